Background: an optimization exercise with open tools, aiming at small area. Do not read the settings as production practice. RTL that was checked went through simulation tests only; none was proved equivalent to the original. Runs are listed by start time; runs that overlapped did not see each other's results, and the first one shown may already differ from the original design. The series may have gaps, and a smaller design here may also do less where the tests do not look. The RTL of runs 4, 5, 7, 9, 14 and 15 was laid out without a check of its function. The flow treats the clock pin as an ideal source, which a real chip does not have. No activity file was given, so power comes from the tool's default toggle rates.

[design/flow/design.v]
module myCPU (
    input  wire        CLK,
    input  wire        RESET,
    input  wire [7:0]  DI,
    output wire [15:0] AB,
    output reg  [7:0]  DO,
    output wire        RW
);
localparam F1 = 2'd0, F2 = 2'd1, MR = 2'd2, MW = 2'd3;
reg [1:0]  ph;
reg        ptr;           
reg [15:0] pc;
reg [7:0]  ra, rb, rc, rd, pl, ph_, sl, sh, ir, r11, jl, jh, re, rf;
wire [2:0] op  = DI[2:0];
wire [3:0] sel = DI[7:4];
wire [2:0] iop = ir[2:0];
wire [3:0] ir_r = ir[7:4];
assign AB = ptr ? {ph_, pl} : pc;
assign RW = (ph == MW) | ((ph == F1) & (iop == 3'd2));
reg [7:0] rv;
always @* begin
    case (sel)
        4'd0:  rv = pc[7:0];
        4'd1:  rv = pc[15:8];
        4'd2:  rv = ra;
        4'd3:  rv = rb;
        4'd4:  rv = rc;
        4'd5:  rv = rd;
        4'd6:  rv = pl;
        4'd7:  rv = ph_;
        4'd8:  rv = sl;
        4'd9:  rv = sh;
        4'd10: rv = ir;
        4'd11: rv = r11;
        4'd12: rv = jl;
        4'd13: rv = jh;
        4'd14: rv = re;
        default: rv = rf;
    endcase
end
wire [8:0] sum = {1'b0, ra} + {1'b0, rv};
reg  [7:0] alu;
always @* begin
    case (op)
        3'd3:    alu = ra & rv;
        3'd4:    alu = sum[7:0];
        3'd5:    alu = ~rv;
        3'd7:    alu = ra;
        default: alu = rv;
    endcase
end
wire f1    = (ph == F1);
wire zop   = (iop == 3'd3) | (iop == 3'd4) | (iop == 3'd5);
wire genw  = f1 & ((iop == 3'd0) | (iop == 3'd1) | (iop == 3'd5) | (iop == 3'd7));
wire wa    = f1 & ((iop == 3'd3) | (iop == 3'd4)) | genw & (ir_r == 4'd2);
wire z     = (DO == 8'h00);
wire jmp   = (iop == 3'd6) & (sl[ir[6:4]] == ir[7]);
wire       f2   = (ph == F2);
wire [7:0] wd   = DO & {8{~RESET}};
wire [15:0] wen = {16{genw}} & (16'd1 << ir_r);
always @(posedge CLK) begin
    if (RESET | wen[3])  rb  <= wd;
    if (RESET | wen[4])  rc  <= wd;
    if (RESET | wen[5])  rd  <= wd;
    if (RESET | wen[6])  pl  <= wd;
    if (RESET | wen[7])  ph_ <= wd;
    if (RESET | wen[9])  sh  <= wd;
    if (RESET | wen[11]) r11 <= wd;
    if (RESET | wen[12]) jl  <= wd;
    if (RESET | wen[13]) jh  <= wd;
    if (RESET | wen[14]) re  <= wd;
    if (RESET | wen[15]) rf  <= wd;
    if (RESET | wa | (f2 & (op == 3'd7)))
        ra <= (f2 ? rv : DO) & {8{~RESET}};
    if (RESET | f2 | wen[10])
        ir <= (f2 ? DI : DO) & {8{~RESET}};
    if (RESET | wen[8])
        sl[7:2] <= wd[7:2];
    if (RESET | wen[8] | (f2 & (op == 3'd4)))
        sl[1] <= (f2 ? sum[8] : DO[1]) & ~RESET;
    if (RESET | wen[8] | (f1 & zop))
        sl[0] <= (zop ? z : DO[0]) & ~RESET;
    if (RESET | f1 | (f2 & (op == 3'd0)))
        pc <= ((f1 & jmp) ? {jh, jl} : pc + 16'd1) | {16{RESET}};
end
always @(posedge CLK) begin
    if (RESET) begin
        ph  <= F1;
        ptr <= 1'b1;
    end else begin
        case (ph)
        F1: begin ph <= F2; ptr <= 1'b0; end
        F2: begin
            case (op)
                3'd0: ph <= MR;
                3'd1: begin ph <= MR; ptr <= 1'b1; end
                3'd2: begin ph <= MW; ptr <= 1'b1; end
                default: ph <= F1;
            endcase
        end
        default: ph <= F1;
        endcase
    end
end
always @(posedge CLK) begin
    if (ph == F2)      DO <= alu;
    else if (ph == MR) DO <= DI;
end
endmodule
[design/flow/run.sh]
#!/bin/bash
# synth_recipe.tcl (not shown) runs the flow's synth.tcl, then flattens the netlist and writes it again
# the make line also repeats each setting of config.mk as NAME=value (left out here)
make -C /OpenROAD-flow-scripts/flow DESIGN_CONFIG=/design/flow/config.mk WORK_HOME=/design/flow/orfs CLKGATE_MAP_FILE= SYNTH_SCRIPT=/design/flow/synth_recipe.tcl finish
[design/flow/config.mk]
export PLATFORM = sky130hd
export DESIGN_NAME = myCPU
export DESIGN_NICKNAME = myCPU
export VERILOG_FILES = /design/flow/design.v
export SDC_FILE = /design/flow/constraint.sdc
export NUM_CORES = 4
export LEC_CHECK = 0
export ABC_AREA = 1
export CAP_MARGIN = 20
export CORE_MARGIN = 2
export CORE_UTILIZATION = 60
export SLEW_MARGIN = 20
[design/flow/constraint.sdc]
create_clock -name core_clock -period 5.5 [get_ports {CLK}]
set_input_delay 1.1000 -clock core_clock [delete_from_list [all_inputs] [get_ports {CLK}]]
set_output_delay 1.1000 -clock core_clock [all_outputs]
set_load 0.01 [all_outputs]
==> flow_metrics.env, run 1 <==
export IMPL_power_switching_mw=1.063
export IMPL_io_buffer_count=34
export IMPL_ys_ff_latch=139
export IMPL_syn2layout_area_growth_pct=14.28
export IMPL_netSwitchingFraction_pct=32.81
export IMPL_end_kind="register"
export IMPL_drt_wl_total_um=25500
export IMPL_grt_pass1_vias=6307
export IMPL_cts_root_buf="clkbuf_16"
export IMPL_period_minus_slack_ns=4.307
export IMPL_synth_adder_area_share_pct=2.212
export IMPL_setup_violations=0
export IMPL_slowest_delay_ns=0.72
export IMPL_nNetsFinal=933
export IMPL_p_clk_share_pct=35.1
export IMPL_nFillCells=961
export IMPL_hold_viol=0
export IMPL_yosys_warnings=1
export IMPL_crit_top_cell="nand2_1"
export IMPL_crit_family="simple AND/OR/NAND/NOR gates"
export IMPL_cts_tree="built"
export IMPL_ioPinCount=35
export IMPL_crit_buf_inv=6
export IMPL_synth_compound_area_share_pct=7.938
export IMPL_crit_fanout=13
export IMPL_holdBufCountCts=0
export IMPL_grt_pass1_wl_um=38060
export IMPL_grtUsageTotal_pct=39.06
export IMPL_core_um2=12570
export IMPL_synth_top_family_by_area="simple AND/OR/NAND/NOR gates"
export IMPL_chipHeight_um=117.2
export IMPL_cp_startpoint="DI[5]"
export IMPL_drv_slew=0
export IMPL_finClkSkew_ns=0.007705
export IMPL_avgSynthCellArea_um2=8.862
export IMPL_std_cell_rows=41
export IMPL_dieWidth_um=117.2
export IMPL_relSlewSlack_pct=20.28
export IMPL_synthMuxAreaShare_pct=0
export IMPL_grt_max_degree=30
export IMPL_synth_seq_area_share_pct=53.87
export IMPL_fin_crit_sh_pct=78.31
export IMPL_tightestPinTransition_ns=1.191
export IMPL_comb_power_share_pct=20.7
export IMPL_p_leak_nw=3.836
export IMPL_viasPerCell=6.400
export IMPL_hold_start="jl[1]$_DFFE_PP_"
export IMPL_cp_slowest_cell="nor2_1"
export IMPL_cts_resized=0
export IMPL_syn_num_nets=891
export IMPL_ir_drop_v=0.0002680
export IMPL_htreeDepth=4
export IMPL_cts_made_buffers=17
export IMPL_grt_overflow=0
export IMPL_cts_buffer_depth=2
export IMPL_dr_pass1_iters=7
export IMPL_cp_cell_sequence="clkdlybuf4s50_1 -> inv_2 -> nor2_1 -> nand3_1 -> nand2_1 -> nor2_1 -> nand2_1 -> o21ai_2 -> inv_1 -> ha_1 -> inv_1 -> fa_1 -> inv_1 -> nand3_1 -> nand2_1 -> a21oi_1 -> o21ai_0 -> nand2_1 -> inv_1 -> nand2_1 -> nand2_1 -> nand2_1"
export IMPL_power_density_nw_per_um2=368.6
export IMPL_r2r_start="ph[1]$_SDFF_PP0_"
export IMPL_via_count=7008
export IMPL_fin_util_pct=69.95
export IMPL_start_util_pct=61.20
export IMPL_synth_simple_area_share_pct=28.19
export IMPL_hp_class="reg2reg"
export IMPL_critPathKind="in2reg"
export IMPL_critPathRequiredTime_ns=5.69
export IMPL_globalplace_congestion=0.9912
export IMPL_cts_sinks=139
export IMPL_status="finished clean"
export IMPL_drt_iter0_drc=1269
export IMPL_yosysUniqueCellTypes=42
export IMPL_cap_violations=0
export IMPL_hpwl_um=18210
export IMPL_antenna_left=0
export IMPL_fin_setup_tns_ns=0
export IMPL_syn_area_um2=7692
export IMPL_synth_edf_count=136
export IMPL_internal_power_mw=2.177
export IMPL_synth_xor_area_share_pct=1.594
export IMPL_syn_inst=868
export IMPL_ys_async_sr_fraction_pct=0
export IMPL_clk_pin_slew_ns=0.07
export IMPL_cts_setup_buffers=0
export IMPL_drive_above_1_share_pct=9.101
export IMPL_dieArea_um2=13740
export IMPL_antenna_cells=0
export IMPL_drc_errors=0
export IMPL_r2r_slack_ns=2.39
export IMPL_synth_main_ff_cell="edfxtp_1"
export IMPL_wl_per_cell_um=23.29
export IMPL_crit_arrival_ns=4.50
export IMPL_crit_path_start_kind="input pin"
export IMPL_clk_latency_ns=0.44
export IMPL_seq_power_share_pct=44.2
export IMPL_antenna_found_initial=0
export IMPL_clock_fmax_mhz=232.2
export IMPL_rsz0062_at_grt="no"
[flip-flops by register name (all words and copies together), names as in the netlist]
signal,flops
pc,16
DO,8
ir,8
jh,8
jl,8
ph_,8
pl,8
r11,8
ra,8
rb,8
rc,8
rd,8
re,8
rf,8
sh,8
sl,8
ph,2
ptr,1
[final timing paths]
check | endpoint | cells past startpoint
min reg2reg | pc[1]$_DFFE_PP_ | 2
max reg2reg | ra[0]$_DFFE_PP_ | 6
max | DO[4]$_DFFE_PP_ | 22
min | pc[1]$_DFFE_PP_ | 2
[layer usage]
metal | share of wire [%] | vias up | track usage [%]
li1 | - | 3066 | -
met1 | 38 | 3239 | 55.96
met2 | 44 | 601 | 56.63
met3 | 14 | 102 | 10.30
met4 | 4.9 | 0 | 16.55
met5 | 0 | - | 0
[cell type report]
class | count | area [um^2] | share of cell area (%)
tap | 172 | 215.2 | 2.448
timing repair buffer | 51 | 467.9 | 5.323
inverter | 83 | 311.5 | 3.544
sequential | 139 | 4144 | 47.14
clock inverter | 15 | 152.6 | 1.736
multi-input combinational | 618 | 3074 | 34.97
clock buffer | 17 | 425.4 | 4.839
[metrics by stage]
stage / power (mW) / instance area, um^2 / hold WS [ns] / worst slack, ns / instances
after global placement: 2.072 / 8210 / 0.6054 / 0.8631 / 1063
after detailed placement: 2.092 / 8210 / 0.6243 / 0.8420 / 1063
final: 3.241 / 8791 / 0.6627 / 1.193 / 1095
after CTS: 3.208 / 8788 / 0.6536 / 1.269 / 1095
after global routing: 3.353 / 8791 / 0.7038 / 0.9867 / 1095
after floorplan: 1.828 / 7692 / 0.5851 / 2.125 / 868
[power groups by stage]
| stage | logic, mW | registers [mW] | clock network, mW |
|---|---|---|---|
| after global placement | 0.631 | 1.44 | 0 |
| final | 0.671 | 1.43 | 1.14 |
| after floorplan | 0.442 | 1.39 | 0 |
| after detailed placement | 0.650 | 1.44 | 0 |
| after global routing | 0.731 | 1.44 | 1.18 |
| after CTS | 0.655 | 1.42 | 1.13 |
[Yosys cell counts, types with 8 or more instances]
cell type  number  area share, %
nor2_2          8           0.65
ha_1           12            2.0
nand4_1        20            1.6
nand3_1        99            6.4
clkbuf_1       14           0.68
o41ai_1         8           0.91
nand2_1       261             13
xor2_1         14            1.6
nor3_1          9           0.59
a21oi_1        25            1.6
edfxtp_1      136             53
inv_1          74            3.6
nor2_1         75            3.7
o21ai_0        35            2.3
[cell families (layout without fill, tap and decap cells)]
logic type	Yosys count	in the layout
simple gates	495	495
buf+inv	111	166
fa+ha+maj	13	13
flops	139	139
compound gates	96	96
xor+xnor	14	14
[tightest hold or removal path, stage by stage (launching register included)]
cell	delay, ns
edfxtp_1	0.36
nand4_1	0.10
nand3_1	0.09
[cell usage in the layout (no fill, tap or decap), types with 3 or more instances in the layout]
cell type / instances
nand2_1: 261
edfxtp_1: 136
nand3_1: 99
inv_1: 74
nor2_1: 74
o21ai_0: 34
clkdlybuf4s50_1: 34
a21oi_1: 25
nand4_1: 20
clkbuf_16: 17
buf_4: 17
xor2_1: 14
ha_1: 12
nor2_2: 9
nor3_1: 9
o41ai_1: 8
o21ai_2: 7
inv_2: 6
inv_6: 6
nand2_2: 5
or2_1: 5
a211oi_1: 5
o211ai_1: 4
clkinv_1: 4
nor4_1: 4
inv_8: 4
a221oi_1: 3
dfxtp_1: 3
==> run 2: changes to the inputs <==
--- a/design/flow/config.mk
+++ b/design/flow/config.mk
@@ -10,3 +10,4 @@
 export CORE_MARGIN = 2
 export CORE_UTILIZATION = 60
+export CTS_BUF_LIST = sky130_fd_sc_hd__clkbuf_4 sky130_fd_sc_hd__clkbuf_8
 export SLEW_MARGIN = 20
==> run 2 against run 1 <==
Effect of this change: sequential cell count stayed put; sequential share of layout area is 1.0 points higher; synthesized area unchanged; clock power decreased by 27%; combinational power is essentially flat; die area unchanged; utilization fell by 1.5 points; clock-buffer cell count unchanged; clock skew increased by 0.0066 ns; maximum frequency up 2.4%; first-iteration DRC count fell by 3.5%.
==> flow_metrics.env, run 2 <==
export IMPL_ir_drop_v=0.0002005
export IMPL_cts_buffer_depth=2
export IMPL_rsz0062_at_grt="no"
export IMPL_cts_resized=0
export IMPL_dieWidth_um=117.2
export IMPL_crit_buf_inv=6
export IMPL_syn_num_nets=891
export IMPL_final_cell_mix="nand2_1, edfxtp_1, nand3_1, inv_1, nor2_1"
export IMPL_crit_arrival_ns=4.42
export IMPL_synth_common_cells="nand2_1, edfxtp_1, nand3_1"
export IMPL_clk_latency_ns=0.45
export IMPL_ys_ff_latch=139
export IMPL_ioPinCount=35
export IMPL_synth_seq_area_share_pct=53.87
export IMPL_power_density_nw_per_um2=340.2
export IMPL_wl_per_cell_um=22.87
export IMPL_synth_main_ff_cell="edfxtp_1"
export IMPL_antenna_cells=0
export IMPL_grtUsageTotal_pct=38.27
export IMPL_cts_made_buffers=17
export IMPL_finClkSkew_ns=0.01429
export IMPL_antenna_left=0
export IMPL_antenna_found_initial=0
export IMPL_synth_edf_count=136
export IMPL_clk_pin_slew_ns=0.09
export IMPL_fin_util_pct=68.42
export IMPL_cp_slowest_cell="nor2_1"
export IMPL_fin_crit_sh_pct=76.50
export IMPL_period_minus_slack_ns=4.208
export IMPL_ys_async_sr_fraction_pct=0
export IMPL_nFillCells=988
export IMPL_holdPathStages=2
export IMPL_syn_area_um2=7692
export IMPL_nNetsFinal=933
export IMPL_holdBufCountCts=0
export IMPL_critPathKind="in2reg"
export IMPL_ff_latch_area_um2=4144
export IMPL_io_buffer_count=34
export IMPL_cts_root_buf="clkbuf_8"
export IMPL_slowest_delay_ns=0.69
export IMPL_cts_setup_buffers=0
export IMPL_grt_pass1_wl_um=37340
export IMPL_tightestPinTransition_ns=1.190
export IMPL_htreeDepth=4
export IMPL_grt_util_met2_pct=55.90
export IMPL_dr_pass1_iters=6
export IMPL_drc_errors=0
export IMPL_hpwl_um=18210
export IMPL_yosysUniqueCellTypes=42
export IMPL_synth_most_common_cell="nand2_1"
export IMPL_crit_path_start_kind="input pin"
export IMPL_via_count=6925
export IMPL_relSlewSlack_pct=20.38
export IMPL_top_usage_layer="met1"
export IMPL_drt_wl_total_um=25050
export IMPL_grt_use_met1_pct=56.23
export IMPL_grt_max_degree=30
export IMPL_std_cell_rows=41
export IMPL_drt_iter0_drc=1224
export IMPL_dieArea_um2=13740
export IMPL_chipHeight_um=117.2
export IMPL_core_um2=12570
export IMPL_drv_slew=0
export IMPL_syn_inst=868
export IMPL_crit_top_cell="nand2_1"
export IMPL_grt_pass1_vias=6209
export IMPL_end_kind="register"
export IMPL_crit_family="simple AND/OR/NAND/NOR gates"
export IMPL_synth_area_leaders="edfxtp_1, nand2_1, nand3_1"
export IMPL_avgSynthCellArea_um2=8.862
export IMPL_cts_tree="built"
export IMPL_start_util_pct=61.20
export IMPL_cts_sinks=139
export IMPL_yosys_warnings=1
export IMPL_hold_viol=0
export IMPL_critPathRequiredTime_ns=5.72
export IMPL_clock_fmax_mhz=237.7
export IMPL_globalplace_congestion=0.9912
export IMPL_ff2ff_path_depth=6
export IMPL_final_common_cell="nand2_1"
export IMPL_yosysTopAreaCell="edfxtp_1"
export IMPL_setup_violations=0
export IMPL_grt_overflow=0
export IMPL_crit_fanout=13
export IMPL_status="finished clean"
export IMPL_cap_violations=0
export IMPL_fin_setup_tns_ns=0
export IMPL_synth_top_area_share_pct=53.09
export IMPL_largest_reg_flops=16
export IMPL_hp_class="reg2reg"
export IMPL_use_met3_pct=8.548
export IMPL_viasPerCell=6.324
export IMPL_drive_above_1_share_pct=9.101
export IMPL_cp_cell_sequence="clkdlybuf4s50_1 -> inv_2 -> nor2_1 -> nand3_1 -> nand2_1 -> nor2_1 -> nand2_1 -> o21ai_2 -> inv_1 -> ha_1 -> inv_1 -> fa_1 -> inv_1 -> nand3_1 -> nand2_1 -> a21oi_1 -> o21ai_0 -> nand2_1 -> inv_1 -> nand2_1 -> nand2_1 -> nand2_1"
export IMPL_path_depth=22
export IMPL_p_leak_nw=3.749
export IMPL_largest_register="pc"
export IMPL_syn2layout_area_growth_pct=11.79
export IMPL_multi_input_area_um2=3074
==> run 2: cell counts after synthesis <==
No cell type changed its count.
==> run 2: worst paths after layout <==
check | startpoint | endpoint | slack [ns]
setup / recovery | DI[5] | DO[4]$_DFFE_PP_ | 1.29
hold reg to reg | jl[2]$_DFFE_PP_ | pc[2]$_DFFE_PP_ | 0.65
setup reg to reg | ph[1]$_SDFF_PP0_ | ra[6]$_DFFE_PP_ | 2.41
hold / removal | jl[2]$_DFFE_PP_ | pc[2]$_DFFE_PP_ | 0.65
==> run 2: cell type report <==
cell class                      count  share of cell area (%)
Sequential cell                   139                   48.19
Multi-Input combinational cell    618                   35.75
Timing Repair Buffer               51                   5.442
Inverter                           83                   3.623
Clock buffer                       17                   2.721
Tap cell                          172                   2.503
Clock inverter                     15                   1.775
==> run 2: worst reg2reg max path, cell delays in order (launching register included) <==
cell,delay (ns)
dfxtp_1,0.33
inv_1,0.08
ha_1,0.22
inv_1,0.16
nor3_1,0.74
nand3_1,0.33
o221ai_1,0.86
==> run 2: per-stage QoR <==
| stage | setup WS, ns | power [mW] | hold slack (ns) | instance area [um^2] | std cells |
|---|---|---|---|---|---|
| 5_1_grt | 1.036 | 3.035 | 0.6932 | 8600 | 1095 |
| 4_1_cts | 1.315 | 2.896 | 0.6501 | 8597 | 1095 |
| 3_3_place_gp | 0.8631 | 2.072 | 0.6054 | 8210 | 1063 |
| 3_5_place_dp | 0.8420 | 2.092 | 0.6243 | 8210 | 1063 |
| 6_report | 1.292 | 2.926 | 0.6550 | 8600 | 1095 |
| 2_1_floorplan | 2.125 | 1.828 | 0.5851 | 7692 | 868 |
==> run 2: cells by family (layout without fill, tap and decap cells) <==
logic type,Yosys count,after routing,synth area share (%)
flip-flops,139,139,53.87
AO/OA/AOI/OAI,96,96,7.938
AND/OR/NAND/NOR,495,495,28.19
buffers and inverters,111,166,6.197
XOR/XNOR,14,14,1.594
adder cells (fa/ha/maj),13,13,2.212
==> run 2: per-layer routing <==
metal / part of all wire (%) / wire, um
met1: 39 / 9790
met2: 44 / 11010
met3: 13 / 3235
met4: 4.0 / 1004
met5: 0 / 0
==> run 2: power by group <==
| part | internal [mW] | switching, mW | total, mW |
|---|---|---|---|
| logic | 0.226 | 0.443 | 0.669 |
| registers | 1.31 | 0.120 | 1.43 |
| clock network | 0.376 | 0.451 | 0.827 |
==> run 3: changes to the inputs <==
==> design/flow/flow/run.sh (new file) <==
#!/bin/bash
# Own layout flow: the standard synthesis, then the combinational logic
# re-mapped for area (registers untouched), then the standard layout
# with small port buffers and a clock tree without dummy loads.
set -euo pipefail
W=$(pwd)
F=$W/flow
R=$W/orfs/results/$FLOW_PLATFORM/myCPU/base
LIB=$FLOW_HOME/platforms/$FLOW_PLATFORM/lib/sky130_fd_sc_hd__tt_025C_1v80.lib
YOSYS=$(command -v yosys || echo /OpenROAD-flow-scripts/tools/install/yosys/bin/yosys)

bash standard.sh synth > $W/synth_std.log 2>&1
cp $R/1_2_yosys.v $W/1_2_yosys.std.v

python3 $F/gen_cells.py $LIB $W/comb_cells.v > $W/gen_cells.log 2>&1
LIB=$LIB CELLS=$W/comb_cells.v IN=$W/1_2_yosys.std.v TOP=$FLOW_TOP \
  ABC_SCRIPT="+strash;&get,-n;&dch,-f;&nf,-R,1000;&put;topo" \
  STAT=$W/resynth_stat.txt OUT=$W/1_2_yosys.resynth.v \
  $YOSYS -c $F/resynth.tcl > $W/resynth.log 2>&1
LIB=$LIB OUT=$W/1_2_yosys.resynth.v TOP=$FLOW_TOP $YOSYS -c $F/check.tcl > $W/resynth_check.log 2>&1
cp $W/1_2_yosys.resynth.v $R/1_2_yosys.v
rm -f $R/1_synth.odb $R/1_synth.sdc

export BUFFER_PORTS_ARGS="-buffer_cell sky130_fd_sc_hd__buf_1"
export CTS_ARGS="-sink_clustering_enable -repair_clock_nets -dont_use_dummy_load -buf_list {sky130_fd_sc_hd__clkbuf_2 sky130_fd_sc_hd__clkbuf_4 sky130_fd_sc_hd__clkbuf_8}"
bash standard.sh > $W/layout.log 2>&1
==> design/flow/flow/check.tcl (new file) <==
# Re-read the re-mapped netlist on its own and check it is fully mapped.
yosys read_liberty -lib $::env(LIB)
yosys read_verilog $::env(OUT)
yosys hierarchy -top $::env(TOP)
yosys check -assert -mapped
==> design/flow/flow/gen_cells.py (new file) <==
#!/usr/bin/env python3
"""Write Verilog models (assign statements) of the liberty's combinational
cells, so Yosys can flatten a mapped netlist back into plain logic."""
import re, sys
lib, out = sys.argv[1], sys.argv[2]
t = open(lib).read()

def block(s, i):
    d = 1
    while d:
        c = s[i]
        if c == '{': d += 1
        elif c == '}': d -= 1
        i += 1
    return i

def conv(f):
    f = f.replace('!', '~').replace('+', '|').replace('*', '&')
    f = re.sub(r'\)\s*\(', ')&(', f)
    f = re.sub(r'(\w|\))\s+(?=[\w(~])', r'\1&', f)
    return f

res = []
for m in re.finditer(r'\n\s*cell\s*\(\s*"?(\w+)"?\s*\)\s*\{', t):
    name = m.group(1)
    body = t[m.end():block(t, m.end())]
    if re.search(r'\b(ff|latch|statetable)\s*\(', body):
        continue
    pins = []
    for pm in re.finditer(r'\n\s*pin\s*\(\s*"?(\w+)"?\s*\)\s*\{', body):
        pb = body[pm.end():block(body, pm.end())]
        dm = re.search(r'direction\s*:\s*"?(\w+)"?', pb)
        fm = re.search(r'function\s*:\s*"([^"]*)"', pb)
        pins.append((pm.group(1), dm.group(1) if dm else None, fm.group(1) if fm else None))
    outs = [p for p in pins if p[1] == 'output']
    if not outs or any(p[2] is None for p in outs):
        continue
    ins = [p for p in pins if p[1] == 'input']
    s = 'module %s(%s);\n' % (name, ', '.join(p[0] for p in ins + outs))
    for p in ins:
        s += '  input %s;\n' % p[0]
    for p in outs:
        s += '  output %s;\n  assign %s = %s;\n' % (p[0], p[0], conv(p[2]))
    res.append(s + 'endmodule\n')
open(out, 'w').write(''.join(res))
==> design/flow/flow/resynth.tcl (new file) <==
# Re-map the combinational logic of the standard synthesis with a stronger
# area-oriented ABC script. Registers (and their names and cell types) are
# kept: flip-flop cells stay black boxes; every combinational cell is
# flattened back into plain logic and mapped again.
set lib $::env(LIB)
yosys read_liberty -lib $lib
yosys read_verilog -overwrite $::env(CELLS)
yosys read_verilog $::env(IN)
yosys hierarchy -top $::env(TOP)
yosys flatten
yosys delete t:\$scopeinfo
yosys techmap
yosys opt -fast
yosys abc -liberty $lib -dont_use sky130_fd_sc_hd__probe_p_8 -dont_use sky130_fd_sc_hd__probec_p_8 -dont_use sky130_fd_sc_hd__lpflow_* -script $::env(ABC_SCRIPT)
yosys opt_clean -purge
yosys hilomap -singleton -hicell sky130_fd_sc_hd__conb_1 HI -locell sky130_fd_sc_hd__conb_1 LO
yosys insbuf -buf sky130_fd_sc_hd__buf_4 A X
yosys tee -o $::env(STAT) stat -liberty $lib
yosys write_verilog -noattr -nohex -nodec $::env(OUT)
==> design/flow/standard.sh (new file) <==
#!/bin/bash
# synth_recipe.tcl (not shown) runs the flow's synth.tcl, then flattens the netlist and writes it again
# the make line also repeats each setting of config.mk as NAME=value (left out here)
make -C /OpenROAD-flow-scripts/flow DESIGN_CONFIG=/design/flow/config.mk WORK_HOME=/design/flow/orfs CLKGATE_MAP_FILE= SYNTH_SCRIPT=/design/flow/synth_recipe.tcl "${@:-finish}"
--- a/design/flow/config.mk
+++ b/design/flow/config.mk
@@ -10,4 +10,3 @@
 export CORE_MARGIN = 2
 export CORE_UTILIZATION = 60
-export CTS_BUF_LIST = sky130_fd_sc_hd__clkbuf_4 sky130_fd_sc_hd__clkbuf_8
 export SLEW_MARGIN = 20
removed: design/flow/run.sh
==> run 3 against run 2 <==
Effect of this change: still clean; sequential power is essentially flat; via count shrank 23%; cell area shrank 15%; wire length shrank 18%; synthesized cell count shrank 37%; global-route usage shrank 1.9 points; setup slack lost 0.68 ns; clock power shrank 26%; critical endpoint is now DO[7]$_DFFE_PP_; largest cell class unchanged; largest power group unchanged; highest routed layer is now met5.
==> flow_metrics.env, run 3 <==
export IMPL_fin_util_pct=67.14
export IMPL_antenna_found_initial=3
export IMPL_hold_start="jl[3]$_DFFE_PP_"
export IMPL_dieArea_um2=11940
export IMPL_wl_per_cell_um=27.40
export IMPL_min_to="pc[3]$_DFFE_PP_"
export IMPL_clk_pin_slew_ns=0.06
export IMPL_dr_pass1_iters=6
export IMPL_ir_drop_v=0.0001813
export IMPL_p_leak_nw=2.501
export IMPL_cts_sinks=139
export IMPL_final_cell_mix="edfxtp_1, nand2_1, a21oi_1, o21ai_0, buf_1"
export IMPL_drive_above_1_share_pct=6.525
export IMPL_cap_violations=0
export IMPL_critPathRequiredTime_ns=5.77
export IMPL_cts_resized=0
export IMPL_cts_buffer_depth=2
export IMPL_grt_pass1_vias=4902
export IMPL_period_minus_slack_ns=4.889
export IMPL_cts_tree="built"
export IMPL_end_kind="register"
export IMPL_relSlewSlack_pct=34.85
export IMPL_hpwl_um=14750
export IMPL_worstReg2RegEnd="DO[7]$_DFFE_PP_"
export IMPL_nFillCells=824
export IMPL_final_common_cell="edfxtp_1"
export IMPL_chipHeight_um=109.3
export IMPL_syn_area_um2=6646
export IMPL_cts_made_buffers=17
export IMPL_grt_overflow=0
export IMPL_hp_class="reg2reg"
export IMPL_clk_latency_ns=0.46
export IMPL_antenna_left=0
export IMPL_core_um2=10840
export IMPL_avgSynthCellArea_um2=12.08
export IMPL_grt_pass1_wl_um=29970
export IMPL_status="finished clean"
export IMPL_hold_viol=0
export IMPL_holdBufCountCts=0
export IMPL_drt_wl_total_um=20640
export IMPL_fin_setup_tns_ns=0
export IMPL_crit_arrival_ns=5.16
export IMPL_drc_errors=0
export IMPL_pre_cts_slack_ns=0.2852
export IMPL_dieWidth_um=109.3
export IMPL_yosys_warnings=1
export IMPL_cts_setup_buffers=0
export IMPL_antenna_cells=0
export IMPL_layout_setup_ws_ns=0.6105
export IMPL_viasPerCell=7.105
export IMPL_crit_fanout=8
export IMPL_rsz0062_at_grt="no"
export IMPL_syn_num_nets=560
export IMPL_power_density_nw_per_um2=342.1
export IMPL_grtUsageTotal_pct=36.36
export IMPL_largest_register="pc"
export IMPL_htreeDepth=4
export IMPL_largest_reg_flops=16
export IMPL_p_total_mw=2.490
export IMPL_drv_slew=0
export IMPL_syn2layout_area_growth_pct=9.507
export IMPL_r2r_slack_ns=1.69
export IMPL_nNetsFinal=625
export IMPL_setup_violations=0
export IMPL_ff2ff_path_depth=14
export IMPL_ioPinCount=35
export IMPL_clock_fmax_mhz=204.5
export IMPL_drt_iter0_drc=691
export IMPL_holdPathStages=2
export IMPL_tightestPinTransition_ns=0.9759
export IMPL_finClkSkew_ns=0.04037
export IMPL_stdcell_count=753
export IMPL_r2r_start="pc[11]$_DFFE_PP_"
export IMPL_via_count=5350
export IMPL_dp_cells=735
export IMPL_crit_path_start_kind="input pin"
export IMPL_fin_crit_sh_pct=88.90
export IMPL_std_cell_rows=38
export IMPL_syn_inst=550
export IMPL_globalplace_congestion=0.9468
export IMPL_cts_root_buf="clkbuf_8"
export IMPL_io_buffer_count=34
export IMPL_critPathKind="in2reg"
export IMPL_grt_max_degree=33
export IMPL_start_util_pct=61.31
==> run 3: worst max-delay path, cell delays in order <==
cell and delay, ns:
buf_1 0.26, clkinv_1 0.23, nand2_1 0.20, nor2_1 0.22
a22o_1 0.24, a221oi_1 0.21, nand4_1 0.16, o22ai_1 0.60
xnor2_1 0.25, nor2_1 0.06, a21boi_0 0.29, nor2_1 0.12
o21ai_0 0.32, o22a_1 0.19, or2_0 0.15, a32oi_1 0.11
a221o_1 0.35, o21ai_0 0.08
==> run 3: through the flow <==
step	area [um^2]	hold slack, ns
floorplan	6646	0.5241
global placement	7039	0.5506
detailed placement	7039	0.5748
CTS	7273	0.5925
global route	7278	0.6363
finish	7278	0.5927
==> run 3: area by class of cell <==
class                      instances  area [um^2]  share of cell area (%)
multi-input combinational        387         2389                   32.82
inverter                          16        60.06                  0.8252
sequential                       139         4144                   56.94
timing repair buffer              54        276.5                   3.799
tap                              140        175.2                   2.407
clock buffer                      17        234.0                   3.215
==> run 3: power by group <==
group | switching (mW) | leakage [nW] | internal, mW
Clock | 0.336 | 0.122 | 0.272
Combinational | 0.302 | 0.989 | 0.155
Sequential | 0.117 | 1.39 | 1.31
==> run 3: per-layer routing <==
| layer | vias up | global-route usage (%) | routed length, um |
|---|---|---|---|
| met5 | - | 0 | 24 |
| met2 | 391 | 51.46 | 8962 |
| met4 | 4 | 14.83 | 695 |
| met3 | 70 | 14.41 | 3130 |
| met1 | 2578 | 50.36 | 7822 |
| li1 | 2307 | - | - |
==> run 3: worst max path at each step <==
| stage | start | to | cells past startpoint |
|---|---|---|---|
| 2_1_floorplan | DI[4] | DO[7]$_DFFE_PP_ | 16 |
| 3_3_place_gp | DI[4] | DO[7]$_DFFE_PP_ | 17 |
| 3_5_place_dp | DI[4] | DO[7]$_DFFE_PP_ | 17 |
| 4_1_cts | DI[4] | DO[7]$_DFFE_PP_ | 17 |
| 5_1_grt | DI[7] | DO[7]$_DFFE_PP_ | 18 |
| 6_report | DI[7] | DO[7]$_DFFE_PP_ | 18 |
==> run 4: changes to the inputs <==
--- a/design/flow/design.v
+++ b/design/flow/design.v
@@ -47,5 +47,6 @@
         3'd5:    alu = ~rv;
         3'd7:    alu = ra;
-        default: alu = rv;
+        3'd2:    alu = rv;
+        default: alu = 8'bx;
     endcase
 end
@@ -55,6 +56,7 @@
 wire wa    = f1 & ((iop == 3'd3) | (iop == 3'd4)) | genw & (ir_r == 4'd2);
 wire z     = (DO == 8'h00);
-wire jmp   = (iop == 3'd6) & (sl[ir[6:4]] == ir[7]);
+wire jmp   = (iop == 3'd6) & (sl[ir[6:4]] == ir[7]) | ptr & (iop == 3'd0);
 wire       f2   = (ph == F2);
+wire       f2n  = f2 & ~RESET;
 wire [7:0] wd   = DO & {8{~RESET}};
 wire [15:0] wen = {16{genw}} & (16'd1 << ir_r);
@@ -72,15 +74,15 @@
     if (RESET | wen[15]) rf  <= wd;
     if (RESET | wa | (f2 & (op == 3'd7)))
-        ra <= (f2 ? rv : DO) & {8{~RESET}};
+        ra <= f2n ? rv : wd;
     if (RESET | f2 | wen[10])
-        ir <= (f2 ? DI : DO) & {8{~RESET}};
+        ir <= f2n ? DI : wd;
     if (RESET | wen[8])
         sl[7:2] <= wd[7:2];
     if (RESET | wen[8] | (f2 & (op == 3'd4)))
-        sl[1] <= (f2 ? sum[8] : DO[1]) & ~RESET;
+        sl[1] <= f2n ? sum[8] : wd[1];
     if (RESET | wen[8] | (f1 & zop))
         sl[0] <= (zop ? z : DO[0]) & ~RESET;
-    if (RESET | f1 | (f2 & (op == 3'd0)))
-        pc <= ((f1 & jmp) ? {jh, jl} : pc + 16'd1) | {16{RESET}};
+    if (f1 | (f2 & (op == 3'd0)))
+        pc <= (f1 & jmp) ? {jh, jl} : pc + 16'd1;
 end
 always @(posedge CLK) begin
--- a/design/flow/flow/run.sh
+++ b/design/flow/flow/run.sh
@@ -14,9 +14,28 @@
 
 python3 $F/gen_cells.py $LIB $W/comb_cells.v > $W/gen_cells.log 2>&1
-LIB=$LIB CELLS=$W/comb_cells.v IN=$W/1_2_yosys.std.v TOP=$FLOW_TOP \
-  ABC_SCRIPT="+strash;&get,-n;&dch,-f;&nf,-R,1000;&put;topo" \
-  STAT=$W/resynth_stat.txt OUT=$W/1_2_yosys.resynth.v \
-  $YOSYS -c $F/resynth.tcl > $W/resynth.log 2>&1
-LIB=$LIB OUT=$W/1_2_yosys.resynth.v TOP=$FLOW_TOP $YOSYS -c $F/check.tcl > $W/resynth_check.log 2>&1
+# Try a few ABC scripts and keep the smallest result.
+best=""; best_area=""
+i=0
+for S in "+strash;&get,-n;&dch,-f;&nf,-R,1000;&put;topo" \
+         "+strash;&get,-n;&dc2;&dch,-f;&nf,-R,1000,-E,100;&put;strash;&get,-n;&dc2;&dch,-f;&nf,-R,1000,-E,100;&put;topo" \
+         "+strash;&get,-n;&deepsyn,-T,30;&dch,-f;&nf,-R,1000;&put;topo"; do
+  i=$((i+1))
+  if LIB=$LIB CELLS=$W/comb_cells.v IN=$W/1_2_yosys.std.v TOP=$FLOW_TOP ABC_SCRIPT="$S" \
+       STAT=$W/resynth_$i.stat OUT=$W/resynth_$i.v \
+       $YOSYS -c $F/resynth.tcl > $W/resynth_$i.log 2>&1 &&
+     LIB=$LIB OUT=$W/resynth_$i.v TOP=$FLOW_TOP $YOSYS -c $F/check.tcl > $W/resynth_check_$i.log 2>&1; then
+    a=$(sed -n 's/.*Chip area for module .* \([0-9.]*\)$/\1/p' $W/resynth_$i.stat)
+    echo "script $i: area $a" >> $W/resynth_choice.log
+    if [[ -z "$best_area" ]] || python3 -c "import sys; sys.exit(0 if $a < $best_area else 1)"; then
+      best=$i; best_area=$a
+    fi
+  fi
+done
+echo "chosen: $best ($best_area)" >> $W/resynth_choice.log
+if [[ -n "$best" ]]; then
+  cp $W/resynth_$best.v $W/1_2_yosys.resynth.v
+else
+  cp $W/1_2_yosys.std.v $W/1_2_yosys.resynth.v
+fi
 cp $W/1_2_yosys.resynth.v $R/1_2_yosys.v
 rm -f $R/1_synth.odb $R/1_synth.sdc
--- a/design/flow/flow/resynth.tcl
+++ b/design/flow/flow/resynth.tcl
@@ -12,8 +12,9 @@
 yosys techmap
 yosys opt -fast
+yosys rename -hide w:*.*
 yosys abc -liberty $lib -dont_use sky130_fd_sc_hd__probe_p_8 -dont_use sky130_fd_sc_hd__probec_p_8 -dont_use sky130_fd_sc_hd__lpflow_* -script $::env(ABC_SCRIPT)
 yosys opt_clean -purge
 yosys hilomap -singleton -hicell sky130_fd_sc_hd__conb_1 HI -locell sky130_fd_sc_hd__conb_1 LO
-yosys insbuf -buf sky130_fd_sc_hd__buf_4 A X
+yosys insbuf -buf sky130_fd_sc_hd__buf_1 A X
 yosys tee -o $::env(STAT) stat -liberty $lib
 yosys write_verilog -noattr -nohex -nodec $::env(OUT)
--- a/design/flow/config.mk
+++ b/design/flow/config.mk
@@ -10,3 +10,4 @@
 export CORE_MARGIN = 2
 export CORE_UTILIZATION = 60
+export GPL_TIMING_DRIVEN = 0
 export SLEW_MARGIN = 20
==> run 4 against run 3 <==
Effect of this change: setup slack lost 0.41 ns; wire length down 9.2%; synthesized area decreased by 3.0%; global-route usage is 2.7 points lower; still clean on timing, DRC and antenna; highest routed layer is now met4; first-iteration DRC count shrank 5.2%; maximum frequency is 7.7% lower; register-to-register slack got worse by 0.25 ns; combinational power up 4.6%; utilization grew 1.3 points; cell area is 2.5% lower.
==> flow_metrics.env, run 4 <==
export IMPL_status="finished clean"
export IMPL_cap_violations=0
export IMPL_clk_latency_ns=0.46
export IMPL_dr_pass1_iters=6
export IMPL_core_um2=10370
export IMPL_layout_setup_ws_ns=0.1999
export IMPL_period_minus_slack_ns=5.300
export IMPL_largest_register="pc"
export IMPL_syn2layout_area_growth_pct=10.03
export IMPL_io_buffer_count=34
export IMPL_dr_max_layer_used="met4"
export IMPL_syn_area_um2=6447
export IMPL_grt_overflow=0
export IMPL_grt_pass1_vias=4638
export IMPL_hold_viol=0
export IMPL_syn_num_nets=545
export IMPL_ioPinCount=35
export IMPL_drive_above_1_share_pct=7.797
export IMPL_stdcell_count=726
export IMPL_start_util_pct=62.17
export IMPL_cts_tree="built"
export IMPL_setup_violations=0
export IMPL_drc_errors=0
export IMPL_dieArea_um2=11590
export IMPL_dp_cells=708
export IMPL_drv_slew=0
export IMPL_wl_met3_um=2346
export IMPL_crit_fanout=12
export IMPL_pre_cts_slack_ns=-0.6139
export IMPL_htreeDepth=4
export IMPL_largest_reg_flops=16
export IMPL_end_kind="register"
export IMPL_drt_wl_total_um=18730
export IMPL_globalplace_congestion=0.9769
export IMPL_cts_setup_buffers=0
export IMPL_antenna_cells=0
export IMPL_dieWidth_um=107.7
export IMPL_final_common_cell="edfxtp_1"
export IMPL_clk_pin_slew_ns=0.07
export IMPL_relSlewSlack_pct=23.60
export IMPL_via_count=5046
export IMPL_grtUsageTotal_pct=33.64
export IMPL_final_cell_mix="edfxtp_1, nand2_1, o21ai_0, a21oi_1, nor2_1"
export IMPL_cts_made_buffers=17
export IMPL_hpwl_um=13000
export IMPL_clock_fmax_mhz=188.7
export IMPL_nNetsFinal=602
export IMPL_ir_drop_v=0.0002197
export IMPL_p_leak_nw=2.399
export IMPL_viasPerCell=6.950
export IMPL_hp_class="reg2reg"
export IMPL_std_cell_rows=37
export IMPL_cts_root_buf="clkbuf_8"
export IMPL_finClkSkew_ns=0.02583
export IMPL_holdBufCountCts=0
export IMPL_nFillCells=797
export IMPL_wl_met2_um=8806
export IMPL_crit_path_start_kind="input pin"
export IMPL_antenna_found_initial=0
export IMPL_avgSynthCellArea_um2=12.05
export IMPL_fin_crit_sh_pct=96.37
export IMPL_cts_buffer_depth=2
export IMPL_tightestPinTransition_ns=1.144
export IMPL_antenna_left=0
export IMPL_wl_met1_um=7125
export IMPL_chipHeight_um=107.7
export IMPL_cts_sinks=139
export IMPL_crit_arrival_ns=5.50
export IMPL_drt_iter0_drc=655
export IMPL_rsz0062_at_grt="no"
export IMPL_power_density_nw_per_um2=360.1
export IMPL_critPathKind="in2reg"
export IMPL_syn_inst=535
export IMPL_cts_resized=1
export IMPL_grt_max_degree=32
export IMPL_critPathRequiredTime_ns=5.70
export IMPL_wl_per_cell_um=25.80
export IMPL_grt_pass1_wl_um=27390
export IMPL_yosys_warnings=1
[run 4: worst paths after layout]
kind / from / depth (start not counted) / end / slack [ns]
max reg2reg: ra[2]$_DFFE_PP_ / 17 / sl[1]$_DFFE_PP_ / 1.44
min reg2reg: jl[4]$_DFFE_PP_ / 1 / pc[4]$_DFFE_PP_ / 0.58
min: jl[4]$_DFFE_PP_ / 1 / pc[4]$_DFFE_PP_ / 0.58
max: DI[6] / 20 / DO[7]$_DFFE_PP_ / 0.20
[run 4: per-layer routing]
metal  track usage (%)  vias to the layer above
met4             13.55                        0
met3             7.446                       45
met2             50.90                      362
li1                  -                     2222
met5                 0                        -
met1             47.77                     2417
[run 4: worst max-delay path, cell delays in order]
cell and delay [ns]:
buf_2 0.22, clkinvlp_4 0.16, nand2_1 0.13, nor3_2 0.74, a22oi_1 0.24, nand4_1 0.17
nor2_1 0.05, a31oi_1 0.36, a21oi_1 0.14, o21ai_0 0.34, maj3_1 0.31, maj3_1 0.21
nand2_1 0.07, a21oi_1 0.22, nand2_1 0.11, a21oi_1 0.25, nand2_1 0.12, a21oi_1 0.28
xnor2_1 0.15, o21ai_0 0.10
[run 4: power by group]
part	internal (mW)	total, mW	switching (mW)	leakage [nW]
logic	0.173	0.478	0.304	0.866
clock network	0.271	0.596	0.325	0.122
registers	1.35	1.48	0.132	1.41
total	1.79	2.55	0.762	2.40
[run 4: stage by stage]
stage / hold slack, ns / utilization [%] / power (mW) / cell area [um^2] / setup TNS [ns]
CTS: 0.5775 / 67.86 / 2.538 / 7037 / -0.03344
floorplan: 0.5059 / - / 1.766 / 6447 / 0
finish: 0.5822 / 68.41 / 2.555 / 7094 / 0
detailed placement: 0.5640 / 65.59 / 1.961 / 6802 / -2.208
global placement: 0.5434 / 65.05 / 1.938 / 6745 / -1.953
global route: 0.6103 / 68.41 / 2.648 / 7094 / 0
[run 4: layout make-up]
type / count / area [um^2] / area share [%]
sequential: 139 / 4144 / 58.41
multi-input combinational: 375 / 2298 / 32.40
clock buffer: 17 / 234.0 / 3.298
tap: 136 / 170.2 / 2.399
timing repair buffer: 38 / 165.2 / 2.328
inverter: 21 / 82.58 / 1.164
==> run 5: changes to the inputs <==
--- a/design/flow/config.mk
+++ b/design/flow/config.mk
@@ -9,5 +9,5 @@
 export CAP_MARGIN = 20
 export CORE_MARGIN = 2
-export CORE_UTILIZATION = 60
+export CORE_UTILIZATION = 75
 export GPL_TIMING_DRIVEN = 0
 export SLEW_MARGIN = 20
==> run 5 against run 4 <==
Effect of this change: still clean; sequential power about the same; cell count decreased by 4.4%; clock skew up 0.0090 ns; critical path depth rose by 1; sequential cell count unchanged; synthesized cell count unchanged; combinational power rose by 4.8%; global-route usage is 7.7 points higher; wire length grew 4.4%; sequential share of layout area shrank 0.33 points; clock-buffer cell count stayed put; power increased by 1.5%; highest routed layer unchanged.
==> flow_metrics.env, run 5 <==
export IMPL_syn_area_um2=6447
export IMPL_drt_wl_total_um=19560
export IMPL_min_to="ph[0]$_SDFF_PP0_"
export IMPL_drv_slew=0
export IMPL_htreeDepth=4
export IMPL_grt_max_degree=32
export IMPL_relSlewSlack_pct=18.68
export IMPL_crit_top_cell="nand2_1"
export IMPL_largest_register="pc"
export IMPL_holdPathStages=1
export IMPL_ff2ff_path_depth=17
export IMPL_ioPinCount=35
export IMPL_final_common_cell="edfxtp_1"
export IMPL_fin_util_pct=86.39
export IMPL_final_cell_mix="edfxtp_1, nand2_1, a21oi_1, o21ai_0, nor2_1"
export IMPL_setup_violations=0
export IMPL_end_kind="register"
export IMPL_seq_power_share_pct=57.5
export IMPL_cts_buffer_depth=2
export IMPL_clk_latency_ns=0.44
export IMPL_antenna_found_initial=0
export IMPL_cap_violations=0
export IMPL_status="finished clean"
export IMPL_yosys_warnings=1
export IMPL_drt_iter0_drc=1228
export IMPL_whs_ns=0.5799
export IMPL_tightestPinTransition_ns=1.217
export IMPL_worstReg2RegEnd="sl[1]$_DFFE_PP_"
export IMPL_hold_start="ph[0]$_SDFF_PP0_"
export IMPL_crit_family="simple AND/OR/NAND/NOR gates"
export IMPL_via_count=5523
export IMPL_crit_buf_inv=3
export IMPL_antenna_cells=0
export IMPL_netSwitchingFraction_pct=30.79
export IMPL_p_total_mw=2.594
export IMPL_power_density_nw_per_um2=363.6
export IMPL_io_buffer_count=34
export IMPL_cts_tree="built"
export IMPL_avgSynthCellArea_um2=12.05
export IMPL_holdBufCountCts=0
export IMPL_chipHeight_um=96.72
export IMPL_dp_cells=676
export IMPL_internal_power_mw=1.795
export IMPL_critPathKind="in2reg"
export IMPL_grt_pass1_vias=5135
export IMPL_comb_power_share_pct=19.3
export IMPL_start_util_pct=78.08
export IMPL_dieArea_um2=9354
export IMPL_p_leak_nw=2.411
export IMPL_hold_viol=0
export IMPL_crit_fanout=8
export IMPL_cp_slowest_cell="maj3_1"
export IMPL_crit_arrival_ns=5.39
export IMPL_dieWidth_um=96.72
export IMPL_syn_inst=535
export IMPL_stdcell_count=694
export IMPL_grtUsageTotal_pct=41.33
export IMPL_dr_pass1_iters=9
export IMPL_core_um2=8258
export IMPL_largest_reg_flops=16
export IMPL_grt_pass1_wl_um=28840
export IMPL_crit_path_start_kind="input pin"
export IMPL_nNetsFinal=601
export IMPL_wl_per_cell_um=28.19
export IMPL_clock_fmax_mhz=191.4
export IMPL_r2r_slack_ns=1.32
export IMPL_fin_crit_sh_pct=94.98
export IMPL_r2r_start="ra[2]$_DFFE_PP_"
export IMPL_cts_made_buffers=17
export IMPL_finClkSkew_ns=0.03486
export IMPL_drc_errors=0
export IMPL_cp_cell_sequence="clkbuf_2 -> clkinv_1 -> nand2_2 -> nor3_4 -> a222oi_1 -> nand2_1 -> nor3_2 -> nor2_1 -> a31oi_2 -> clkinv_1 -> maj3_1 -> maj3_1 -> nor2_1 -> a21oi_1 -> nand2_1 -> a21oi_1 -> nor2_1 -> a21oi_1 -> maj3_1 -> nand2_1 -> nand2_1"
export IMPL_power_switching_mw=0.7988
export IMPL_hp_class="reg2reg"
export IMPL_std_cell_rows=33
export IMPL_slowest_delay_ns=0.47
export IMPL_period_minus_slack_ns=5.224
export IMPL_antenna_left=0
export IMPL_grt_overflow=0
export IMPL_ir_drop_v=0.0002570
export IMPL_critPathRequiredTime_ns=5.67
export IMPL_p_clk_share_pct=23.2
export IMPL_syn2layout_area_growth_pct=10.65
export IMPL_cts_sinks=139
export IMPL_hpwl_um=13120
export IMPL_globalplace_congestion=0.9347
export IMPL_viasPerCell=7.958
export IMPL_cts_root_buf="clkbuf_8"
export IMPL_clk_pin_slew_ns=0.06
export IMPL_syn_num_nets=545
export IMPL_drive_above_1_share_pct=8.829
-- run 5: what timing repair did --
item | in CTS | in global routing
pin swaps | 0 | 1
setup buffers | 0 | 1
endpoints found under the setup margin | 4 | 4
gates cloned | 0 | 0
resized for setup | 7 | 28
endpoints found under the hold margin | 0 | 0
-- run 5: metrics by stage --
stage          TNS (ns)  setup WS (ns)  instance area [um^2]
6_report              0         0.2759                  7134
5_1_grt        -0.01354       -0.01229                  7134
4_1_cts               0         0.1067                  7005
3_5_place_dp     -2.067        -0.5845                  6755
3_3_place_gp     -1.507        -0.4431                  6706
2_1_floorplan         0          1.052                  6447
-- run 5: metal layers --
| metal | GRT usage, % | wire [um] | vias up | part of all wire, % |
|---|---|---|---|---|
| met5 | 0 | 0 | - | 0 |
| met4 | 18.42 | 1130 | 0 | 5.8 |
| met3 | 13.22 | 3240 | 129 | 17 |
| met2 | 62.18 | 8849 | 644 | 45 |
| met1 | 56.08 | 6341 | 2538 | 32 |
| li1 | - | - | 2212 | - |
-- run 5: worst max-delay path by stage --
stage | from | endpoint | slack [ns] | depth (start not counted)
2_1_floorplan | DI[7] | sl[1]$_DFFE_PP_ | 1.05 | 19
3_3_place_gp | DI[6] | sl[1]$_DFFE_PP_ | -0.44 | 19
3_5_place_dp | DI[6] | DO[7]$_DFFE_PP_ | -0.58 | 19
4_1_cts | DI[7] | sl[1]$_DFFE_PP_ | 0.11 | 20
5_1_grt | DI[4] | sl[1]$_DFFE_PP_ | -0.01 | 21
6_report | DI[7] | sl[1]$_DFFE_PP_ | 0.28 | 21
-- run 5: layout make-up --
| class | instances | area, um^2 |
|---|---|---|
| timing repair buffer | 37 | 165.2 |
| tap | 105 | 131.4 |
| sequential | 139 | 4144 |
| inverter | 21 | 90.09 |
| clock buffer | 17 | 234.0 |
| multi-input combinational | 375 | 2370 |
| fill | 392 | 1124 |
-- run 5: power by group through the flow --
stage	clock (mW)	combinational (mW)	sequential [mW]
floorplan	0	0.319	1.45
global placement	0	0.435	1.49
detailed placement	0	0.466	1.50
CTS	0.584	0.470	1.48
global route	0.623	0.539	1.50
finish	0.602	0.501	1.49
==> run 6: changes to the inputs <==
--- a/design/flow/design.v
+++ b/design/flow/design.v
@@ -12,10 +12,12 @@
 reg [15:0] pc;
 reg [7:0]  ra, rb, rc, rd, pl, ph_, sl, sh, ir, r11, jl, jh, re, rf;
-wire [2:0] op  = DI[2:0];
-wire [3:0] sel = DI[7:4];
-wire [2:0] iop = ir[2:0];
+wire [2:0] op   = DI[2:0];
+wire [3:0] sel  = DI[7:4];
+wire [2:0] iop  = ir[2:0];
 wire [3:0] ir_r = ir[7:4];
+wire       f1   = (ph == F1);
+wire       f2   = (ph == F2);
 assign AB = ptr ? {ph_, pl} : pc;
-assign RW = (ph == MW) | ((ph == F1) & (iop == 3'd2));
+assign RW = (ph == MW) | (f1 & (iop == 3'd2));
 reg [7:0] rv;
 always @* begin
@@ -39,25 +41,26 @@
     endcase
 end
-wire [8:0] sum = {1'b0, ra} + {1'b0, rv};
-reg  [7:0] alu;
+always @(posedge CLK) begin
+    if (f2)             DO <= rv;
+    else if (ph == MR)  DO <= DI;
+end
+wire [8:0] sum = {1'b0, ra} + {1'b0, DO};
+reg  [7:0] res;
 always @* begin
-    case (op)
-        3'd3:    alu = ra & rv;
-        3'd4:    alu = sum[7:0];
-        3'd5:    alu = ~rv;
-        3'd7:    alu = ra;
-        3'd2:    alu = rv;
-        default: alu = 8'bx;
+    case (iop)
+        3'd3:    res = ra & DO;
+        3'd4:    res = sum[7:0];
+        3'd5:    res = ~DO;
+        3'd7:    res = ra;
+        default: res = DO;       
     endcase
 end
-wire f1    = (ph == F1);
-wire zop   = (iop == 3'd3) | (iop == 3'd4) | (iop == 3'd5);
-wire genw  = f1 & ((iop == 3'd0) | (iop == 3'd1) | (iop == 3'd5) | (iop == 3'd7));
-wire wa    = f1 & ((iop == 3'd3) | (iop == 3'd4)) | genw & (ir_r == 4'd2);
-wire z     = (DO == 8'h00);
-wire jmp   = (iop == 3'd6) & (sl[ir[6:4]] == ir[7]) | ptr & (iop == 3'd0);
-wire       f2   = (ph == F2);
-wire       f2n  = f2 & ~RESET;
-wire [7:0] wd   = DO & {8{~RESET}};
+wire zop  = (iop == 3'd3) | (iop == 3'd4) | (iop == 3'd5);
+wire genw = f1 & ((iop == 3'd0) | (iop == 3'd1) | (iop == 3'd5) | (iop == 3'd7));
+wire wa   = f1 & ((iop == 3'd3) | (iop == 3'd4) | (iop == 3'd7)) | genw & (ir_r == 4'd2);
+wire z    = (res == 8'h00);
+wire jmp  = (iop == 3'd6) & (sl[ir[6:4]] == ir[7]) | ptr & (iop == 3'd0);
+wire        f2n = f2 & ~RESET;
+wire [7:0]  wd  = res & {8{~RESET}};
 wire [15:0] wen = {16{genw}} & (16'd1 << ir_r);
 always @(posedge CLK) begin
@@ -73,14 +76,14 @@
     if (RESET | wen[14]) re  <= wd;
     if (RESET | wen[15]) rf  <= wd;
-    if (RESET | wa | (f2 & (op == 3'd7)))
-        ra <= f2n ? rv : wd;
+    if (RESET | wa)
+        ra <= ((iop == 3'd7) ? DO : res) & {8{~RESET}};
     if (RESET | f2 | wen[10])
         ir <= f2n ? DI : wd;
     if (RESET | wen[8])
         sl[7:2] <= wd[7:2];
-    if (RESET | wen[8] | (f2 & (op == 3'd4)))
-        sl[1] <= f2n ? sum[8] : wd[1];
+    if (RESET | wen[8] | (f1 & (iop == 3'd4)))
+        sl[1] <= ((iop == 3'd4) ? sum[8] : res[1]) & ~RESET;
     if (RESET | wen[8] | (f1 & zop))
-        sl[0] <= (zop ? z : DO[0]) & ~RESET;
+        sl[0] <= (zop ? z : res[0]) & ~RESET;
     if (f1 | (f2 & (op == 3'd0)))
         pc <= (f1 & jmp) ? {jh, jl} : pc + 16'd1;
@@ -105,7 +108,3 @@
     end
 end
-always @(posedge CLK) begin
-    if (ph == F2)      DO <= alu;
-    else if (ph == MR) DO <= DI;
-end
 endmodule
--- a/design/flow/flow/run.sh
+++ b/design/flow/flow/run.sh
@@ -43,3 +43,4 @@
 export BUFFER_PORTS_ARGS="-buffer_cell sky130_fd_sc_hd__buf_1"
 export CTS_ARGS="-sink_clustering_enable -repair_clock_nets -dont_use_dummy_load -buf_list {sky130_fd_sc_hd__clkbuf_2 sky130_fd_sc_hd__clkbuf_4 sky130_fd_sc_hd__clkbuf_8}"
+export POST_CTS_TCL=$F/downsize_clk.tcl
 bash standard.sh > $W/layout.log 2>&1
==> design/flow/flow/downsize_clk.tcl (new file) <==
set clk_limit 0.110
set sizes {sky130_fd_sc_hd__clkbuf_4 sky130_fd_sc_hd__clkbuf_8 sky130_fd_sc_hd__clkbuf_16}
proc clk_slew_ok {limit} {
  foreach p [get_pins -hierarchical */CLK] {
    if {[get_property $p slew_max] > $limit} { return 0 }
  }
  return 1
}
estimate_parasitics -placement
puts "clock slew limit $clk_limit, ok at start: [clk_slew_ok $clk_limit]"
foreach inst [get_cells -hierarchical clkbuf_*] {
  set name [get_full_name $inst]
  if {[string match "clkbuf_0_*" $name]} { continue }
  set cur [get_property [get_lib_cells -of_objects $inst] name]
  set idx [lsearch $sizes $cur]
  while {$idx > 0} {
    set smaller [lindex $sizes [expr {$idx - 1}]]
    replace_cell $inst $smaller
    estimate_parasitics -placement
    if {[clk_slew_ok $clk_limit]} {
      puts "downsized $name $cur -> $smaller"
      set cur $smaller
      incr idx -1
    } else {
      replace_cell $inst $cur
      estimate_parasitics -placement
      break
    }
  }
}
detailed_placement
check_placement
estimate_parasitics -placement
--- a/design/flow/config.mk
+++ b/design/flow/config.mk
@@ -9,5 +9,5 @@
 export CAP_MARGIN = 20
 export CORE_MARGIN = 2
-export CORE_UTILIZATION = 75
+export CORE_UTILIZATION = 60
 export GPL_TIMING_DRIVEN = 0
 export SLEW_MARGIN = 20
==> run 6 against run 5 <==
Effect of this change: still clean; utilization is 19 points lower; register-to-register slack worse by 0.18 ns; cell count is 0.72% higher.
==> flow_metrics.env, run 6 <==
export IMPL_viasPerCell=7.067
export IMPL_multi_input_area_um2=2271
export IMPL_cp_cell_sequence="a21o_1 -> nand2_1 -> nand2_1 -> or2_0 -> nand2_1 -> nand2_1 -> or2_0 -> nand2_1 -> nand2_1 -> or2_0 -> nand2_1 -> nand2_1 -> or2_0 -> nand2_1 -> nand2_1 -> or2_0 -> nand2_1 -> nand2_1 -> or2_0 -> a21o_1 -> nand3_1 -> o21ai_0 -> nor3_2 -> a22o_1"
export IMPL_hold_start="jl[1]$_DFFE_PP_"
export IMPL_syn_inst=502
export IMPL_crit_buf_inv=0
export IMPL_core_um2=10320
export IMPL_fin_area_um2=6972
export IMPL_r2r_slack_ns=1.14
export IMPL_syn2layout_area_growth_pct=9.169
export IMPL_crit_top_cell="nand2_1"
export IMPL_nNetsFinal=575
export IMPL_dieWidth_um=107.2
export IMPL_ioPinCount=35
export IMPL_holdPathStages=1
export IMPL_post_dp_cell_area_um2=6825
export IMPL_wl_per_cell_um=26.60
export IMPL_via_count=4940
export IMPL_drt_wl_total_um=18590
export IMPL_end_kind="register"
export IMPL_netSwitchingFraction_pct=32.22
export IMPL_grtUsageTotal_pct=34.35
export IMPL_antenna_found_initial=0
export IMPL_power_density_nw_per_um2=381.5
export IMPL_grt_overflow=0
export IMPL_critPathRequiredTime_ns=5.81
export IMPL_globalplace_congestion=0.9188
export IMPL_min_to="pc[1]$_DFFE_PP_"
export IMPL_dr_pass1_iters=5
export IMPL_crit_arrival_ns=4.67
export IMPL_cts_tree="built"
export IMPL_final_cell_mix="edfxtp_1, nand2_1, nor2_1, buf_1, a21oi_1"
export IMPL_period_minus_slack_ns=4.360
export IMPL_p_leak_nw=2.409
export IMPL_grt_pass1_wl_um=27920
export IMPL_io_buffer_count=34
export IMPL_comb_power_share_pct=21.2
export IMPL_grt_pass1_vias=4727
export IMPL_antenna_cells=0
export IMPL_relSlewSlack_pct=29.57
export IMPL_drv_slew=0
export IMPL_crit_fanout=13
export IMPL_std_cell_rows=37
export IMPL_fin_crit_sh_pct=79.28
export IMPL_nFillCells=770
export IMPL_worstReg2RegEnd="ra[7]$_DFFE_PP_"
export IMPL_syn_num_nets=512
export IMPL_cts_sinks=139
export IMPL_drive_above_1_share_pct=6.927
export IMPL_fin_setup_tns_ns=0
export IMPL_clock_fmax_mhz=229.3
export IMPL_ir_drop_v=0.0002481
export IMPL_internal_power_mw=1.803
export IMPL_setup_violations=0
export IMPL_p_clk_share_pct=18.1
export IMPL_drc_errors=0
export IMPL_antenna_left=0
export IMPL_cp_slowest_cell="nor3_2"
export IMPL_r2r_start="ra[0]$_DFFE_PP_"
export IMPL_power_switching_mw=0.8570
export IMPL_largest_reg_flops=16
export IMPL_dieArea_um2=11480
export IMPL_status="finished clean"
export IMPL_hp_class="reg2reg"
export IMPL_finClkSkew_ns=0.02943
export IMPL_hold_viol=0
export IMPL_slowest_delay_ns=0.69
export IMPL_yosys_warnings=1
export IMPL_syn_area_um2=6386
export IMPL_start_util_pct=61.86
export IMPL_clk_latency_ns=0.43
export IMPL_rsz0062_at_grt="no"
export IMPL_tightestPinTransition_ns=1.053
export IMPL_crit_family="simple AND/OR/NAND/NOR gates"
export IMPL_seq_power_share_pct=60.7
export IMPL_ff2ff_path_depth=24
export IMPL_largest_register="pc"
export IMPL_final_common_cell="edfxtp_1"
export IMPL_clk_pin_slew_ns=0.11
export IMPL_ff_latch_area_um2=4144
export IMPL_hpwl_um=13080
export IMPL_chipHeight_um=107.2
export IMPL_critPathKind="reg2reg"
export IMPL_p_total_mw=2.660
export IMPL_cap_violations=0
export IMPL_grt_max_degree=25
export IMPL_crit_path_start_kind="register"
export IMPL_avgSynthCellArea_um2=12.72
export IMPL_drt_iter0_drc=801
-- run 6: worst max path at each step --
stage                          startpoint               to  slack (ns)  cells past startpoint
after global placement    DO[0]$_DFFE_PP_  ra[7]$_DFFE_PP_        0.85                     24
after global routing      DO[0]$_DFFE_PP_  ra[7]$_DFFE_PP_        0.70                     24
after detailed placement  ra[0]$_DFFE_PP_  ra[7]$_DFFE_PP_        1.20                     24
final                     ra[0]$_DFFE_PP_  ra[7]$_DFFE_PP_        1.14                     24
after floorplan           DO[0]$_DFFE_PP_  ra[7]$_DFFE_PP_        1.55                     24
-- run 6: power groups by stage --
| stage | combinational [mW] | sequential, mW | clock [mW] |
|---|---|---|---|
| floorplan | 0.377 | 1.55 | 0 |
| global placement | 0.519 | 1.62 | 0 |
| detailed placement | 0.552 | 1.63 | 0 |
| global route | 0.622 | 1.63 | 0.521 |
| finish | 0.563 | 1.61 | 0.482 |
-- run 6: stage by stage --
stage | std cells | hold WS [ns] | setup slack [ns] | utilization, %
2_1_floorplan | 502 | 0.5248 | 1.555 | -
3_3_place_gp | 672 | 0.5493 | 0.8540 | 64.74
3_5_place_dp | 682 | 0.5670 | 1.204 | 66.11
5_1_grt | 699 | 0.5884 | 0.7046 | 67.53
6_report | 699 | 0.5729 | 1.140 | 67.53
-- run 6: layer usage --
metal  GRT usage (%)  wire, um
met1           48.71      7459
met2           52.22      8618
met3           8.146      1971
met4           12.43       545
met5               0         0
-- run 6: layout make-up --
type	count	area share, %
clock buffer	17	2.100
sequential	139	59.44
inverter	9	0.4846
timing repair buffer	44	2.961
multi-input combinational	354	32.57
tap	136	2.441
==> run 7: changes to the inputs <==
--- a/design/flow/design.v
+++ b/design/flow/design.v
@@ -42,6 +42,5 @@
 end
 always @(posedge CLK) begin
-    if (f2)             DO <= rv;
-    else if (ph == MR)  DO <= DI;
+    if (f2) DO <= rv;
 end
 wire [8:0] sum = {1'b0, ra} + {1'b0, DO};
@@ -53,5 +52,5 @@
         3'd5:    res = ~DO;
         3'd7:    res = ra;
-        default: res = DO;       
+        default: res = DI;       
     endcase
 end
--- a/design/flow/config.mk
+++ b/design/flow/config.mk
@@ -7,7 +7,7 @@
 export LEC_CHECK = 0
 export ABC_AREA = 1
-export CAP_MARGIN = 20
+export CAP_MARGIN = 5
 export CORE_MARGIN = 2
 export CORE_UTILIZATION = 60
 export GPL_TIMING_DRIVEN = 0
-export SLEW_MARGIN = 20
+export SLEW_MARGIN = 5
==> run 7 against run 6 <==
Effect of this change: now fails the layout checks on capacitance limit, slew limit; via count fell by 0.24%; wire length fell by 1.8%; setup slack improved by 0.018 ns; cell count fell by 0.29%; critical path depth fell by 9; utilization fell by 0.55 points; critical endpoint is now rd[7]$_DFFE_PP_; largest power group unchanged.
==> flow_metrics.env, run 7 <==
export IMPL_status="failed layout checks"
export IMPL_so_violations="capacitance limit, slew limit"
export IMPL_layout_setup_ws_ns=1.158
export IMPL_antenna_found_initial=0
export IMPL_viasPerCell=7.070
export IMPL_critPathKind="reg2reg"
export IMPL_finClkSkew_ns=0.03262
export IMPL_dieWidth_um=107.2
export IMPL_tightestPinTransition_ns=1.524
export IMPL_syn_inst=505
export IMPL_avgSynthCellArea_um2=12.64
export IMPL_ioPinCount=35
export IMPL_grt_pass1_wl_um=27120
export IMPL_drive_above_1_share_pct=4.635
export IMPL_final_common_cell="edfxtp_1"
export IMPL_setup_violations=0
export IMPL_holdPathStages=2
export IMPL_largest_reg_flops=16
export IMPL_cp_cell_sequence="and2_0 -> nor3_1 -> or3_1 -> nand2_1 -> nand2_1 -> maj3_1 -> nor3_1 -> nor2_1 -> maj3_1 -> maj3_1 -> xor2_1 -> o211ai_1 -> o221ai_1 -> or3_1 -> clkinv_1"
export IMPL_core_um2=10320
export IMPL_slowest_delay_ns=0.48
export IMPL_min_to="pc[12]$_DFFE_PP_"
export IMPL_dieArea_um2=11480
export IMPL_drt_iter0_drc=868
export IMPL_cp_slowest_cell="edfxtp_1"
export IMPL_pre_cts_slack_ns=1.294
export IMPL_nNetsFinal=573
export IMPL_via_count=4928
export IMPL_fin_crit_sh_pct=78.95
export IMPL_rsz0062_at_grt="no"
export IMPL_globalplace_congestion=0.9567
export IMPL_wl_per_cell_um=26.20
export IMPL_clock_fmax_mhz=230.3
export IMPL_clk_pin_slew_ns=0.10
export IMPL_stdcell_count=697
export IMPL_hp_class="reg2reg"
export IMPL_hold_viol=0
export IMPL_critPathRequiredTime_ns=5.70
export IMPL_grt_pass1_vias=4681
export IMPL_hpwl_um=12950
export IMPL_p_leak_nw=2.286
export IMPL_final_cell_mix="edfxtp_1, nand2_1, nor2_1, buf_1, o21ai_0"
export IMPL_r2r_start="DO[1]$_DFFE_PP_"
export IMPL_fin_area_um2=6915
export IMPL_worstReg2RegEnd="rd[7]$_DFFE_PP_"
export IMPL_post_dp_cell_area_um2=6746
export IMPL_clk_latency_ns=0.43
export IMPL_crit_fanout=12
export IMPL_grtUsageTotal_pct=33.30
export IMPL_cap_violations=1
export IMPL_drt_wl_total_um=18260
export IMPL_antenna_left=0
export IMPL_io_buffer_count=34
export IMPL_power_density_nw_per_um2=390.1
export IMPL_start_util_pct=61.85
export IMPL_period_minus_slack_ns=4.342
export IMPL_crit_top_cell="maj3_1"
export IMPL_fin_setup_tns_ns=0
export IMPL_ff2ff_path_depth=15
export IMPL_crit_buf_inv=1
export IMPL_r2r_slack_ns=1.16
export IMPL_dp_cells=679
export IMPL_end_kind="register"
export IMPL_cts_tree="built"
export IMPL_crit_path_start_kind="register"
export IMPL_drv_slew=9
export IMPL_syn_area_um2=6385
export IMPL_nFillCells=804
export IMPL_relSlewSlack_pct=-2.406
export IMPL_cts_sinks=139
export IMPL_crit_family="simple AND/OR/NAND/NOR gates"
export IMPL_syn2layout_area_growth_pct=8.309
export IMPL_antenna_cells=0
export IMPL_syn_num_nets=515
export IMPL_grt_overflow=0
export IMPL_crit_arrival_ns=4.55
export IMPL_yosys_warnings=1
export IMPL_dr_pass1_iters=7
export IMPL_grt_max_degree=31
export IMPL_chipHeight_um=107.2
export IMPL_drc_errors=0
export IMPL_hold_start="jh[4]$_DFFE_PP_"
export IMPL_whs_ns=0.5436
export IMPL_std_cell_rows=37
export IMPL_ir_drop_v=0.0002471
export IMPL_largest_register="pc"
[run 7: worst register-to-register path, cell delays in order, from the launching register on]
cell,delay (ns)
edfxtp_1,0.48
and2_0,0.23
nor3_1,0.09
or3_1,0.33
nand2_1,0.08
nand2_1,0.14
maj3_1,0.42
nor3_1,0.15
nor2_1,0.10
maj3_1,0.40
maj3_1,0.43
xor2_1,0.18
o211ai_1,0.23
o221ai_1,0.17
or3_1,0.43
clkinv_1,0.25
[run 7: metrics by stage]
stage | power (mW) | util [%]
floorplan | 1.954 | -
global placement | 2.179 | 64.73
detailed placement | 2.214 | 65.35
global route | 2.812 | 66.99
finish | 2.698 | 66.99
[run 7: layer usage]
layer  vias up  track usage (%)  part of all wire (%)
met1      2368            45.36                    39
li1       2140                -                     -
met2       350            51.58                    47
met4         0            15.12                   3.9
met3        70            7.356                    11
met5         -                0                     0
[run 7: worst max path at each step]
stage | endpoint | cells after the start | from | slack [ns]
5_1_grt | rd[7]$_DFFE_PP_ | 15 | DO[1]$_DFFE_PP_ | 0.88
3_3_place_gp | ptr$_SDFFE_PP1P_ | 4 | DI[2] | 0.52
2_1_floorplan | sl[0]$_DFFE_PP_ | 14 | DO[1]$_DFFE_PP_ | 1.77
3_5_place_dp | r11[7]$_DFFE_PP_ | 15 | DO[1]$_DFFE_PP_ | 1.29
6_report | rd[7]$_DFFE_PP_ | 15 | DO[1]$_DFFE_PP_ | 1.16
[run 7: final cells by class]
cell class | instances | area [um^2] | area share (%)
clock buffers | 17 | 158.9 | 2.298
inverters | 12 | 45.04 | 0.6513
multi-input cells | 354 | 2227 | 32.21
flip-flops and latches | 139 | 4144 | 59.92
well taps | 136 | 170.2 | 2.461
repair buffers | 39 | 170.2 | 2.461
[run 7: power breakdown]
part | leakage, nW | internal (mW) | switching, mW | total, mW
Clock | 0.0912 | 0.182 | 0.310 | 0.493
Combinational | 0.781 | 0.208 | 0.361 | 0.569
Sequential | 1.41 | 1.44 | 0.193 | 1.64
==> run 8: changes to the inputs <==
--- a/design/flow/design.v
+++ b/design/flow/design.v
@@ -42,5 +42,6 @@
 end
 always @(posedge CLK) begin
-    if (f2) DO <= rv;
+    if (f2)             DO <= rv;
+    else if (ph == MR)  DO <= DI;
 end
 wire [8:0] sum = {1'b0, ra} + {1'b0, DO};
@@ -52,5 +53,5 @@
         3'd5:    res = ~DO;
         3'd7:    res = ra;
-        default: res = DI;       
+        default: res = DO;       
     endcase
 end
--- a/design/flow/flow/run.sh
+++ b/design/flow/flow/run.sh
@@ -14,20 +14,34 @@
 
 python3 $F/gen_cells.py $LIB $W/comb_cells.v > $W/gen_cells.log 2>&1
-# Try a few ABC scripts and keep the smallest result.
+# Try several ABC scripts (four of them deepsyn with different seeds, run in
+# parallel) and keep the smallest result.
+SCRIPTS=(
+  "+strash;&get,-n;&dch,-f;&nf,-R,1000;&put;topo"
+  "+strash;&get,-n;&dc2;&dch,-f;&nf,-R,1000,-E,100;&put;strash;&get,-n;&dc2;&dch,-f;&nf,-R,1000,-E,100;&put;topo"
+  "+strash;&get,-n;&deepsyn,-T,60,-S,1;&dch,-f;&nf,-R,1000;&put;topo"
+  "+strash;&get,-n;&deepsyn,-T,60,-S,2;&dch,-f;&nf,-R,1000;&put;topo"
+  "+strash;&get,-n;&deepsyn,-T,60,-S,3;&dch,-f;&nf,-R,1000;&put;topo"
+  "+strash;&get,-n;&deepsyn,-T,60,-S,4;&dch,-f;&nf,-R,1000;&put;topo"
+)
+resynth_one() {
+  local i=$1 S=$2
+  LIB=$LIB CELLS=$W/comb_cells.v IN=$W/1_2_yosys.std.v TOP=$FLOW_TOP ABC_SCRIPT="$S" \
+    STAT=$W/resynth_$i.stat OUT=$W/resynth_$i.v \
+    $YOSYS -c $F/resynth.tcl > $W/resynth_$i.log 2>&1 &&
+  LIB=$LIB OUT=$W/resynth_$i.v TOP=$FLOW_TOP $YOSYS -c $F/check.tcl > $W/resynth_check_$i.log 2>&1 &&
+  touch $W/resynth_$i.ok
+}
+for i in "${!SCRIPTS[@]}"; do
+  resynth_one $i "${SCRIPTS[$i]}" &
+  if (( i % 4 == 3 )); then wait; fi
+done
+wait
 best=""; best_area=""
-i=0
-for S in "+strash;&get,-n;&dch,-f;&nf,-R,1000;&put;topo" \
-         "+strash;&get,-n;&dc2;&dch,-f;&nf,-R,1000,-E,100;&put;strash;&get,-n;&dc2;&dch,-f;&nf,-R,1000,-E,100;&put;topo" \
-         "+strash;&get,-n;&deepsyn,-T,30;&dch,-f;&nf,-R,1000;&put;topo"; do
-  i=$((i+1))
-  if LIB=$LIB CELLS=$W/comb_cells.v IN=$W/1_2_yosys.std.v TOP=$FLOW_TOP ABC_SCRIPT="$S" \
-       STAT=$W/resynth_$i.stat OUT=$W/resynth_$i.v \
-       $YOSYS -c $F/resynth.tcl > $W/resynth_$i.log 2>&1 &&
-     LIB=$LIB OUT=$W/resynth_$i.v TOP=$FLOW_TOP $YOSYS -c $F/check.tcl > $W/resynth_check_$i.log 2>&1; then
-    a=$(sed -n 's/.*Chip area for module .* \([0-9.]*\)$/\1/p' $W/resynth_$i.stat)
-    echo "script $i: area $a" >> $W/resynth_choice.log
-    if [[ -z "$best_area" ]] || python3 -c "import sys; sys.exit(0 if $a < $best_area else 1)"; then
-      best=$i; best_area=$a
-    fi
+for i in "${!SCRIPTS[@]}"; do
+  [[ -f $W/resynth_$i.ok ]] || { echo "script $i: failed" >> $W/resynth_choice.log; continue; }
+  a=$(sed -n 's/.*Chip area for module .* \([0-9.]*\)$/\1/p' $W/resynth_$i.stat)
+  echo "script $i: area $a" >> $W/resynth_choice.log
+  if [[ -z "$best_area" ]] || python3 -c "import sys; sys.exit(0 if $a < $best_area else 1)"; then
+    best=$i; best_area=$a
   fi
 done
--- a/design/flow/config.mk
+++ b/design/flow/config.mk
@@ -7,7 +7,7 @@
 export LEC_CHECK = 0
 export ABC_AREA = 1
-export CAP_MARGIN = 5
+export CAP_MARGIN = 20
 export CORE_MARGIN = 2
 export CORE_UTILIZATION = 60
 export GPL_TIMING_DRIVEN = 0
-export SLEW_MARGIN = 5
+export SLEW_MARGIN = 20
==> run 8 against run 7 <==
Effect of this change: the run now finishes clean; global-route usage rose by 2.4 points; setup slack got worse by 0.10 ns; power fell by 0.56%; clock-buffer cell count did not move; maximum frequency fell by 2.3%; combinational power fell by 1%; via count rose by 0.81%.
==> flow_metrics.env, run 8 <==
export IMPL_clk_pin_slew_ns=0.09
export IMPL_std_cell_rows=37
export IMPL_dieWidth_um=106.8
export IMPL_antenna_cells=0
export IMPL_largest_register="pc"
export IMPL_clk_latency_ns=0.42
export IMPL_ff2ff_path_depth=16
export IMPL_drv_slew=0
export IMPL_avgSynthCellArea_um2=12.69
export IMPL_crit_fanout=14
export IMPL_p_leak_nw=2.341
export IMPL_holdPathStages=2
export IMPL_critPathRequiredTime_ns=5.77
export IMPL_slowest_delay_ns=0.61
export IMPL_grt_pass1_wl_um=28720
export IMPL_syn_inst=500
export IMPL_grtUsageTotal_pct=35.69
export IMPL_drt_wl_total_um=19410
export IMPL_viasPerCell=7.159
export IMPL_cts_tree="built"
export IMPL_hp_class="reg2reg"
export IMPL_grt_max_degree=31
export IMPL_grt_overflow=0
export IMPL_io_buffer_count=34
export IMPL_drt_iter0_drc=889
export IMPL_post_dp_cell_area_um2=6726
export IMPL_antenna_left=0
export IMPL_tightestPinTransition_ns=1.156
export IMPL_cts_sinks=139
export IMPL_syn_area_um2=6346
export IMPL_yosys_warnings=1
export IMPL_setup_violations=0
export IMPL_wl_per_cell_um=27.96
export IMPL_grt_pass1_vias=4552
export IMPL_whs_ns=0.5652
export IMPL_clock_fmax_mhz=225.0
export IMPL_drive_above_1_share_pct=6.810
export IMPL_period_minus_slack_ns=4.445
export IMPL_fin_crit_sh_pct=80.81
export IMPL_hold_viol=0
export IMPL_relSlewSlack_pct=22.67
export IMPL_syn2layout_area_growth_pct=8.793
export IMPL_dp_cells=677
export IMPL_fin_util_pct=67.18
export IMPL_crit_arrival_ns=4.72
export IMPL_critPathKind="reg2reg"
export IMPL_final_common_cell="edfxtp_1"
export IMPL_dr_pass1_iters=6
export IMPL_drc_errors=0
export IMPL_fin_setup_tns_ns=0
export IMPL_nFillCells=779
export IMPL_syn_num_nets=510
export IMPL_ir_drop_v=0.0002256
export IMPL_power_density_nw_per_um2=388.6
export IMPL_ioPinCount=35
export IMPL_finClkSkew_ns=0.03217
export IMPL_start_util_pct=61.75
export IMPL_crit_top_cell="maj3_1"
export IMPL_cp_slowest_cell="nor2_2"
export IMPL_rsz0062_at_grt="no"
export IMPL_globalplace_congestion=1.038
export IMPL_via_count=4968
export IMPL_fin_area_um2=6904
export IMPL_crit_path_start_kind="register"
export IMPL_antenna_found_initial=0
export IMPL_cp_cell_sequence="a21oi_1 -> nor2_1 -> a21o_1 -> maj3_1 -> maj3_1 -> and2_0 -> nor2_1 -> nor2_1 -> maj3_1 -> maj3_1 -> a21oi_1 -> o21a_1 -> o32a_1 -> nand2_1 -> nor2_2 -> a22o_1"
export IMPL_status="finished clean"
export IMPL_largest_reg_flops=16
export IMPL_hpwl_um=13660
export IMPL_cap_violations=0
export IMPL_final_cell_mix="edfxtp_1, nand2_1, nor2_1, buf_1, a222oi_1"
export IMPL_end_kind="register"
export IMPL_nNetsFinal=570
export IMPL_stdcell_count=694
export IMPL_core_um2=10280
export IMPL_dieArea_um2=11420
export IMPL_chipHeight_um=106.8
run 8: stage by stage:
stage / worst slack (ns) / power [mW]
floorplan: 1.580 / 1.919
global placement: 0.4210 / 2.158
detailed placement: 1.165 / 2.188
global route: 0.8245 / 2.786
finish: 1.055 / 2.683
run 8: layout make-up:
type / count / area, um^2 / area share (%)
tap: 136 / 170.2 / 2.465
clock buffer: 17 / 152.6 / 2.211
timing repair buffer: 41 / 173.9 / 2.519
inverter: 6 / 22.52 / 0.3262
sequential: 139 / 4144 / 60.02
multi-input combinational: 355 / 2241 / 32.46
run 8: path summary, 6_finish.rpt:
| check | to | slack [ns] | start |
|---|---|---|---|
| setup / recovery | ir[7]$_DFFE_PP_ | 1.06 | DO[0]$_DFFE_PP_ |
| hold / removal | pc[3]$_DFFE_PP_ | 0.57 | jl[3]$_DFFE_PP_ |
| setup reg to reg | ir[7]$_DFFE_PP_ | 1.06 | DO[0]$_DFFE_PP_ |
| hold reg to reg | pc[3]$_DFFE_PP_ | 0.57 | jl[3]$_DFFE_PP_ |
run 8: power by group:
part           internal, mW  switching [mW]
Combinational         0.197           0.365
Sequential             1.43           0.198
Clock                 0.175           0.317
Total                  1.80           0.880
run 8: critical path: cells and delay by family (launching register included):
kind	cells	cell delay (ns)
AOI/OAI and AO/OA	6	1.14
adders and majority gates	4	1.57
DFF	1	0.48
and+or+nand+nor	6	1.12
run 8: metal layers:
metal | part of all wire, % | wire, um | GRT usage, % | vias to the layer above
li1 | - | - | - | 2145
met1 | 38 | 7346 | 49.83 | 2387
met2 | 45 | 8688 | 52.68 | 379
met3 | 14 | 2680 | 11.61 | 57
met4 | 3.6 | 691 | 13.45 | 0
met5 | 0 | 0 | 0 | -
==> run 9: changes to the inputs <==
--- a/design/flow/design.v
+++ b/design/flow/design.v
@@ -42,6 +42,5 @@
 end
 always @(posedge CLK) begin
-    if (f2)             DO <= rv;
-    else if (ph == MR)  DO <= DI;
+    if (f2) DO <= rv;
 end
 wire [8:0] sum = {1'b0, ra} + {1'b0, DO};
@@ -53,5 +52,5 @@
         3'd5:    res = ~DO;
         3'd7:    res = ra;
-        default: res = DO;       
+        default: res = DI;       
     endcase
 end
==> run 9 against run 8 <==
Effect of this change: critical path type unchanged; clock skew shrank 0.0028 ns; synthesized area shrank 0.49%; non-clock buffer count grew 9; combinational power increased by 4.8%; first-iteration DRC count grew 6.3%; power grew 1.1%; sequential power barely moved; largest cell class unchanged; hold slack improved by 0.0062 ns.
==> flow_metrics.env, run 9 <==
export IMPL_status="finished clean"
export IMPL_tightestPinTransition_ns=1.082
export IMPL_cap_violations=0
export IMPL_p_leak_nw=2.363
export IMPL_dp_cells=677
export IMPL_yosys_warnings=1
export IMPL_std_cell_rows=37
export IMPL_cts_sinks=139
export IMPL_fin_crit_sh_pct=71.85
export IMPL_hp_class="reg2reg"
export IMPL_ir_drop_v=0.0002024
export IMPL_crit_arrival_ns=4.10
export IMPL_core_um2=10280
export IMPL_syn_inst=492
export IMPL_setup_violations=0
export IMPL_finClkSkew_ns=0.02942
export IMPL_drive_above_1_share_pct=8.408
export IMPL_slowest_delay_ns=0.51
export IMPL_final_common_cell="edfxtp_1"
export IMPL_crit_path_start_kind="register"
export IMPL_grt_pass1_vias=4586
export IMPL_viasPerCell=7.250
export IMPL_ff2ff_path_depth=18
export IMPL_wl_met2_um=8757
export IMPL_cts_tree="built"
export IMPL_critPathKind="reg2reg"
export IMPL_wl_per_cell_um=28.54
export IMPL_r2r_start="ra[1]$_DFFE_PP_"
export IMPL_path_depth=18
export IMPL_clk_latency_ns=0.42
export IMPL_crit_buf_inv=1
export IMPL_end_kind="register"
export IMPL_cp_cell_sequence="a21o_1 -> nand2_1 -> nand2_1 -> or2_0 -> nand2_1 -> nand3b_1 -> a21oi_1 -> nand2_1 -> nand2_1 -> nand3b_1 -> a21oi_1 -> nand2_1 -> a21oi_1 -> nor2_1 -> o31ai_1 -> nand2b_1 -> clkinv_1 -> a22o_1"
export IMPL_cp_startpoint="ra[1]$_DFFE_PP_"
export IMPL_drv_slew=0
export IMPL_largest_register="pc"
export IMPL_relSlewSlack_pct=27.32
export IMPL_drc_errors=0
export IMPL_whs_ns=0.5714
export IMPL_drt_iter0_drc=945
export IMPL_globalplace_congestion=0.9981
export IMPL_grtUsageTotal_pct=36.18
export IMPL_clock_fmax_mhz=253.0
export IMPL_dieWidth_um=106.6
export IMPL_post_dp_cell_area_um2=6789
export IMPL_crit_family="compound AO/OA/AOI/OAI gates"
export IMPL_fin_area_um2=6954
export IMPL_via_count=5039
export IMPL_wl_met1_um=7360
export IMPL_cp_slowest_cell="edfxtp_1"
export IMPL_stdcell_count=695
export IMPL_power_density_nw_per_um2=390.2
export IMPL_crit_top_cell="nand2_1"
export IMPL_ioPinCount=35
export IMPL_dr_max_layer_used="met5"
export IMPL_wl_met3_um=2979
export IMPL_critPathRequiredTime_ns=5.65
export IMPL_syn_num_nets=502
export IMPL_dieArea_um2=11360
export IMPL_syn_area_um2=6315
export IMPL_final_cell_mix="edfxtp_1, nand2_1, buf_1, nor2_1, a222oi_1"
export IMPL_clk_pin_slew_ns=0.09
export IMPL_drt_wl_total_um=19840
export IMPL_r2r_slack_ns=1.55
export IMPL_io_buffer_count=34
export IMPL_avgSynthCellArea_um2=12.83
export IMPL_grt_max_degree=21
export IMPL_hold_viol=0
export IMPL_hpwl_um=14150
export IMPL_grt_overflow=0
export IMPL_antenna_left=0
export IMPL_start_util_pct=61.44
export IMPL_nNetsFinal=571
export IMPL_antenna_cells=0
export IMPL_fin_setup_tns_ns=0
export IMPL_worstReg2RegEnd="ra[6]$_DFFE_PP_"
export IMPL_dr_pass1_iters=10
export IMPL_antenna_found_initial=0
export IMPL_period_minus_slack_ns=3.952
export IMPL_crit_fanout=13
export IMPL_chipHeight_um=106.6
export IMPL_nFillCells=805
export IMPL_largest_reg_flops=16
export IMPL_rsz0062_at_grt="no"
export IMPL_crit_end="ra[6]$_DFFE_PP_"
export IMPL_fin_util_pct=67.66
export IMPL_grt_pass1_wl_um=28960
export IMPL_syn2layout_area_growth_pct=10.12
## run 9: per-stage QoR
stage | worst slack, ns | power, mW
floorplan | 2.058 | 1.926
global placement | 0.4430 | 2.172
detailed placement | 1.420 | 2.223
global route | 1.136 | 2.812
finish | 1.548 | 2.714
## run 9: area by class of cell
| type | instances | area (um^2) | area share [%] |
|---|---|---|---|
| Inverter | 12 | 45.04 | 0.6477 |
| Multi-Input combinational cell | 341 | 2197 | 31.59 |
| Timing Repair Buffer | 50 | 245.2 | 3.526 |
| Clock buffer | 17 | 152.6 | 2.195 |
| Sequential cell | 139 | 4144 | 59.59 |
| Tap cell | 136 | 170.2 | 2.447 |
## run 9: how the worst min path moves through the flow
stage	start	end	slack, ns	depth (start not counted)
after global routing	ph[1]$_SDFF_PP0_	ptr$_SDFFE_PP1P_	0.59	1
after floorplan	ph[1]$_SDFF_PP0_	ptr$_SDFFE_PP1P_	0.49	1
after detailed placement	ph[1]$_SDFF_PP0_	ptr$_SDFFE_PP1P_	0.55	1
after global placement	ph[1]$_SDFF_PP0_	ptr$_SDFFE_PP1P_	0.52	1
final	ph[1]$_SDFF_PP0_	ptr$_SDFFE_PP1P_	0.57	1
## run 9: layer usage
layer / global-route usage (%) / vias to the layer above
li1: - / 2146
met1: 53.44 / 2395
met2: 51.91 / 446
met3: 8.936 / 50
met4: 13.91 / 2
met5: 4.286 / -
## run 9: report_power, final
| part | total, mW | switching [mW] | internal, mW |
|---|---|---|---|
| Combinational | 0.589 | 0.378 | 0.211 |
| Clock | 0.476 | 0.302 | 0.175 |
| Sequential | 1.65 | 0.217 | 1.43 |
| Total | 2.71 | 0.896 | 1.82 |
==> run 10: changes to the inputs <==
--- a/design/flow/design.v
+++ b/design/flow/design.v
@@ -42,5 +42,6 @@
 end
 always @(posedge CLK) begin
-    if (f2) DO <= rv;
+    if (f2)             DO <= rv;
+    else if (ph == MR)  DO <= DI;
 end
 wire [8:0] sum = {1'b0, ra} + {1'b0, DO};
@@ -52,5 +53,5 @@
         3'd5:    res = ~DO;
         3'd7:    res = ra;
-        default: res = DI;       
+        default: res = DO;       
     endcase
 end
--- a/design/flow/flow/run.sh
+++ b/design/flow/flow/run.sh
@@ -17,10 +17,10 @@
 # parallel) and keep the smallest result.
 SCRIPTS=(
-  "+strash;&get,-n;&dch,-f;&nf,-R,1000;&put;topo"
-  "+strash;&get,-n;&dc2;&dch,-f;&nf,-R,1000,-E,100;&put;strash;&get,-n;&dc2;&dch,-f;&nf,-R,1000,-E,100;&put;topo"
-  "+strash;&get,-n;&deepsyn,-T,60,-S,1;&dch,-f;&nf,-R,1000;&put;topo"
-  "+strash;&get,-n;&deepsyn,-T,60,-S,2;&dch,-f;&nf,-R,1000;&put;topo"
-  "+strash;&get,-n;&deepsyn,-T,60,-S,3;&dch,-f;&nf,-R,1000;&put;topo"
-  "+strash;&get,-n;&deepsyn,-T,60,-S,4;&dch,-f;&nf,-R,1000;&put;topo"
+  "+strash;&get,-n;&dch,-f;&nf,-R,1000;&put;mfs3,-a;topo"
+  "+strash;&get,-n;&dc2;&dch,-f;&nf,-R,1000,-E,100;&put;strash;&get,-n;&dc2;&dch,-f;&nf,-R,1000,-E,100;&put;mfs3,-a;topo"
+  "+strash;&get,-n;&deepsyn,-T,60,-S,1;&dch,-f;&nf,-R,1000;&put;mfs3,-a;topo"
+  "+strash;&get,-n;&deepsyn,-T,60,-S,2;&dch,-f;&nf,-R,1000;&put;mfs3,-a;topo"
+  "+strash;&get,-n;&deepsyn,-T,60,-S,3;&dch,-f;&nf,-R,1000;&put;mfs3,-a;topo"
+  "+strash;&get,-n;&deepsyn,-T,60,-S,4;&dch,-f;&nf,-R,1000;&put;mfs3,-a;topo"
 )
 resynth_one() {
==> run 10 against run 9 <==
Effect of this change: wire length shrank 0.97%; clock skew is essentially flat; utilization shrank 0.30 points; still clean on timing, DRC and antenna; via count shrank 0.46%; power shrank 0.69%.
==> flow_metrics.env, run 10 <==
export IMPL_grt_pass1_wl_um=28790
export IMPL_setup_violations=0
export IMPL_globalplace_congestion=1.014
export IMPL_chipHeight_um=106.8
export IMPL_rsz0062_at_grt="no"
export IMPL_cts_tree="built"
export IMPL_hpwl_um=13590
export IMPL_drt_iter0_drc=882
export IMPL_avgSynthCellArea_um2=12.77
export IMPL_slowest_delay_ns=0.64
export IMPL_critPathRequiredTime_ns=5.77
export IMPL_core_um2=10280
export IMPL_drive_above_1_share_pct=7.387
export IMPL_period_minus_slack_ns=4.382
export IMPL_largest_reg_flops=16
export IMPL_yosys_warnings=1
export IMPL_dieArea_um2=11400
export IMPL_hp_class="reg2reg"
export IMPL_drt_wl_total_um=19650
export IMPL_clock_fmax_mhz=228.2
export IMPL_ioPinCount=35
export IMPL_syn_inst=496
export IMPL_cts_sinks=139
export IMPL_power_density_nw_per_um2=389.3
export IMPL_cp_cell_sequence="and3_1 -> nor2_1 -> nor2_1 -> maj3_1 -> maj3_1 -> and2_0 -> nor2_1 -> nor2_1 -> maj3_1 -> maj3_1 -> a21oi_1 -> o21a_1 -> o32a_1 -> nand2_1 -> nor2_2 -> a22o_1"
export IMPL_relSlewSlack_pct=23.37
export IMPL_dr_pass1_iters=7
export IMPL_status="finished clean"
export IMPL_syn_num_nets=506
export IMPL_io_buffer_count=34
export IMPL_crit_arrival_ns=4.65
export IMPL_cap_violations=0
export IMPL_via_count=5016
export IMPL_cp_slowest_cell="nor2_2"
export IMPL_fin_setup_tns_ns=0
export IMPL_ir_drop_v=0.0002114
export IMPL_tightestPinTransition_ns=1.147
export IMPL_clk_pin_slew_ns=0.10
export IMPL_start_util_pct=61.65
export IMPL_final_common_cell="edfxtp_1"
export IMPL_grt_overflow=0
export IMPL_wl_per_cell_um=28.43
export IMPL_grt_pass1_vias=4676
export IMPL_finClkSkew_ns=0.02981
export IMPL_dieWidth_um=106.8
export IMPL_grtUsageTotal_pct=35.92
export IMPL_syn_area_um2=6336
export IMPL_grt_max_degree=31
export IMPL_syn2layout_area_growth_pct=9.261
export IMPL_drv_slew=0
export IMPL_nNetsFinal=567
export IMPL_antenna_found_initial=0
export IMPL_final_cell_mix="edfxtp_1, nand2_1, nor2_1, buf_1, a222oi_1"
export IMPL_clk_latency_ns=0.42
export IMPL_viasPerCell=7.259
export IMPL_hold_viol=0
export IMPL_p_total_mw=2.695
export IMPL_std_cell_rows=37
export IMPL_largest_register="pc"
export IMPL_crit_fanout=14
export IMPL_antenna_left=0
export IMPL_antenna_cells=0
export IMPL_critPathKind="reg2reg"
export IMPL_crit_path_start_kind="register"
export IMPL_end_kind="register"
export IMPL_fin_crit_sh_pct=79.68
export IMPL_drc_errors=0
export IMPL_p_leak_nw=2.326
run 10: routing by layer:
layer	vias to the layer above	global-route usage, %	wire [um]
met3	75	10.58	2769
met2	406	54.60	8957
met1	2406	49.43	7108
met4	0	13.73	809
met5	-	0	0
li1	2129	-	-
run 10: critical path: cells and delay by family (launching register included):
kind | cells | cell delay, ns
flops | 1 | 0.50
compound gates | 4 | 0.73
fa+ha+maj | 4 | 1.55
simple gates | 8 | 1.45
run 10: final timing paths:
check,end,slack [ns],depth (start not counted),from
min reg2reg,pc[1]$_DFFE_PP_,0.57,2,jl[1]$_DFFE_PP_
max,ir[7]$_DFFE_PP_,1.12,16,ra[0]$_DFFE_PP_
max reg2reg,ir[7]$_DFFE_PP_,1.12,16,ra[0]$_DFFE_PP_
min,pc[1]$_DFFE_PP_,0.57,2,jl[1]$_DFFE_PP_
run 10: stage by stage:
step | instance area, um^2 | setup slack (ns) | hold slack [ns] | util [%] | instances
6_report | 6923 | 1.118 | 0.5670 | 67.36 | 691
3_5_place_dp | 6735 | 0.9009 | 0.5483 | 65.53 | 673
2_1_floorplan | 6336 | 1.631 | 0.5174 | - | 496
5_1_grt | 6923 | 0.8593 | 0.5936 | 67.36 | 691
3_3_place_gp | 6634 | 0.5320 | 0.5465 | 64.55 | 666
run 10: layout make-up:
class / count / area (um^2)
inverters: 8 / 30.03
repair buffers: 42 / 185.2
flip-flops and latches: 139 / 4144
fillers: 774 / 3354
clock buffers: 17 / 165.2
multi-input cells: 349 / 2228
well taps: 136 / 170.2
run 10: where the power goes:
part	total (mW)	internal (mW)	switching (mW)
Combinational	0.562	0.197	0.364
Clock	0.503	0.190	0.314
Sequential	1.63	1.43	0.200
Total	2.70	1.82	0.878
==> run 11: changes to the inputs <==
--- a/design/flow/design.v
+++ b/design/flow/design.v
@@ -7,7 +7,6 @@
     output wire        RW
 );
-localparam F1 = 2'd0, F2 = 2'd1, MR = 2'd2, MW = 2'd3;
+localparam F1 = 2'd0, F2 = 2'd1, M = 2'd2, F1R = 2'd3;
 reg [1:0]  ph;
-reg        ptr;           
 reg [15:0] pc;
 reg [7:0]  ra, rb, rc, rd, pl, ph_, sl, sh, ir, r11, jl, jh, re, rf;
@@ -18,6 +17,9 @@
 wire       f1   = (ph == F1);
 wire       f2   = (ph == F2);
+wire       mem  = (ph == M);
+wire       ldst = (iop == 3'd1) | (iop == 3'd2);
+wire       ptr  = (mem | f1) & ldst | (ph == F1R);
 assign AB = ptr ? {ph_, pl} : pc;
-assign RW = (ph == MW) | (f1 & (iop == 3'd2));
+assign RW = (mem | f1) & (iop == 3'd2);
 reg [7:0] rv;
 always @* begin
@@ -42,6 +44,6 @@
 end
 always @(posedge CLK) begin
-    if (f2)             DO <= rv;
-    else if (ph == MR)  DO <= DI;
+    if (f2)                        DO <= rv;
+    else if (mem & (iop != 3'd2))  DO <= DI;
 end
 wire [8:0] sum = {1'b0, ra} + {1'b0, DO};
@@ -60,5 +62,5 @@
 wire wa   = f1 & ((iop == 3'd3) | (iop == 3'd4) | (iop == 3'd7)) | genw & (ir_r == 4'd2);
 wire z    = (res == 8'h00);
-wire jmp  = (iop == 3'd6) & (sl[ir[6:4]] == ir[7]) | ptr & (iop == 3'd0);
+wire jmp  = f1 & (iop == 3'd6) & (sl[ir[6:4]] == ir[7]) | (ph == F1R);
 wire        f2n = f2 & ~RESET;
 wire [7:0]  wd  = res & {8{~RESET}};
@@ -86,25 +88,15 @@
     if (RESET | wen[8] | (f1 & zop))
         sl[0] <= (zop ? z : res[0]) & ~RESET;
-    if (f1 | (f2 & (op == 3'd0)))
-        pc <= (f1 & jmp) ? {jh, jl} : pc + 16'd1;
+    if (f1 | (ph == F1R) | (f2 & (op == 3'd0)))
+        pc <= jmp ? {jh, jl} : pc + 16'd1;
 end
 always @(posedge CLK) begin
-    if (RESET) begin
-        ph  <= F1;
-        ptr <= 1'b1;
-    end else begin
-        case (ph)
-        F1: begin ph <= F2; ptr <= 1'b0; end
-        F2: begin
-            case (op)
-                3'd0: ph <= MR;
-                3'd1: begin ph <= MR; ptr <= 1'b1; end
-                3'd2: begin ph <= MW; ptr <= 1'b1; end
-                default: ph <= F1;
-            endcase
-        end
-        default: ph <= F1;
-        endcase
-    end
+    if (RESET)
+        ph <= F1R;
+    else case (ph)
+        F2:      ph <= ((op == 3'd0) | (op == 3'd1) | (op == 3'd2)) ? M : F1;
+        M:       ph <= F1;
+        default: ph <= F2;
+    endcase
 end
 endmodule
--- a/design/flow/config.mk
+++ b/design/flow/config.mk
@@ -11,3 +11,4 @@
 export CORE_UTILIZATION = 60
 export GPL_TIMING_DRIVEN = 0
+export PLACE_DENSITY = 0.85
 export SLEW_MARGIN = 20
==> run 11 against run 10 <==
Effect of this change: critical path type unchanged; via count down 1.0%; still clean on timing, DRC and antenna; hold slack better by 0.038 ns; power down 9.8%; non-clock buffer count unchanged.
==> flow_metrics.env, run 11 <==
export IMPL_dieWidth_um=106.4
export IMPL_worstReg2RegEnd="ra[7]$_DFFE_PP_"
export IMPL_critPathRequiredTime_ns=5.79
export IMPL_via_count=4966
export IMPL_drt_iter0_drc=911
export IMPL_wl_per_cell_um=27.37
export IMPL_grt_max_degree=24
export IMPL_crit_arrival_ns=5.03
export IMPL_hpwl_um=13120
export IMPL_final_cell_mix="edfxtp_1, nor2_1, nand2_1, buf_1, a21oi_1"
export IMPL_tightestPinTransition_ns=1.169
export IMPL_largest_reg_flops=16
export IMPL_antenna_left=0
export IMPL_setup_violations=0
export IMPL_nNetsFinal=552
export IMPL_drive_above_1_share_pct=6.667
export IMPL_hp_class="reg2reg"
export IMPL_start_util_pct=61.25
export IMPL_finClkSkew_ns=0.03458
export IMPL_critPathKind="reg2reg"
export IMPL_std_cell_rows=37
export IMPL_syn2layout_area_growth_pct=8.766
export IMPL_grt_pass1_vias=4609
export IMPL_clk_latency_ns=0.44
export IMPL_ioPinCount=35
export IMPL_rsz0062_at_grt="no"
export IMPL_use_met3_pct=11.04
export IMPL_yosys_warnings=1
export IMPL_cp_startpoint="DO[1]$_DFFE_PP_"
export IMPL_crit_fanout=14
export IMPL_power_density_nw_per_um2=355.2
export IMPL_viasPerCell=7.346
export IMPL_layout_setup_ws_ns=0.7673
export IMPL_syn_inst=481
export IMPL_core_um2=10280
export IMPL_grt_util_met2_pct=50.50
export IMPL_fin_setup_tns_ns=0
export IMPL_grt_use_met1_pct=47.86
export IMPL_globalplace_congestion=0.9616
export IMPL_antenna_cells=0
export IMPL_relSlewSlack_pct=21.77
export IMPL_cap_violations=0
export IMPL_p_total_mw=2.432
export IMPL_fin_util_pct=66.62
export IMPL_pre_cts_slack_ns=0.7873
export IMPL_clk_pin_slew_ns=0.10
export IMPL_end_kind="register"
export IMPL_fin_crit_sh_pct=86.05
export IMPL_dieArea_um2=11330
export IMPL_drt_wl_total_um=18500
export IMPL_crit_path_start_kind="register"
export IMPL_syn_area_um2=6295
export IMPL_grt_overflow=0
export IMPL_p_leak_nw=2.302
export IMPL_ir_drop_v=0.0002311
export IMPL_dr_pass1_iters=7
export IMPL_avgSynthCellArea_um2=13.09
export IMPL_final_common_cell="edfxtp_1"
export IMPL_period_minus_slack_ns=4.733
export IMPL_largest_register="pc"
export IMPL_cts_tree="built"
export IMPL_r2r_start="DO[1]$_DFFE_PP_"
export IMPL_syn_num_nets=491
export IMPL_status="finished clean"
export IMPL_io_buffer_count=34
export IMPL_top_usage_layer="met2"
export IMPL_grtUsageTotal_pct=34.47
export IMPL_cts_sinks=138
export IMPL_crit_end="ra[7]$_DFFE_PP_"
export IMPL_hold_viol=0
export IMPL_drv_slew=0
export IMPL_chipHeight_um=106.4
export IMPL_clock_fmax_mhz=211.3
export IMPL_r2r_slack_ns=0.77
export IMPL_ff2ff_path_depth=17
export IMPL_drc_errors=0
export IMPL_antenna_found_initial=1
export IMPL_grt_pass1_wl_um=27690
## run 11: cell types whose count changed in the layout (fill, tap and decap cells not counted), sizes merged, moves of 4 or more
cell / change
o21ai: -12
o32a: -6
o21bai: -8
xnor2: +4
a222oi: -5
nand2: -21
a21oi: +9
a22o: +8
## run 11: area by class of cell
type,count,area (um^2)
repair buffers,42,181.4
fillers,773,3431
multi-input cells,333,2193
well taps,136,170.2
flip-flops and latches,138,4124
clock buffers,17,140.1
inverters,10,37.54
## run 11: worst min-delay path by stage
stage                     slack (ns)  cells past startpoint            start          endpoint
after global routing            0.62                      1  rf[0]$_DFFE_PP_   DO[0]$_DFFE_PP_
after floorplan                 0.53                      2  rf[3]$_DFFE_PP_   DO[3]$_DFFE_PP_
after global placement          0.55                      2  jl[2]$_DFFE_PP_   pc[2]$_DFFE_PP_
after detailed placement        0.58                      1  jh[4]$_DFFE_PP_  pc[12]$_DFFE_PP_
final                           0.60                      1  rf[0]$_DFFE_PP_   DO[0]$_DFFE_PP_
## run 11: report_power, final
part           switching (mW)  leakage (nW)  internal (mW)
Clock                   0.301        0.0834          0.159
Sequential              0.130          1.39           1.36
Combinational           0.315         0.823          0.165
## run 11: critical path: stages (launching register included)
cell	delay, ns
edfxtp_1	0.47
or2_0	0.20
nand2_1	0.09
a21o_1	0.19
and3_1	0.20
nor2_1	0.09
nor2_1	0.07
maj3_1	0.44
maj3_1	0.42
maj3_1	0.39
or2_0	0.23
nand2_1	0.07
nand2_1	0.07
or2_0	0.22
a21o_1	0.17
a311o_1	0.36
nor2_1	0.66
a22o_1	0.26
## run 11: per-layer routing
metal | up-vias | share of wire (%) | wire (um)
li1 | 2094 | - | -
met1 | 2383 | 38 | 6987
met2 | 408 | 45 | 8351
met3 | 79 | 13 | 2327
met4 | 2 | 4.4 | 823
met5 | - | 0.070 | 13
## run 11: stage by stage
step                      hold WS, ns  cell area, um^2  cells
after floorplan                0.5328             6295    481
after global placement         0.5541             6593    651
after detailed placement       0.5816             6695    659
after global routing           0.6205             6847    676
final                          0.6049             6847    676
==> run 12: changes to the inputs <==
--- a/design/flow/config.mk
+++ b/design/flow/config.mk
@@ -11,4 +11,3 @@
 export CORE_UTILIZATION = 60
 export GPL_TIMING_DRIVEN = 0
-export PLACE_DENSITY = 0.85
 export SLEW_MARGIN = 20
==> run 12 against run 11 <==
Effect of this change: power up 1.1%; clock skew down 0.0052 ns; synthesized cell count unchanged; utilization up 0.097 points; sequential power about the same; sequential share of layout area down 0.088 points; cell count up 0.15%; highest routed layer is now met4; hold slack worse by 0.019 ns; global-route usage up 1.6 points.
==> flow_metrics.env, run 12 <==
export IMPL_status="finished clean"
export IMPL_crit_arrival_ns=5.00
export IMPL_relSlewSlack_pct=21.11
export IMPL_clock_fmax_mhz=213.3
export IMPL_seq_power_share_pct=61.2
export IMPL_finClkSkew_ns=0.02934
export IMPL_grt_pass1_wl_um=28680
export IMPL_cts_tree="built"
export IMPL_crit_fanout=14
export IMPL_r2r_start="ra[1]$_DFFE_PP_"
export IMPL_nNetsFinal=552
export IMPL_cp_startpoint="ra[1]$_DFFE_PP_"
export IMPL_drt_wl_total_um=19600
export IMPL_grt_overflow=0
export IMPL_hold_viol=0
export IMPL_dieWidth_um=106.4
export IMPL_grt_use_met1_pct=51.61
export IMPL_dieArea_um2=11330
export IMPL_power_density_nw_per_um2=358.6
export IMPL_via_count=4997
export IMPL_whs_ns=0.5856
export IMPL_tightestPinTransition_ns=1.174
export IMPL_io_buffer_count=34
export IMPL_setup_violations=0
export IMPL_drive_above_1_share_pct=7.407
export IMPL_fin_setup_tns_ns=0
export IMPL_dr_pass1_iters=11
export IMPL_hpwl_um=13590
export IMPL_syn_inst=481
export IMPL_ir_drop_v=0.0002097
export IMPL_grt_pass1_vias=4548
export IMPL_final_cell_mix="edfxtp_1, nor2_1, nand2_1, buf_1, a21oi_1"
export IMPL_clk_pin_slew_ns=0.11
export IMPL_top_usage_layer="met2"
export IMPL_syn_area_um2=6295
export IMPL_ff2ff_path_depth=17
export IMPL_p_leak_nw=2.301
export IMPL_grtUsageTotal_pct=36.04
export IMPL_drv_slew=0
export IMPL_fin_util_pct=66.72
export IMPL_netSwitchingFraction_pct=31.61
export IMPL_power_switching_mw=0.7772
export IMPL_ioPinCount=35
export IMPL_critPathKind="reg2reg"
export IMPL_syn2layout_area_growth_pct=8.925
export IMPL_use_met3_pct=11.10
export IMPL_rsz0062_at_grt="no"
export IMPL_cap_violations=0
export IMPL_p_clk_share_pct=18.8
export IMPL_avgSynthCellArea_um2=13.09
export IMPL_end_kind="register"
export IMPL_comb_power_share_pct=20.0
export IMPL_std_cell_rows=37
export IMPL_critPathRequiredTime_ns=5.81
export IMPL_globalplace_congestion=0.9571
export IMPL_crit_path_start_kind="register"
export IMPL_drc_errors=0
export IMPL_largest_reg_flops=16
export IMPL_drt_iter0_drc=939
export IMPL_worstReg2RegEnd="ra[7]$_DFFE_PP_"
export IMPL_final_common_cell="edfxtp_1"
export IMPL_cts_sinks=138
export IMPL_yosys_warnings=1
export IMPL_r2r_slack_ns=0.81
export IMPL_viasPerCell=7.381
export IMPL_syn_num_nets=491
export IMPL_internal_power_mw=1.681
export IMPL_largest_register="pc"
export IMPL_start_util_pct=61.25
export IMPL_grt_util_met2_pct=53.21
export IMPL_chipHeight_um=106.4
export IMPL_grt_max_degree=20
export IMPL_wl_per_cell_um=28.94
export IMPL_hp_class="reg2reg"
export IMPL_period_minus_slack_ns=4.689
export IMPL_antenna_left=0
export IMPL_antenna_found_initial=1
export IMPL_crit_end="ra[7]$_DFFE_PP_"
export IMPL_clk_latency_ns=0.43
export IMPL_core_um2=10280
export IMPL_fin_crit_sh_pct=85.25
run 12: power groups by stage:
| stage | sequential, mW | combinational [mW] | clock (mW) |
|---|---|---|---|
| 5_1_grt | 1.52 | 0.527 | 0.502 |
| 3_5_place_dp | 1.52 | 0.476 | 0 |
| 6_report | 1.51 | 0.492 | 0.461 |
| 3_3_place_gp | 1.51 | 0.450 | 0 |
| 2_1_floorplan | 1.46 | 0.308 | 0 |
run 12: how the worst min path moves through the flow:
stage | cells after the start | startpoint | endpoint | slack, ns
6_report | 1 | jh[4]$_DFFE_PP_ | pc[12]$_DFFE_PP_ | 0.59
5_1_grt | 1 | jh[4]$_DFFE_PP_ | pc[12]$_DFFE_PP_ | 0.60
3_5_place_dp | 1 | jh[4]$_DFFE_PP_ | pc[12]$_DFFE_PP_ | 0.58
3_3_place_gp | 1 | jh[4]$_DFFE_PP_ | pc[12]$_DFFE_PP_ | 0.56
2_1_floorplan | 2 | rf[3]$_DFFE_PP_ | DO[3]$_DFFE_PP_ | 0.53
run 12: cell type report:
type | instances | area (um^2)
multi-input cells | 333 | 2201
clock buffers | 17 | 133.9
diodes | 1 | 2.502
flip-flops and latches | 138 | 4124
inverters | 10 | 37.54
repair buffers | 42 | 187.7
well taps | 136 | 170.2
fillers | 826 | 3421
run 12: per-stage QoR:
| step | area, um^2 | std cells | power, mW | worst slack (ns) |
|---|---|---|---|---|
| after floorplan | 6295 | 481 | 1.767 | 1.397 |
| after global placement | 6593 | 651 | 1.965 | 0.6468 |
| after detailed placement | 6703 | 658 | 1.996 | 0.9070 |
| after global routing | 6854 | 676 | 2.545 | 0.5859 |
| final | 6857 | 677 | 2.458 | 0.8112 |
run 12: worst max-delay path, stage by stage (launching register included):
cell	delay [ns]
edfxtp_1	0.44
or2_0	0.23
nand2_1	0.10
a21o_1	0.21
and3_1	0.21
nor2_1	0.08
nor2_1	0.07
maj3_1	0.40
maj3_1	0.41
maj3_1	0.39
or2_0	0.23
nand2_1	0.08
nand2_1	0.08
or2_0	0.23
a21o_1	0.18
a311o_1	0.38
nor2_2	0.60
a22o_1	0.25
run 12: routing by layer:
metal  vias up  routed length, um
met4         0                660
met5         -                  0
met1      2409               7250
met3        68               2927
li1       2089                  -
met2       431               8756
==> run 13: changes to the inputs <==
--- a/design/flow/config.mk
+++ b/design/flow/config.mk
@@ -7,7 +7,8 @@
 export LEC_CHECK = 0
 export ABC_AREA = 1
-export CAP_MARGIN = 20
+export CAP_MARGIN = 10
 export CORE_MARGIN = 2
 export CORE_UTILIZATION = 60
 export GPL_TIMING_DRIVEN = 0
-export SLEW_MARGIN = 20
+export PLACE_DENSITY = 0.85
+export SLEW_MARGIN = 10
==> run 13 against run 12 <==
Effect of this change: critical path type unchanged; first-iteration DRC count down 15%; still clean on timing, DRC and antenna; clock-buffer cell count unchanged; sequential share of layout area is essentially flat.
==> flow_metrics.env, run 13 <==
export IMPL_rsz0062_at_grt="no"
export IMPL_power_density_nw_per_um2=356.8
export IMPL_path_depth=17
export IMPL_cts_tree="built"
export IMPL_slowest_delay_ns=0.72
export IMPL_yosys_warnings=1
export IMPL_period_minus_slack_ns=4.807
export IMPL_crit_path_start_kind="register"
export IMPL_grtUsageTotal_pct=33.74
export IMPL_drv_slew=0
export IMPL_via_count=4870
export IMPL_crit_fanout=14
export IMPL_drc_errors=0
export IMPL_hold_viol=0
export IMPL_holdPathStages=1
export IMPL_clk_latency_ns=0.44
export IMPL_globalplace_congestion=0.9616
export IMPL_io_buffer_count=34
export IMPL_grt_overflow=0
export IMPL_chipHeight_um=106.4
export IMPL_clk_pin_slew_ns=0.10
export IMPL_end_kind="register"
export IMPL_cp_slowest_cell="nor2_1"
export IMPL_setup_violations=0
export IMPL_ff2ff_path_depth=17
export IMPL_finClkSkew_ns=0.02664
export IMPL_crit_arrival_ns=5.12
export IMPL_viasPerCell=7.194
export IMPL_std_cell_rows=37
export IMPL_ir_drop_v=0.0002139
export IMPL_drt_wl_total_um=18460
export IMPL_crit_family="simple AND/OR/NAND/NOR gates"
export IMPL_grt_max_degree=25
export IMPL_largest_register="pc"
export IMPL_fin_setup_tns_ns=0
export IMPL_critPathKind="reg2reg"
export IMPL_hp_class="reg2reg"
export IMPL_final_common_cell="edfxtp_1"
export IMPL_core_um2=10280
export IMPL_nNetsFinal=552
export IMPL_start_util_pct=61.25
export IMPL_fin_crit_sh_pct=87.40
export IMPL_drt_iter0_drc=801
export IMPL_antenna_left=0
export IMPL_grt_pass1_wl_um=27180
export IMPL_status="finished clean"
export IMPL_fin_util_pct=66.69
export IMPL_cap_violations=0
export IMPL_syn_area_um2=6295
export IMPL_tightestPinTransition_ns=1.301
export IMPL_largest_reg_flops=16
export IMPL_final_cell_mix="edfxtp_1, nor2_1, nand2_1, buf_1, a21oi_1"
export IMPL_cp_cell_sequence="or2_0 -> nand2_1 -> a21o_1 -> and3_1 -> nor2_1 -> nor2_1 -> maj3_1 -> maj3_1 -> maj3_1 -> or2_0 -> nand2_1 -> nand2_1 -> or2_0 -> a21o_1 -> a311o_1 -> nor2_1 -> a22o_1"
export IMPL_clock_fmax_mhz=208.0
export IMPL_dieWidth_um=106.4
export IMPL_wl_per_cell_um=27.27
export IMPL_hpwl_um=12910
export IMPL_dr_pass1_iters=6
export IMPL_dieArea_um2=11330
export IMPL_grt_pass1_vias=4496
export IMPL_syn2layout_area_growth_pct=8.885
export IMPL_r2r_slack_ns=0.69
export IMPL_syn_inst=481
export IMPL_drive_above_1_share_pct=6.296
export IMPL_cts_sinks=138
export IMPL_antenna_found_initial=1
export IMPL_relSlewSlack_pct=12.57
export IMPL_critPathRequiredTime_ns=5.81
export IMPL_avgSynthCellArea_um2=13.09
export IMPL_p_leak_nw=2.306
export IMPL_syn_num_nets=491
export IMPL_ioPinCount=35
export IMPL_crit_buf_inv=0
==> run 13: final timing paths <==
path	startpoint	endpoint
hold / removal	jl[4]$_DFFE_PP_	pc[4]$_DFFE_PP_
hold reg to reg	jl[4]$_DFFE_PP_	pc[4]$_DFFE_PP_
setup reg to reg	DO[1]$_DFFE_PP_	ra[7]$_DFFE_PP_
setup / recovery	DO[1]$_DFFE_PP_	ra[7]$_DFFE_PP_
==> run 13: metal layers <==
layer / up-vias / GRT usage (%) / wire, um
li1: 2087 / - / -
met1: 2323 / 46.02 / 6891
met2: 394 / 48.08 / 8205
met3: 66 / 12.20 / 2516
met4: 0 / 16.88 / 849
met5: - / 0 / 0
==> run 13: final cells by class <==
type | count | area [um^2]
fillers | 786 | 3423
multi-input cells | 333 | 2183
clock buffers | 17 | 146.4
diodes | 1 | 2.502
well taps | 136 | 170.2
inverters | 10 | 37.54
flip-flops and latches | 138 | 4124
repair buffers | 42 | 190.2
==> run 13: worst register-to-register path: cells and delay by family, from the launching register on <==
family	cells	cell delay (ns)
AOI/OAI and AO/OA	4	1.01
adders and majority gates	3	1.23
DFF	1	0.46
and+or+nand+nor	10	2.00
==> run 13: through the flow <==
step / instances / power (mW) / worst slack (ns) / hold slack (ns) / cell area [um^2]
after global routing: 676 / 2.533 / 0.4101 / 0.6188 / 6852
final: 677 / 2.446 / 0.6932 / 0.5944 / 6854
after floorplan: 481 / 1.767 / 1.397 / 0.5328 / 6295
after detailed placement: 658 / 1.974 / 0.8073 / 0.5633 / 6689
after global placement: 651 / 1.946 / 0.8800 / 0.5541 / 6593
==> run 13: power breakdown <==
group,switching (mW),total (mW),internal (mW),leakage (nW)
Combinational,0.313,0.479,0.166,0.825
Clock,0.307,0.473,0.166,0.0860
Sequential,0.130,1.49,1.36,1.39
Total,0.751,2.45,1.69,2.31
==> run 14: changes to the inputs <==
--- a/design/flow/design.v
+++ b/design/flow/design.v
@@ -7,5 +7,5 @@
     output wire        RW
 );
-localparam F1 = 2'd0, F2 = 2'd1, M = 2'd2, F1R = 2'd3;
+localparam F1 = 2'd0, F2 = 2'd1, M = 2'd3, F1R = 2'd2;
 reg [1:0]  ph;
 reg [15:0] pc;
--- a/design/flow/config.mk
+++ b/design/flow/config.mk
@@ -7,8 +7,7 @@
 export LEC_CHECK = 0
 export ABC_AREA = 1
-export CAP_MARGIN = 10
+export CAP_MARGIN = 20
 export CORE_MARGIN = 2
 export CORE_UTILIZATION = 60
 export GPL_TIMING_DRIVEN = 0
-export PLACE_DENSITY = 0.85
-export SLEW_MARGIN = 10
+export SLEW_MARGIN = 20
==> run 14 against run 13 <==
Effect of this change: cell count increased by 1.2%; largest cell class unchanged; global-route usage increased by 1.3 points; via count rose by 1.5%; still clean; first-iteration DRC count rose by 25%.
==> flow_metrics.env, run 14 <==
export IMPL_hold_viol=0
export IMPL_io_buffer_count=34
export IMPL_cap_violations=0
export IMPL_post_dp_cell_area_um2=6719
export IMPL_drive_above_1_share_pct=6.922
export IMPL_status="finished clean"
export IMPL_slowest_delay_ns=0.77
export IMPL_comb_power_share_pct=19.2
export IMPL_power_switching_mw=0.7395
export IMPL_syn_area_um2=6324
export IMPL_crit_buf_inv=0
export IMPL_p_leak_nw=2.323
export IMPL_wl_per_cell_um=28.27
export IMPL_drt_wl_total_um=19370
export IMPL_crit_path_start_kind="register"
export IMPL_crit_top_cell="nand2_1"
export IMPL_layout_setup_ws_ns=0.7326
export IMPL_clk_pin_slew_ns=0.09
export IMPL_crit_family="simple AND/OR/NAND/NOR gates"
export IMPL_p_clk_share_pct=20.1
export IMPL_cp_startpoint="DO[0]$_DFFE_PP_"
export IMPL_pre_cts_slack_ns=0.8967
export IMPL_ioPinCount=35
export IMPL_dieArea_um2=11380
export IMPL_start_util_pct=61.53
export IMPL_fin_setup_tns_ns=0
export IMPL_relSlewSlack_pct=21.75
export IMPL_seq_power_share_pct=60.7
export IMPL_viasPerCell=7.213
export IMPL_dieWidth_um=106.7
export IMPL_critPathKind="reg2reg"
export IMPL_tightestPinTransition_ns=1.171
export IMPL_whs_ns=0.5279
export IMPL_setup_violations=0
export IMPL_largest_register="pc"
export IMPL_p_total_mw=2.413
export IMPL_largest_reg_flops=16
export IMPL_antenna_cells=0
export IMPL_hold_start="rf[7]$_DFFE_PP_"
export IMPL_finClkSkew_ns=0.04200
export IMPL_clk_latency_ns=0.44
export IMPL_via_count=4941
export IMPL_grtUsageTotal_pct=35.03
export IMPL_crit_fanout=13
export IMPL_syn_num_nets=503
export IMPL_grt_max_degree=30
export IMPL_final_cell_mix="edfxtp_1, nand2_1, nor2_1, a21oi_1, buf_1"
export IMPL_critPathRequiredTime_ns=5.76
export IMPL_antenna_left=0
export IMPL_cts_tree="built"
export IMPL_cp_cell_sequence="and3_1 -> nor2_1 -> nor2_1 -> or2_0 -> nand2_1 -> nand2_1 -> or2_0 -> nand2_1 -> nand2_1 -> or2_0 -> nand2_1 -> nand2_1 -> or2_0 -> nand2_1 -> nand2_1 -> or2_0 -> nand2_1 -> nand2_1 -> or2_0 -> a21oi_1 -> nand3b_1 -> o221ai_1 -> nor2_1 -> a22o_1"
export IMPL_hp_class="reg2reg"
export IMPL_chipHeight_um=106.7
export IMPL_fin_crit_sh_pct=86.68
export IMPL_end_kind="register"
export IMPL_hpwl_um=13590
export IMPL_cp_slowest_cell="nor2_1"
export IMPL_nNetsFinal=561
export IMPL_drv_slew=0
export IMPL_clock_fmax_mhz=209.8
export IMPL_globalplace_congestion=0.9688
export IMPL_power_density_nw_per_um2=349.5
export IMPL_syn_inst=493
export IMPL_r2r_start="DO[0]$_DFFE_PP_"
export IMPL_cts_sinks=138
export IMPL_grt_pass1_vias=4594
export IMPL_syn2layout_area_growth_pct=9.181
export IMPL_std_cell_rows=37
export IMPL_ir_drop_v=0.0002253
export IMPL_drt_iter0_drc=1001
export IMPL_crit_arrival_ns=5.03
export IMPL_yosys_warnings=1
export IMPL_grt_pass1_wl_um=28260
export IMPL_antenna_found_initial=0
export IMPL_grt_overflow=0
export IMPL_drc_errors=0
export IMPL_avgSynthCellArea_um2=12.83
export IMPL_core_um2=10280
export IMPL_netSwitchingFraction_pct=30.65
export IMPL_period_minus_slack_ns=4.767
export IMPL_rsz0062_at_grt="no"
export IMPL_fin_area_um2=6904
export IMPL_internal_power_mw=1.673
export IMPL_final_common_cell="edfxtp_1"
export IMPL_dr_pass1_iters=9
-- run 14: cell count changes in the layout (fill, tap and decap cells not counted), moves of 4 or more --
cell / change
a21oi_1: +4
a22o_1: -5
a22oi_1: +8
and3_1: +4
buf_4: -4
clkinv_1: -4
nand2_1: +9
nand3_1: -5
nor3_1: -6
o21bai_1: +10
or2_0: +5
-- run 14: final cells by class --
| cell class | count | area (um^2) |
|---|---|---|
| flip-flops and latches | 138 | 4124 |
| fillers | 827 | 3373 |
| multi-input cells | 349 | 2250 |
| repair buffers | 39 | 185.2 |
| well taps | 136 | 170.2 |
| clock buffers | 17 | 152.6 |
| inverters | 6 | 22.52 |
-- run 14: metrics by stage --
| stage | utilization, % | instances |
|---|---|---|
| floorplan | - | 493 |
| global placement | 64.43 | 663 |
| detailed placement | 65.38 | 668 |
| global route | 67.18 | 685 |
| finish | 67.18 | 685 |
-- run 14: metal layers --
metal	share of wire (%)	vias to the layer above	global-route usage (%)
met1	38	2393	49.90
met2	45	377	50.55
met4	4.2	0	15.96
li1	-	2104	-
met3	13	67	9.726
met5	0	-	0
-- run 14: worst paths after layout --
| check | end | depth (start not counted) | slack [ns] |
|---|---|---|---|
| worst min-delay path | DO[7]$_DFFE_PP_ | 2 | 0.53 |
| worst max-delay path | ra[7]$_DFFE_PP_ | 24 | 0.73 |
| worst max register to register | ra[7]$_DFFE_PP_ | 24 | 0.73 |
| worst min register to register | DO[7]$_DFFE_PP_ | 2 | 0.53 |
-- run 14: worst reg2reg max path: cells and delay by family, from the launching register on --
| kind | cells | cell delay (ns) |
|---|---|---|
| AO/OA/AOI/OAI | 3 | 0.64 |
| flip-flops | 1 | 0.50 |
| AND/OR/NAND/NOR | 21 | 3.47 |
-- run 14: power groups by stage --
stage,clock network [mW],logic [mW],registers [mW]
after global routing,0.519,0.497,1.48
final,0.486,0.463,1.46
after floorplan,0,0.289,1.43
after detailed placement,0,0.448,1.48
after global placement,0,0.423,1.48
==> run 15: changes to the inputs <==
--- a/design/flow/design.v
+++ b/design/flow/design.v
@@ -7,10 +7,10 @@
     output wire        RW
 );
-localparam F1 = 2'd0, F2 = 2'd1, M = 2'd3, F1R = 2'd2;
+localparam F1 = 2'd0, F2 = 2'd1, M = 2'd2, F1R = 2'd3;
 reg [1:0]  ph;
 reg [15:0] pc;
 reg [7:0]  ra, rb, rc, rd, pl, ph_, sl, sh, ir, r11, jl, jh, re, rf;
 wire [2:0] op   = DI[2:0];
-wire [3:0] sel  = DI[7:4];
+wire [3:0] ridx;          
 wire [2:0] iop  = ir[2:0];
 wire [3:0] ir_r = ir[7:4];
@@ -18,4 +18,5 @@
 wire       f2   = (ph == F2);
 wire       mem  = (ph == M);
+assign ridx = f2 ? DI[7:4] : ir[7:4];
 wire       ldst = (iop == 3'd1) | (iop == 3'd2);
 wire       ptr  = (mem | f1) & ldst | (ph == F1R);
@@ -24,5 +25,5 @@
 reg [7:0] rv;
 always @* begin
-    case (sel)
+    case (ridx)
         4'd0:  rv = pc[7:0];
         4'd1:  rv = pc[15:8];
@@ -65,5 +66,5 @@
 wire        f2n = f2 & ~RESET;
 wire [7:0]  wd  = res & {8{~RESET}};
-wire [15:0] wen = {16{genw}} & (16'd1 << ir_r);
+wire [15:0] wen = {16{genw}} & (16'd1 << ridx);
 always @(posedge CLK) begin
     if (RESET | wen[3])  rb  <= wd;
==> run 15 against run 14 <==
Effect of this change: clock skew down 0.010 ns; setup slack better by 0.31 ns; synthesized area up 0.38%.
==> flow_metrics.env, run 15 <==
export IMPL_cp_cell_sequence="a21o_1 -> nand2_1 -> nand2_1 -> or2_0 -> nand2_1 -> nand2_1 -> or2_0 -> nand2_1 -> nand2_1 -> or2_0 -> nand2_1 -> nand2_1 -> or2_0 -> nand2_1 -> nand2_1 -> or2_0 -> nand2_1 -> nand2_1 -> or2_0 -> a21oi_1 -> nand3b_1 -> o221ai_1 -> nor2_2 -> mux2_1"
export IMPL_hpwl_um=12770
export IMPL_syn_num_nets=513
export IMPL_dieWidth_um=106.9
export IMPL_crit_family="simple AND/OR/NAND/NOR gates"
export IMPL_io_buffer_count=34
export IMPL_grt_overflow=0
export IMPL_drc_errors=0
export IMPL_viasPerCell=6.990
export IMPL_syn_inst=503
export IMPL_crit_top_cell="nand2_1"
export IMPL_grt_pass1_wl_um=27430
export IMPL_relSlewSlack_pct=38.11
export IMPL_dp_cells=680
export IMPL_antenna_cells=0
export IMPL_drt_wl_total_um=18140
export IMPL_avgSynthCellArea_um2=12.62
export IMPL_crit_fanout=14
export IMPL_start_util_pct=61.76
export IMPL_cts_tree="built"
export IMPL_clk_pin_slew_ns=0.10
export IMPL_whs_ns=0.5806
export IMPL_stdcell_count=697
export IMPL_via_count=4872
export IMPL_std_cell_rows=37
export IMPL_ir_drop_v=0.0002086
export IMPL_cap_violations=0
export IMPL_clk_latency_ns=0.43
export IMPL_wl_per_cell_um=26.02
export IMPL_slowest_delay_ns=0.66
export IMPL_syn2layout_area_growth_pct=8.614
export IMPL_antenna_found_initial=0
export IMPL_final_cell_mix="edfxtp_1, nand2_1, nor2_1, buf_1, a22oi_1"
export IMPL_dieArea_um2=11420
export IMPL_crit_path_start_kind="register"
export IMPL_power_density_nw_per_um2=383.5
export IMPL_nNetsFinal=573
export IMPL_crit_arrival_ns=4.76
export IMPL_grt_pass1_vias=4578
export IMPL_critPathKind="reg2reg"
export IMPL_antenna_left=0
export IMPL_p_leak_nw=2.389
export IMPL_critPathRequiredTime_ns=5.80
export IMPL_drv_slew=0
export IMPL_largest_register="pc"
export IMPL_globalplace_congestion=0.9040
export IMPL_fin_area_um2=6894
export IMPL_grtUsageTotal_pct=33.54
export IMPL_yosys_warnings=1
export IMPL_chipHeight_um=106.9
export IMPL_finClkSkew_ns=0.03164
export IMPL_status="finished clean"
export IMPL_post_dp_cell_area_um2=6734
export IMPL_fin_crit_sh_pct=81.08
export IMPL_final_common_cell="edfxtp_1"
export IMPL_dr_pass1_iters=6
export IMPL_end_kind="register"
export IMPL_cts_sinks=138
export IMPL_clock_fmax_mhz=224.2
export IMPL_rsz0062_at_grt="no"
export IMPL_hp_class="reg2reg"
export IMPL_syn_area_um2=6347
export IMPL_drt_iter0_drc=898
export IMPL_crit_buf_inv=0
export IMPL_core_um2=10280
export IMPL_setup_violations=0
export IMPL_fin_util_pct=67.08
export IMPL_cp_slowest_cell="nor2_2"
export IMPL_period_minus_slack_ns=4.459
export IMPL_hold_viol=0
export IMPL_tightestPinTransition_ns=0.9242
export IMPL_ioPinCount=35
export IMPL_drive_above_1_share_pct=6.774
export IMPL_grt_max_degree=32
export IMPL_largest_reg_flops=16
==> run 15: cell count changes in the layout (fill, tap and decap cells not counted), moves of 6 or more <==
cell,before,now
a22o_1,15,3
a21o_1,5,13
o22ai_1,2,12
mux2_1,16,22
nand2_1,53,60
a22oi_1,15,30
a222oi_1,23,17
a21oi_1,36,27
a221oi_1,8,0
and3_1,9,3
o21bai_1,11,1
==> run 15: metrics by stage <==
stage                     total power [mW]  worst slack (ns)  setup TNS, ns
after floorplan                      1.882             1.223              0
after global placement               2.128           -0.2648         -3.582
after global routing                 2.746            0.7289              0
after detailed placement             2.161             1.185              0
final                                2.644             1.041              0
==> run 15: worst register-to-register path, cell delays in order (launching register included) <==
cell and delay (ns):
edfxtp_1 0.50, a21o_1 0.21, nand2_1 0.06, nand2_1 0.06, or2_0 0.23, nand2_1 0.09
nand2_1 0.06, or2_0 0.22, nand2_1 0.08, nand2_1 0.06, or2_0 0.22, nand2_1 0.08
nand2_1 0.06, or2_0 0.24, nand2_1 0.09, nand2_1 0.08, or2_0 0.23, nand2_1 0.08
nand2_1 0.06, or2_0 0.22, a21oi_1 0.20, nand3b_1 0.14, o221ai_1 0.15, nor2_2 0.66
mux2_1 0.26
==> run 15: path summary, 6_finish.rpt <==
check	slack [ns]	to	cells past startpoint	start
min	0.58	pc[0]$_DFFE_PP_	2	jl[0]$_DFFE_PP_
min reg2reg	0.58	pc[0]$_DFFE_PP_	2	jl[0]$_DFFE_PP_
max reg2reg	1.04	ra[7]$_DFFE_PP_	24	ra[0]$_DFFE_PP_
max	1.04	ra[7]$_DFFE_PP_	24	ra[0]$_DFFE_PP_
==> run 15: layer usage <==
metal  global-route usage [%]  part of all wire (%)  vias to the layer above
li1                         -                     -                     2121
met1                    50.94                    40                     2322
met2                    46.72                    43                      380
met3                    7.538                    14                       49
met4                    14.29                   3.3                        0
met5                        0                     0                        -
==> run 15: layout make-up <==
type / count / area [um^2]
tap: 136 / 170.2
timing repair buffer: 41 / 172.7
clock buffer: 17 / 152.6
fill: 804 / 3383
multi-input combinational: 356 / 2241
inverter: 9 / 33.78
sequential: 138 / 4124
==> run 15: power by group <==
part / switching [mW] / total (mW) / leakage (nW) / internal, mW
registers: 0.163 / 1.56 / 1.40 / 1.39
logic: 0.409 / 0.610 / 0.902 / 0.200
clock network: 0.303 / 0.477 / 0.0886 / 0.174
==> run 16: changes to the inputs <==
--- a/design/flow/design.v
+++ b/design/flow/design.v
@@ -12,5 +12,5 @@
 reg [7:0]  ra, rb, rc, rd, pl, ph_, sl, sh, ir, r11, jl, jh, re, rf;
 wire [2:0] op   = DI[2:0];
-wire [3:0] ridx;          
+wire [3:0] sel  = DI[7:4];
 wire [2:0] iop  = ir[2:0];
 wire [3:0] ir_r = ir[7:4];
@@ -18,5 +18,4 @@
 wire       f2   = (ph == F2);
 wire       mem  = (ph == M);
-assign ridx = f2 ? DI[7:4] : ir[7:4];
 wire       ldst = (iop == 3'd1) | (iop == 3'd2);
 wire       ptr  = (mem | f1) & ldst | (ph == F1R);
@@ -25,5 +24,5 @@
 reg [7:0] rv;
 always @* begin
-    case (ridx)
+    case (sel)
         4'd0:  rv = pc[7:0];
         4'd1:  rv = pc[15:8];
@@ -66,5 +65,5 @@
 wire        f2n = f2 & ~RESET;
 wire [7:0]  wd  = res & {8{~RESET}};
-wire [15:0] wen = {16{genw}} & (16'd1 << ridx);
+wire [15:0] wen = {16{genw}} & (16'd1 << ir_r);
 always @(posedge CLK) begin
     if (RESET | wen[3])  rb  <= wd;
--- a/design/flow/flow/downsize_clk.tcl
+++ b/design/flow/flow/downsize_clk.tcl
@@ -1,3 +1,3 @@
-set clk_limit 0.110
+set clk_limit 0.120
 set sizes {sky130_fd_sc_hd__clkbuf_4 sky130_fd_sc_hd__clkbuf_8 sky130_fd_sc_hd__clkbuf_16}
 proc clk_slew_ok {limit} {
==> run 16 against run 15 <==
Effect of this change: still clean; combinational power fell by 19%; global-route usage rose by 2.5 points; via count rose by 2.6%; cell area fell by 0.54%; hold slack improved by 0.0050 ns; clock-buffer cell count did not move; synthesized area fell by 0.83%; critical path depth fell by 7; highest routed layer unchanged.
==> flow_metrics.env, run 16 <==
export IMPL_seq_power_share_pct=61.2
export IMPL_drv_slew=0
export IMPL_hold_viol=0
export IMPL_crit_end="ra[7]$_DFFE_PP_"
export IMPL_drt_iter0_drc=939
export IMPL_power_switching_mw=0.7772
export IMPL_fin_crit_sh_pct=85.25
export IMPL_wl_per_cell_um=28.94
export IMPL_final_cell_mix="edfxtp_1, nor2_1, nand2_1, buf_1, a21oi_1"
export IMPL_dp_cells=658
export IMPL_r2r_slack_ns=0.81
export IMPL_drive_above_1_share_pct=7.407
export IMPL_ir_drop_v=0.0002097
export IMPL_ioPinCount=35
export IMPL_crit_fanout=14
export IMPL_rsz0062_at_grt="no"
export IMPL_holdPathStages=1
export IMPL_period_minus_slack_ns=4.689
export IMPL_grt_pass1_wl_um=28680
export IMPL_std_cell_rows=37
export IMPL_yosys_warnings=1
export IMPL_pre_cts_slack_ns=0.9070
export IMPL_antenna_found_initial=1
export IMPL_cp_startpoint="ra[1]$_DFFE_PP_"
export IMPL_finClkSkew_ns=0.02934
export IMPL_io_buffer_count=34
export IMPL_multi_input_area_um2=2201
export IMPL_critPathKind="reg2reg"
export IMPL_syn_area_um2=6295
export IMPL_crit_arrival_ns=5.00
export IMPL_syn2layout_area_growth_pct=8.925
export IMPL_core_um2=10280
export IMPL_grt_pass1_vias=4548
export IMPL_final_common_cell="edfxtp_1"
export IMPL_largest_reg_flops=16
export IMPL_viasPerCell=7.381
export IMPL_p_clk_share_pct=18.8
export IMPL_chipHeight_um=106.4
export IMPL_dieArea_um2=11330
export IMPL_stdcell_count=677
export IMPL_p_leak_nw=2.301
export IMPL_end_kind="register"
export IMPL_largest_register="pc"
export IMPL_clk_latency_ns=0.43
export IMPL_ff_latch_area_um2=4124
export IMPL_r2r_start="ra[1]$_DFFE_PP_"
export IMPL_start_util_pct=61.25
export IMPL_grt_overflow=0
export IMPL_grt_max_degree=20
export IMPL_hp_class="reg2reg"
export IMPL_grtUsageTotal_pct=36.04
export IMPL_relSlewSlack_pct=21.11
export IMPL_nNetsFinal=552
export IMPL_drt_wl_total_um=19600
export IMPL_cts_sinks=138
export IMPL_dr_pass1_iters=11
export IMPL_netSwitchingFraction_pct=31.61
export IMPL_nFillCells=826
export IMPL_avgSynthCellArea_um2=13.09
export IMPL_cap_violations=0
export IMPL_antenna_left=0
export IMPL_power_density_nw_per_um2=358.6
export IMPL_syn_num_nets=491
export IMPL_crit_path_start_kind="register"
export IMPL_dieWidth_um=106.4
export IMPL_clock_fmax_mhz=213.3
export IMPL_worstReg2RegEnd="ra[7]$_DFFE_PP_"
export IMPL_critPathRequiredTime_ns=5.81
export IMPL_p_total_mw=2.458
export IMPL_hpwl_um=13590
export IMPL_ff2ff_path_depth=17
export IMPL_via_count=4997
export IMPL_cts_tree="built"
export IMPL_status="finished clean"
export IMPL_tightestPinTransition_ns=1.174
export IMPL_globalplace_congestion=0.9571
export IMPL_layout_setup_ws_ns=0.8112
export IMPL_syn_inst=481
export IMPL_drc_errors=0
export IMPL_setup_violations=0
export IMPL_clk_pin_slew_ns=0.11
export IMPL_comb_power_share_pct=20.0
export IMPL_internal_power_mw=1.681
export IMPL_fin_setup_tns_ns=0
## run 16: worst min path at each step
stage               startpoint  slack (ns)          endpoint
5_1_grt        jh[4]$_DFFE_PP_        0.60  pc[12]$_DFFE_PP_
3_3_place_gp   jh[4]$_DFFE_PP_        0.56  pc[12]$_DFFE_PP_
3_5_place_dp   jh[4]$_DFFE_PP_        0.58  pc[12]$_DFFE_PP_
6_report       jh[4]$_DFFE_PP_        0.59  pc[12]$_DFFE_PP_
2_1_floorplan  rf[3]$_DFFE_PP_        0.53   DO[3]$_DFFE_PP_
## run 16: routing by layer
| metal | vias to the layer above | routed length (um) | part of all wire (%) | global-route usage (%) |
|---|---|---|---|---|
| met5 | - | 0 | 0 | 0 |
| met4 | 0 | 660 | 3.4 | 11.97 |
| met3 | 68 | 2927 | 15 | 11.10 |
| met2 | 431 | 8756 | 45 | 53.21 |
| met1 | 2409 | 7250 | 37 | 51.61 |
| li1 | 2089 | - | - | - |
## run 16: area by class of cell
class / count / share of cell area (%)
Antenna cell: 1 / 0.03650
Inverter: 10 / 0.5474
Clock buffer: 17 / 1.953
Multi-Input combinational cell: 333 / 32.10
Timing Repair Buffer: 42 / 2.737
Sequential cell: 138 / 60.15
Tap cell: 136 / 2.482
## run 16: worst max-delay path: stages, from the launching register on
cell and delay [ns]:
edfxtp_1 0.44, or2_0 0.23, nand2_1 0.10, a21o_1 0.21, and3_1 0.21, nor2_1 0.08, nor2_1 0.07, maj3_1 0.40
maj3_1 0.41, maj3_1 0.39, or2_0 0.23, nand2_1 0.08, nand2_1 0.08, or2_0 0.23, a21o_1 0.18, a311o_1 0.38
nor2_2 0.60, a22o_1 0.25
## run 16: per-stage QoR
stage / hold WS [ns] / util, % / cell area (um^2)
2_1_floorplan: 0.5328 / - / 6295
3_3_place_gp: 0.5625 / 64.15 / 6593
3_5_place_dp: 0.5789 / 65.22 / 6703
5_1_grt: 0.6024 / 66.69 / 6854
6_report: 0.5856 / 66.72 / 6857
## run 16: power by group through the flow
stage	combinational [mW]	sequential (mW)	clock, mW
3_3_place_gp	0.450	1.51	0
6_report	0.492	1.51	0.461
2_1_floorplan	0.308	1.46	0
3_5_place_dp	0.476	1.52	0
5_1_grt	0.527	1.52	0.502

[afterwards: timing with drivers on the ports]
The results above use ideal ports. As a check the final layouts listed here were re-extracted and re-timed, cells and wires unchanged. Step 1 sets driving cells, clkbuf_16 on the clock port and buf_2 on the other inputs (assumed; they add their load-dependent delay and slew). Step 2 times the ports against the registers' clock, not the clock port: input delays grow and output delays shrink by t, the midpoint of the rising clock arrivals with the driver on. Three values: no drivers, after step 1, after step 2; two values: the first two.
| run | shift t [ns] | slack for setup (ns) | hold slack, ns | latest minus earliest clock arrival (ns) |
|---|---|---|---|---|
| run 1 | 0.479 | 1.193 / 1.209 / 0.730 | 0.663 / 0.663 / 0.663 | 0.008 / 0.008 |
| run 2 | 0.484 | 1.292 / 1.302 / 0.818 | 0.655 / 0.655 / 0.655 | 0.014 / 0.014 |
| run 3 | 0.478 | 0.611 / 0.622 / 0.145 | 0.593 / 0.593 / 0.593 | 0.040 / 0.041 |
| run 4 | 0.480 | 0.200 / 0.216 / -0.264 | 0.582 / 0.582 / 0.582 | 0.026 / 0.026 |
| run 5 | 0.463 | 0.276 / 0.284 / -0.178 | 0.580 / 0.580 / 0.580 | 0.035 / 0.035 |
| run 6 | 0.456 | 1.140 / 1.140 / 1.140 | 0.573 / 0.573 / 0.573 | 0.030 / 0.029 |
| run 7 | 0.443 | 1.158 / 1.158 / 1.158 | 0.544 / 0.544 / 0.544 | 0.033 / 0.032 |
| run 8 | 0.437 | 1.055 / 1.055 / 1.055 | 0.565 / 0.565 / 0.565 | 0.032 / 0.032 |
| run 9 | 0.440 | 1.548 / 1.548 / 1.548 | 0.571 / 0.571 / 0.571 | 0.034 / 0.034 |
| run 10 | 0.444 | 1.118 / 1.118 / 1.118 | 0.567 / 0.567 / 0.567 | 0.031 / 0.031 |
| run 11 | 0.453 | 0.767 / 0.767 / 0.767 | 0.605 / 0.605 / 0.605 | 0.035 / 0.035 |
| run 12 | 0.450 | 0.811 / 0.811 / 0.811 | 0.586 / 0.586 / 0.586 | 0.030 / 0.031 |
| run 13 | 0.459 | 0.693 / 0.693 / 0.693 | 0.594 / 0.594 / 0.594 | 0.027 / 0.027 |
| run 14 | 0.448 | 0.733 / 0.733 / 0.733 | 0.528 / 0.528 / 0.528 | 0.042 / 0.042 |
| run 15 | 0.447 | 1.041 / 1.041 / 1.041 | 0.581 / 0.581 / 0.581 | 0.032 / 0.032 |
| run 16 | 0.450 | 0.811 / 0.811 / 0.811 | 0.586 / 0.586 / 0.586 | 0.030 / 0.031 |
Met with ideal ports but missed after step 2: setup timing in run 4 and run 5. For run 2, which loses most, drivers alone change the setup slack by +0.010 ns; drivers and shift together by -0.474 ns.
